Context: an optimization exercise on an open-source flow, tuned for small area. The choices shown serve that exercise and are no tape-out recipe. Where RTL was checked, it was by simulation tests only, not by an equivalence proof against the original. Order is by start time. A run may have started before the one above it ended, and the first run may already hold edits. The series may have gaps, and a smaller design here may also do less where the tests do not look. For run 2, only the layout was checked, not whether the RTL still works. The flow treats the clock pin as an ideal source, which a real chip does not have. Power and IR drop assume default switching activity.

==> flow/design.v <==
module alu_regs(
    input  wire        clk,
    input  wire [63:0] op1,
    input  wire [63:0] op2,
    input  wire [3:0]  alu_ctrl,
    output reg  [63:0] result,
    output reg         zero
);
    reg  [63:0] op1_q, op2_q;
    reg  [3:0]  alu_ctrl_q;
    wire [63:0] alu_result;
    wire        alu_zero;
    alu alu_inst (
        .op1(op1_q),
        .op2(op2_q),
        .alu_ctrl(alu_ctrl_q),
        .result(alu_result),
        .zero(alu_zero)
    );
    always @(posedge clk) begin
        op1_q      <= op1;
        op2_q      <= op2;
        alu_ctrl_q <= alu_ctrl;
        result     <= alu_result;
        zero       <= alu_zero;
    end
endmodule

module base_alu(
    input  wire [63:0] op1, op2,
    input  wire [3:0]  alu_ctrl,
    output wire [63:0] result
);
    reg [63:0] base_result;
    localparam ALU_ADD  = 4'b0000;
    localparam ALU_SUB  = 4'b0001;
    localparam ALU_AND  = 4'b0010;
    localparam ALU_OR   = 4'b0011;
    localparam ALU_XOR  = 4'b0100;
    localparam ALU_NOT  = 4'b0101;
    localparam ALU_SLT  = 4'b0110;   
    localparam ALU_SLTU = 4'b0111;   
    localparam ALU_SLL  = 4'b1000;   
    localparam ALU_SRL  = 4'b1001;   
    localparam ALU_SRA  = 4'b1010;   
    always @* begin
        case (alu_ctrl)
            ALU_ADD: base_result = op1 + op2;
            ALU_SUB: base_result = op1 - op2;
            ALU_AND: base_result = op1 & op2;
            ALU_OR:  base_result = op1 | op2;
            ALU_XOR: base_result = op1 ^ op2;
            ALU_NOT: base_result = ~op1;
            ALU_SLT: base_result = ($signed(op1) < $signed(op2)) ? 64'd1 : 64'd0;
            ALU_SLTU: base_result = (op1 < op2) ? 64'd1 : 64'd0;
            ALU_SLL: base_result = op1 << op2[5:0]; 
            ALU_SRL: base_result = op1 >> op2[5:0];
            ALU_SRA: base_result = $signed(op1) >>> op2[5:0];
            default: base_result = 64'b0;
        endcase
    end
    assign result = base_result;
endmodule
module alu(
    input  wire [63:0] op1, op2,
    input  wire [3:0]  alu_ctrl,
    output wire [63:0] result,
    output wire        zero                
);
    wire [63:0] base_result;
    base_alu base_alu_inst (
        .op1(op1),
        .op2(op2),
        .alu_ctrl(alu_ctrl),
        .result(base_result)
    );
    assign result = base_result;
    assign zero = (base_result == 64'b0);
endmodule
==> flow/run.sh <==
#!/bin/bash
# synth_recipe.tcl (not shown) runs the flow's synth.tcl, then flattens the netlist and writes it again
# the make line also repeats each setting of config.mk as NAME=value (left out here)
make -C /OpenROAD-flow-scripts/flow DESIGN_CONFIG=/design/flow/config.mk WORK_HOME=/design/flow/orfs CLKGATE_MAP_FILE= SYNTH_SCRIPT=/design/flow/synth_recipe.tcl finish
==> flow/config.mk <==
export PLATFORM = sky130hd
export DESIGN_NAME = alu_regs
export DESIGN_NICKNAME = alu_regs
export VERILOG_FILES = /design/flow/design.v
export SDC_FILE = /design/flow/constraint.sdc
export NUM_CORES = 8
export LEC_CHECK = 0
export CAP_MARGIN = 20
export CORE_MARGIN = 2
export CORE_UTILIZATION = 40
export SETUP_SLACK_MARGIN = 0.15
export SLEW_MARGIN = 20
==> flow/constraint.sdc <==
create_clock -name core_clock -period 6.0 [get_ports {clk}]
set_input_delay 1.2000 -clock core_clock [delete_from_list [all_inputs] [get_ports {clk}]]
set_output_delay 1.2000 -clock core_clock [all_outputs]
set_load 0.01 [all_outputs]
==> impl_metrics.json, run 1 <==
{
  "critPathArrivalTime_ns": 6.18,
  "yosys.area.top_type": "dfxtp_1",
  "dp.cells": 4623,
  "ctsHoldBuffers": 0,
  "fmax_mhz": 174,
  "synth_warnings": 2,
  "grt_remaining_overflow": 0,
  "fp-row-count": 95,
  "tightest_slew_ns": 1.32,
  "required_ns": 6.45,
  "endpoint_kind": "flop",
  "routabilityCongestion": 1.15,
  "path_clk_slew_ns": 0.09,
  "final_hold_viol_count": 0,
  "yosysTopAreaCellShare_pct": 14.6,
  "synth_commonest_cells": "nor2_1, nand2_1, a21oi_1",
  "routed_wirelength_mm": 182,
  "grt_max_degree": 134,
  "cts_buffer_depth": 2,
  "syn-cell-area_um2": 27000,
  "drc": 0,
  "setup_tns_ns": 0,
  "die_area_um2": 69600,
  "ir_worst_vdd_mv": 0.179,
  "synth_flop_cell": "dfxtp_1",
  "synth_area_per_cell_um2": 7.54,
  "finalSetupViolations": 0,
  "critical_path.max_fanout": 78,
  "skew_ns": 0.0220,
  "cts_buffers": 17,
  "synth.area.top_cells": "dfxtp_1, ha_1, mux4_2",
  "vias": 34600,
  "slew_headroom_pct": 11.4,
  "ys_async_sr_fraction_pct": 0,
  "synth_edf_count": 0,
  "critPathKind": "flop to flop",
  "path_depth": 16,
  "antenna_found_initial": 20,
  "dp_hpwl_mm": 145,
  "grt_pass1_vias": 31600,
  "antenna_left": 0,
  "drv_slew": 0,
  "routedWlPerCell_um": 39.0,
  "synth.most_common_cell": "nor2_1",
  "synth-seq-area-share_pct": 14.6,
  "io_pins": 198,
  "cts_sinks": 197,
  "grt_usage_pct": 50.5,
  "power_density_nw_per_um2": 192,
  "fin_crit_ns": 5.74,
  "final_util_pct": 47.4,
  "drive_above_1_share_pct": 14.3,
  "fin_nets": 4105,
  "crit_buf_inv": 3,
  "via_per_inst": 7.42,
  "hp-class": "flop to flop",
  "syn_to_final_growth_pct": 17.5,
  "drt_iter0_drc": 6752,
  "synthCells": 3577,
  "num-fill-cells": 6781,
  "fin_crit_sh_pct": 95.6,
  "start_util_pct": 40.3,
  "cts_tree": "yes",
  "cts-root-buf": "clkbuf_16",
  "status": "finished clean",
  "fin_cells": 4668,
  "die_h_um": 264,
  "io_buffers": 197,
  "cpPeakStageDelay_ns": 1.03,
  "cap_violations": 0,
  "slowest_stage": "o311ai_1",
  "crit_chain": "buf_12 -> inv_1 -> ha_1 -> o21ba_2 -> a2111o_1 -> a21oi_1 -> o311ai_1 -> a31oi_1 -> buf_4 -> a211o_1 -> a311o_1 -> o21ai_0 -> or4bb_1 -> nor4bb_1 -> nand4_1 -> nor2_1",
  "grt_pass1_wl_mm": 249,
  "r2r_cells": 16,
  "drtPass1Iterations": 9,
  "rsz0062_at_grt": "no",
  "holdPathStages": 3,
  "core_area_um2": 66900,
  "ys_types": 100,
  "die_w_um": 264,
  "h-tree-depth": 4,
  "crit_family": "compound AO/OA/AOI/OAI gates",
  "power.leakage_nw": 12.8,
  "cp-start-kind": "flop",
  "insertion_delay_ns": 0.52,
  "synth_fp_nets": 3908,
  "ys_seq_elements": 197
}
-- tightest hold or removal path, cell delays in order, from the launching register on --
cell	delay (ns)
dfxtp_1	0.45
o21ai_0	0.22
nor3_1	0.05
nand3_1	0.11
-- cell type report --
cell class	instances	area [µm²]	area share, %
Antenna cell	8	20.0	0.0631
Clock inverter	15	233	0.734
Inverter	219	822	2.59
Timing Repair Buffer	475	4180	13.2
Sequential cell	197	3970	12.5
Clock buffer	17	425	1.34
Tap cell	873	1090	3.44
Multi-Input combinational cell	2864	21000	66.1
-- sequential cells by signal, indices dropped and copies added (netlist names) --
| signal | count |
|---|---|
| zero | 1 |
| result | 64 |
| alu_ctrl_q | 4 |
| op2_q | 64 |
| op1_q | 64 |
-- what timing repair did --
action	4_1_cts	5_1_grt
resized for setup	0	5
setup buffers	0	3
endpoints found under the setup margin	0	1
-- path summary, 6_finish.rpt --
check / from / to / slack, ns
max: op2_q[1] / zero / 0.26
min: op1_q[9] / result[9] / 0.87
max reg2reg: op2_q[1] / zero / 0.26
min reg2reg: op1_q[9] / result[9] / 0.87
-- logic make-up (layout without fill, tap and decap cells) --
family	count (synthesis)	after routing	synth area share, %
simple gates	1118	1118	19.7
other cells	0	8	0
compound gates	1203	1203	30.5
fa+ha+maj	198	198	9.24
mux	321	321	17.0
buf+inv	516	726	8.11
xor+xnor	24	24	0.779
flops	197	197	14.6
-- cells in the final DEF (no fill, tap or decap), drive strengths merged, types with 62 or more instances in the layout --
cell type	instances
nand3	71
clkdlybuf4s50	197
mux2	64
mux2i	159
mux4	98
o22ai	87
o211ai	62
buf	278
ha	196
inv	223
nor2	328
dfxtp	197
a21oi	278
a211oi	78
nor3	96
nand2	321
o21ai	204
-- power breakdown --
group	internal (mW)	switching [mW]
Sequential	1.43	0.136
Clock	0.685	0.695
Combinational	1.09	2.04
-- metal layers --
layer  up-vias  wire length, µm  global-route usage (%)
met3       842            29300                    22.7
li1      14000                -                       -
met2      3308            69400                    68.1
met5         -              293                    1.59
met4        22            14900                    32.0
met1     16500            68200                    64.5
-- stage by stage --
stage                     total power, mW  cell area [µm²]  hold WS (ns)  setup slack (ns)
after floorplan                      3.13            27000         0.668             0.656
after global placement               4.52            31000         0.813             0.423
after detailed placement             4.50            31000         0.831             0.511
after CTS                            5.88            31600         0.852             0.437
after global routing                 6.17            31700         0.958             0.150
final                                6.08            31700         0.868             0.264
==> inputs of run 2 (changes only) <==
==> flow/design.v (replaced) <==
module alu_regs(
    input  wire        clk,
    input  wire [63:0] op1,
    input  wire [63:0] op2,
    input  wire [3:0]  alu_ctrl,
    output reg  [63:0] result,
    output reg         zero
);
    reg  [63:0] op1_q, op2_q;
    reg  [3:0]  alu_ctrl_q;
    wire [63:0] alu_result;
    wire        alu_zero;
    alu alu_inst (
        .op1(op1_q),
        .op2(op2_q),
        .alu_ctrl(alu_ctrl_q),
        .result(alu_result),
        .zero(alu_zero)
    );
    always @(posedge clk) begin
        op1_q      <= op1;
        op2_q      <= op2;
        alu_ctrl_q <= alu_ctrl;
        result     <= alu_result;
        zero       <= alu_zero;
    end
endmodule

module base_alu(
    input  wire [63:0] op1, op2,
    input  wire [3:0]  alu_ctrl,
    output wire [63:0] result
);
    wire c0 = alu_ctrl == 4'd0;    
    wire c1 = alu_ctrl == 4'd1;    
    wire c2 = alu_ctrl == 4'd2;    
    wire c3 = alu_ctrl == 4'd3;    
    wire c4 = alu_ctrl == 4'd4;    
    wire c5 = alu_ctrl == 4'd5;    
    wire c6 = alu_ctrl == 4'd6;    
    wire c7 = alu_ctrl == 4'd7;    
    wire c8 = alu_ctrl == 4'd8;    
    wire c9 = alu_ctrl == 4'd9;    
    wire c10 = alu_ctrl == 4'd10;  
    wire sub = c1 | c6 | c7;
    wire [63:0] bx = op2 ^ {64{sub}};
    wire [63:0] p = op1 ^ bx;
    wire [63:0] g = op1 & bx;
    localparam K = 8;
    wire [64:0] c;
    wire [63:0] gl, pl;
    wire [64/K:0] cb;
    assign cb[0] = sub;
    genvar i;
    generate
        for (i = 0; i < 64; i = i + 1) begin : g_carry
            if (i % K == 0) begin : g_first
                assign gl[i] = g[i];
                assign pl[i] = p[i];
            end else begin : g_next
                assign gl[i] = g[i] | (p[i] & gl[i-1]);
                assign pl[i] = p[i] & pl[i-1];
            end
            assign c[i+1] = gl[i] | (pl[i] & cb[i/K]);
            if (i % K == K - 1) begin : g_blk
                assign cb[i/K+1] = c[i+1];
            end
        end
    endgenerate
    assign c[0] = sub;
    wire [63:0] sum = p ^ c[63:0];
    wire ltu = ~c[64];
    wire lts = (op1[63] ^ op2[63]) ? op1[63] : ltu;
    wire [63:0] rin;
    generate
        for (i = 0; i < 64; i = i + 1) begin : g_rev
            assign rin[i] = c8 ? op1[63-i] : op1[i];
        end
    endgenerate
    wire fill = c10 & op1[63];
    wire [63:0] sr = $signed({fill, rin}) >>> op2[5:0];
    wire [63:0] sl;
    generate
        for (i = 0; i < 64; i = i + 1) begin : g_rev2
            assign sl[i] = sr[63-i];
        end
    endgenerate
    assign result = ({64{c0 | c1}} & sum)
                  | ({64{c2 | c3}} & (op1 & op2))
                  | ({64{c3 | c4}} & (op1 ^ op2))
                  | ({64{c5}} & ~op1)
                  | {63'd0, (c6 & lts) | (c7 & ltu)}
                  | ({64{c8}} & sl)
                  | ({64{c9 | c10}} & sr);
endmodule
module alu(
    input  wire [63:0] op1, op2,
    input  wire [3:0]  alu_ctrl,
    output wire [63:0] result,
    output wire        zero
);
    wire [63:0] base_result;
    base_alu base_alu_inst (
        .op1(op1),
        .op2(op2),
        .alu_ctrl(alu_ctrl),
        .result(base_result)
    );
    assign result = base_result;
    assign zero = ~|base_result;
endmodule
--- a/flow/config.mk
+++ b/flow/config.mk
@@ -7,2 +7,3 @@
 export LEC_CHECK = 0
+export ABC_AREA = 1
 export CAP_MARGIN = 20
@@ -10,3 +11,3 @@
 export CORE_UTILIZATION = 40
-export SETUP_SLACK_MARGIN = 0.15
+export SETUP_SLACK_MARGIN = 0.05
 export SLEW_MARGIN = 20
==> run 2 against run 1 <==
- setup slack gained 0.015 ns
- total power decreased by 24%
- sequential power hardly changed
- critical path depth rose by 26
- maximum frequency is 0.27% higher
- critical endpoint unchanged
- highest routed layer is now met4
==> impl_metrics.json, run 2 <==
{
  "multi_input_area_um2": 11400,
  "path_common_cell": "nand2_4",
  "final_cell_mix": "nand2_1, nand3_1, clkdlybuf4s50_1",
  "path_clk_slew_ns": 0.09,
  "ys_types": 44,
  "power_mw": 4.59,
  "drive_above_1_share_pct": 7.98,
  "start_util_pct": 40.3,
  "slew_headroom_pct": 25.2,
  "cts-root-buf": "clkbuf_16",
  "synthCells": 2611,
  "die_area_um2": 42600,
  "routabilityCongestion": 1.04,
  "die_h_um": 206,
  "dp_hpwl_mm": 64.5,
  "layout_commonest_cell": "nand2_1",
  "vias": 19700,
  "setup_tns_ns": 0,
  "drt_iter0_drc": 2431,
  "hp-class": "flop to flop",
  "required_ns": 6.45,
  "routed_wirelength_mm": 83.8,
  "synth.most_common_cell": "nand2_1",
  "synth_warnings": 1,
  "drc": 0,
  "endpoint_kind": "flop",
  "dp_slack_ns": -0.0900,
  "cap_violations": 0,
  "yosys.area.top_type": "dfxtp_1",
  "skew_ns": 0.0187,
  "ys_async_sr_fraction_pct": 0,
  "cts_buffers": 17,
  "synth_edf_count": 0,
  "finalSetupViolations": 0,
  "antenna_found_initial": 0,
  "critPathKind": "flop to flop",
  "ys_seq_elements": 197,
  "rsz0062_at_grt": "yes",
  "cts_buffer_depth": 2,
  "r2r-start": "alu_ctrl_q[2]",
  "status": "finished clean",
  "grt_remaining_overflow": 0,
  "fin_ws_ns": 0.280,
  "synth_fp_nets": 2879,
  "antenna_left": 0,
  "fin_crit_ns": 5.72,
  "crit_family": "simple AND/OR/NAND/NOR gates",
  "grt_usage_pct": 39.2,
  "synth-seq-area-share_pct": 24.1,
  "slowest_stage": "fa_1",
  "critPathArrivalTime_ns": 6.17,
  "dp.cells": 3241,
  "tightest_slew_ns": 1.12,
  "die_w_um": 206,
  "drv_slew": 0,
  "routedWlPerCell_um": 25.2,
  "via_per_inst": 5.91,
  "cts_tree": "yes",
  "regArea_um2": 3960,
  "drtPass1Iterations": 6,
  "synth_commonest_cells": "nand2_1, nand3_1, dfxtp_1",
  "syn_to_final_growth_pct": 22.8,
  "fin_nets": 3048,
  "grt_max_degree": 75,
  "hp-start": "op2_q[25]",
  "fmax_mhz": 175,
  "synth.area.top_cells": "dfxtp_1, nand3_1, nand2_1",
  "crit_buf_inv": 4,
  "critical_path.max_fanout": 11,
  "power_density_nw_per_um2": 228,
  "cp-start-kind": "flop",
  "grt_pass1_vias": 18400,
  "synth_area_per_cell_um2": 6.27,
  "cpPeakStageDelay_ns": 0.41,
  "fin_crit_sh_pct": 95.3,
  "io_pins": 198,
  "cts_sinks": 197,
  "core_area_um2": 40600,
  "power.leakage_nw": 9.93,
  "final_hold_viol_count": 0,
  "syn-cell-area_um2": 16400,
  "num-fill-cells": 4133,
  "io_buffers": 197,
  "reg.largest.list": "op1_q (64), op2_q (64), result (64)",
  "synth_flop_cell": "dfxtp_1",
  "yosysTopAreaCellShare_pct": 24.1,
  "cp-startpoint": "alu_ctrl_q[2]",
  "fp-row-count": 74,
  "ctsHoldBuffers": 0,
  "h-tree-depth": 4,
  "fin_cells": 3327,
  "ir_worst_vdd_mv": 0.220,
  "insertion_delay_ns": 0.51,
  "grt_pass1_wl_mm": 120
}
[run 2: cell types whose count changed after synthesis, sizes merged, moves of 77 or more]
| cell | before | now |
|---|---|---|
| a21oi | 278 | 63 |
| clkbuf | 186 | 54 |
| mux2i | 159 | 0 |
| mux4 | 98 | 0 |
| nand2 | 321 | 848 |
| nand3 | 71 | 641 |
| nor2 | 328 | 137 |
| nor3 | 96 | 8 |
| o21ai | 204 | 51 |
| o22ai | 87 | 10 |
[run 2: final timing paths]
| kind | endpoint | depth (start not counted) | slack, ns |
|---|---|---|---|
| worst max register to register | zero | 42 | 0.28 |
| worst min-delay path | result[25] | 3 | 0.72 |
| worst min register to register | result[25] | 3 | 0.72 |
| worst max-delay path | zero | 42 | 0.28 |
[run 2: stage by stage]
step,hold slack [ns],util [%],cell area (µm²)
after floorplan,0.542,-,16400
after global placement,0.679,46.4,18800
after detailed placement,0.697,46.4,18800
after CTS,0.718,48.0,19500
after global routing,0.747,49.4,20100
final,0.724,49.5,20100
[run 2: report_power, final]
part,internal [mW],switching [mW]
sequential,1.42,0.113
clock,0.636,0.624
combinational,0.674,1.13
[run 2: logic make-up (layout without fill, tap and decap cells)]
group / count (synthesis) / after routing / share of synthesized area, %
buffers and inverters: 314 / 496 / 7.71
and+or+nand+nor: 1654 / 1654 / 44.2
DFF: 197 / 197 / 24.1
AOI/OAI and AO/OA: 239 / 239 / 9.48
adders and majority gates: 135 / 135 / 10.6
xor gates and xnor gates: 72 / 72 / 3.85
other: 0 / 2 / 0
[run 2: area by class of cell]
class,instances,share of cell area (%)
antenna,2,0.0249
clock buffer,19,2.15
clock inverter,13,0.896
sequential,197,19.7
timing repair buffer,298,14.0
multi-input combinational,2100,56.8
inverter,166,3.13
tap,532,3.31
[run 2: layer usage]
| layer | vias to the layer above | GRT usage (%) | part of all wire, % |
|---|---|---|---|
| li1 | 9113 | - | - |
| met1 | 9213 | 51.6 | 42 |
| met2 | 1136 | 58.1 | 42 |
| met3 | 217 | 7.76 | 9.1 |
| met4 | 0 | 25.3 | 7.1 |
| met5 | - | 0 | 0 |
[run 2: repair_timing]
action                                  4_1_cts  5_1_grt
setup buffers                                 2       49
pin swaps                                     2       40
gates resized for setup                       4       50
gates cloned                                  1        0
endpoints found under the setup margin        1        1
hold endpoints to repair                      0        0
[run 2: tightest hold or removal path: stages, from the launching register on]
cell and delay [ns]:
dfxtp_1 0.37, ha_1 0.14, a221oi_1 0.08, nand3_1 0.11
==> inputs of run 3 (changes only) <==
--- a/flow/design.v
+++ b/flow/design.v
@@ -45,5 +45,6 @@
     wire sub = c1 | c6 | c7;
-    wire [63:0] bx = op2 ^ {64{sub}};
+    wire arith = c0 | c1 | c6 | c7;
+    wire [63:0] bx = (op2 ^ {64{sub}}) | {64{c5}};
     wire [63:0] p = op1 ^ bx;
-    wire [63:0] g = op1 & bx;
+    wire [63:0] g = op1 & bx & {64{arith}};
     localparam K = 8;
@@ -76,3 +77,3 @@
         for (i = 0; i < 64; i = i + 1) begin : g_rev
-            assign rin[i] = c8 ? op1[63-i] : op1[i];
+            assign rin[i] = (c8 & op1[63-i]) | ((c9 | c10) & op1[i]);
         end
@@ -87,6 +88,6 @@
     endgenerate
-    assign result = ({64{c0 | c1}} & sum)
-                  | ({64{c2 | c3}} & (op1 & op2))
-                  | ({64{c3 | c4}} & (op1 ^ op2))
-                  | ({64{c5}} & ~op1)
+    wire [63:0] ab = op1 & op2;
+    assign result = ({64{c0 | c1 | c4 | c5}} & sum)
+                  | ({64{c2 | c3}} & ab)
+                  | ({64{c3}} & p)
                   | {63'd0, (c6 & lts) | (c7 & ltu)}
==> run 3 against run 2 <==
- critical endpoint unchanged
- worst hold slack worse by 0.14 ns
- highest routed layer unchanged
- register-to-register slack better by 0.34 ns
- clock skew down 0.0048 ns
- critical path depth up 4
- still clean on timing, DRC and antenna
==> impl_metrics.json, run 3 <==
{
  "io_pins": 198,
  "cts-root-buf": "clkbuf_16",
  "finalSetupViolations": 0,
  "routabilityCongestion": 0.991,
  "antenna_left": 0,
  "die_area_um2": 39000,
  "endpoint": "zero",
  "grt_pass1_wl_mm": 98.6,
  "syn_to_final_growth_pct": 19.7,
  "cts_buffer_depth": 2,
  "synth_edf_count": 0,
  "yosys.area.top_type": "dfxtp_1",
  "critPathKind": "flop to flop",
  "die_h_um": 197,
  "ctsHoldBuffers": 0,
  "routed_wirelength_mm": 66.7,
  "diodes": 0,
  "r2r-start": "alu_ctrl_q[0]",
  "fp-row-count": 70,
  "path_common_cell": "nand2_4",
  "drc": 0,
  "insertion_delay_ns": 0.47,
  "grt_pass1_vias": 16300,
  "cts_tree": "yes",
  "core_area_um2": 36700,
  "yosysTopAreaCellShare_pct": 26.3,
  "highest_layer": "met4",
  "final_cell_mix": "nand2_1, inv_1, o21ai_0",
  "grt_usage_pct": 33.9,
  "die_w_um": 197,
  "r2r_cells": 46,
  "synth_area_per_cell_um2": 6.42,
  "dp_hpwl_mm": 51.9,
  "r2r_end": "zero",
  "start_util_pct": 40.8,
  "vias": 17000,
  "path_clk_slew_ns": 0.08,
  "status": "finished clean",
  "cp-startpoint": "alu_ctrl_q[0]",
  "power.leakage_nw": 8.42,
  "skew_ns": 0.0140,
  "ir_worst_vdd_mv": 0.197,
  "required_ns": 6.41,
  "power_density_nw_per_um2": 224,
  "wl_met2_mm": 30.6,
  "r2r_slack_ns": 0.62,
  "grt_max_degree": 71,
  "post_cts_buffers": 0,
  "cp-start-kind": "flop",
  "drt_iter0_drc": 1651,
  "syn-cell-area_um2": 15000,
  "fin_crit_ns": 5.38,
  "synth-seq-area-share_pct": 26.3,
  "ys_types": 61,
  "wirelength_met1_mm": 27.0,
  "final_util_pct": 48.9,
  "whs_ns": 0.588,
  "via_per_inst": 5.78,
  "io_buffers": 197,
  "dp_slack_ns": 0.458,
  "fin_ws_ns": 0.621,
  "endpoint_kind": "flop",
  "synth_warnings": 1,
  "holdPathStages": 2,
  "rsz0062_at_grt": "no",
  "synth_fp_nets": 2538,
  "h-tree-depth": 4,
  "drv_slew": 0,
  "tightest_slew_ns": 1.13,
  "synth.area.top_cells": "dfxtp_1, nand2_1, o21ai_0",
  "synthCells": 2332,
  "slowest_stage": "dfxtp_1",
  "synth_flop_cell": "dfxtp_1",
  "setup_tns_ns": 0,
  "fin_nets": 2659,
  "final_hold_viol_count": 0,
  "ys_seq_elements": 197,
  "fin_crit_sh_pct": 89.6,
  "reg.largest.list": "op1_q (64), op2_q (64), result (64)",
  "critPathArrivalTime_ns": 5.79,
  "dr_wl_met3_mm": 4.91,
  "routedWlPerCell_um": 22.7,
  "slew_headroom_pct": 23.6,
  "synth.most_common_cell": "nand2_1",
  "grt_remaining_overflow": 0,
  "drtPass1Iterations": 6,
  "cpPeakStageDelay_ns": 0.40,
  "fmax_mhz": 186,
  "fin_cells": 2934,
  "layout_commonest_cell": "nand2_1",
  "cap_violations": 0,
  "hp-class": "flop to flop",
  "drive_above_1_share_pct": 7.75,
  "cts_buffers": 17,
  "critical_path.max_fanout": 28,
  "antenna_found_initial": 0,
  "cts_sinks": 197,
  "dp.cells": 2902,
  "ys_async_sr_fraction_pct": 0,
  "synth_commonest_cells": "nand2_1, inv_1, o21ai_0"
}
[run 3: cell types whose count changed after synthesis, moves of 69 or more]
cell and change:
or2_2 +69, nand3_1 -428, mux2i_1 +74, o21ai_0 +177
nand2_1 -227
[run 3: through the flow]
step / power (mW) / instance area (µm²)
after floorplan: 2.27 / 15000
after global placement: 2.82 / 17300
after detailed placement: 2.82 / 17300
after CTS: 4.02 / 17900
after global routing: 4.21 / 17900
final: 4.02 / 17900
[run 3: cell families after synthesis]
kind of cell / Yosys count / share of synthesized area, %
AO/OA/AOI/OAI: 506 / 19.8
flip-flops: 197 / 26.3
multiplexers: 74 / 4.95
AND/OR/NAND/NOR: 1115 / 33.0
buffers and inverters: 366 / 9.80
XOR/XNOR: 1 / 0.0585
adder cells (fa/ha/maj): 73 / 6.10
[run 3: how the worst min path moves through the flow]
stage	from	end	slack (ns)
finish	op2_q[41]	result[41]	0.59
global route	op2_q[49]	result[49]	0.62
CTS	op2_q[41]	result[41]	0.59
global placement	op2_q[41]	result[41]	0.55
floorplan	op2_q[17]	result[17]	0.49
detailed placement	op2_q[41]	result[41]	0.57
[run 3: timing repair]
item	4_1_cts	5_1_grt
hold endpoints to repair	0	0
resized for setup	0	8
endpoints found under the setup margin	0	1
[run 3: routing by layer]
layer | up-vias | track usage (%)
li1 | 8090 | -
met1 | 7778 | 41.0
met2 | 897 | 56.9
met3 | 200 | 5.24
met4 | 0 | 20.5
met5 | - | 0
[run 3: cell type report]
class / count / area [µm²]
Multi-Input combinational cell: 1769 / 9580
Sequential cell: 197 / 3950
Timing Repair Buffer: 244 / 2370
Clock inverter: 14 / 163
Clock buffer: 18 / 439
Fill cell: 3805 / 18800
Inverter: 224 / 846
Tap cell: 468 / 586
[run 3: worst max-delay path, delay by kind of cell, from the launching register on]
| family | cells | cell delay, ns |
|---|---|---|
| simple gates | 38 | 3.59 |
| fa+ha+maj | 2 | 0.51 |
| buf+inv | 3 | 0.41 |
| flops | 1 | 0.40 |
| compound gates | 3 | 0.40 |
[run 3: where the power goes]
group	internal [mW]	total, mW	switching, mW
logic	0.509	1.34	0.829
clock network	0.605	1.19	0.588
registers	1.41	1.49	0.0761
==> inputs of run 4 (changes only) <==
==> flow/flow/run.sh (new file) <==
#!/bin/bash
# Own layout flow.
# 1. the standard synthesis (its netlist gives the register names).
# 2. flow/gen_netlist.py writes the same design as a hand-mapped netlist of
#    sky130 cells (same registers, same instance names and cell type); it
#    simulates the netlist against a model of the ALU first. If it fails, or
#    its registers differ from the standard synthesis's, the standard netlist
#    is kept.
# 3. the standard layout steps, with port buffers of the smallest buffer,
#    no dummy clock-tree loads and power (area) recovery after global routing.
# Each tool's output goes to a log_*.txt file in the work folder.
set -euo pipefail
W=$(pwd)
RES=$W/orfs/results/$FLOW_PLATFORM/alu_regs/base
LIB=$FLOW_HOME/platforms/$FLOW_PLATFORM/lib/sky130_fd_sc_hd__tt_025C_1v80.lib

bash standard.sh synth > $W/log_synth_standard.txt 2>&1
cp $RES/1_2_yosys.v $W/standard_1_2_yosys.v

regs() { grep -oE "sky130_fd_sc_hd__df[a-z0-9_]+ +\\\\[^ ]+" "$1" | sed 's/  */ /' | sort; }
if python3 $W/flow/gen_netlist.py $LIB $W/hand_1_2_yosys.v > $W/log_gen_netlist.txt 2>&1 \
   && diff <(regs $W/standard_1_2_yosys.v) <(regs $W/hand_1_2_yosys.v) > $W/log_regs_diff.txt 2>&1 \
   && [ "$(regs $W/hand_1_2_yosys.v | wc -l)" -gt 0 ]; then
  cp $W/hand_1_2_yosys.v $RES/1_2_yosys.v
  bash standard.sh do-1_synth > $W/log_synth_odb.txt 2>&1
  echo "using the hand-mapped netlist" > $W/log_netlist_choice.txt
else
  echo "using the standard netlist" > $W/log_netlist_choice.txt
fi

export BUFFER_PORTS_ARGS="-buffer_cell sky130_fd_sc_hd__buf_1"
export REMOVE_ABC_BUFFERS=1
export RECOVER_POWER=100
export CTS_ARGS="-sink_clustering_enable -repair_clock_nets -dont_use_dummy_load"
bash standard.sh finish > $W/log_layout.txt 2>&1
==> flow/flow/gen_netlist.py (new file) <==
#!/usr/bin/env python3
"""Write alu_regs as a netlist of sky130_fd_sc_hd cells, mapped by hand.

usage: gen_netlist.py LIBERTY OUT.v

The registers are the standard synthesis's (same instance names and cell);
the logic between them is the ALU of rtl/base_alu.v and rtl/alu.v built from
hand-chosen cells:
  - adder: per-bit propagate/generate, carries rippled inside 8-bit blocks,
    block carries chained with inverting muxes;
  - logic operations from the adder's propagate/generate terms;
  - one right shifter (SLL through bit reversal at its input and output),
    stages alternating a22oi/o22ai so no inverters are needed;
  - result and zero flag.
Before writing, the netlist is simulated with the cells' liberty functions
against a model of the ALU; any mismatch aborts with exit status 1.
"""
import random
import re
import sys

P = "sky130_fd_sc_hd__"


class Netlist:
    def __init__(self):
        self.cells = []  # (type, name, {pin: net})
        self.n = 0

    def net(self, hint="n"):
        self.n += 1
        return f"{hint}_{self.n}"

    def add(self, typ, out_pin, ins, hint="n", out=None):
        o = out or self.net(hint)
        pins = dict(ins)
        pins[out_pin] = o
        self.cells.append((typ, None, pins))
        return o


N = Netlist()


def g(typ, out_pin, hint="n", **ins):
    return N.add(typ, out_pin, ins, hint)


# cell helpers (all drive strength 1; repair sizes them where timing needs)
def inv(a): return g("inv_1", "Y", A=a)
def nand2(a, b): return g("nand2_1", "Y", A=a, B=b)
def nor2(a, b): return g("nor2_1", "Y", A=a, B=b)
def and2(a, b): return g("and2_1", "X", A=a, B=b)
def nand3(a, b, c): return g("nand3_1", "Y", A=a, B=b, C=c)
def nor3(a, b, c): return g("nor3_1", "Y", A=a, B=b, C=c)
def nand4(a, b, c, d): return g("nand4_1", "Y", A=a, B=b, C=c, D=d)
def nor4(a, b, c, d): return g("nor4_1", "Y", A=a, B=b, C=c, D=d)
def xor2(a, b): return g("xor2_1", "X", A=a, B=b)
def xnor2(a, b): return g("xnor2_1", "Y", A=a, B=b)
def a21oi(a1, a2, b1): return g("a21oi_1", "Y", A1=a1, A2=a2, B1=b1)
def o21ai(a1, a2, b1): return g("o21ai_0", "Y", A1=a1, A2=a2, B1=b1)
def a21boi(a1, a2, b1n): return g("a21boi_0", "Y", A1=a1, A2=a2, B1_N=b1n)
def a22oi(a1, a2, b1, b2): return g("a22oi_1", "Y", A1=a1, A2=a2, B1=b1, B2=b2)
def o22ai(a1, a2, b1, b2): return g("o22ai_1", "Y", A1=a1, A2=a2, B1=b1, B2=b2)
def a22o(a1, a2, b1, b2): return g("a22o_1", "X", A1=a1, A2=a2, B1=b1, B2=b2)
def a221oi(a1, a2, b1, b2, c1):
    return g("a221oi_1", "Y", A1=a1, A2=a2, B1=b1, B2=b2, C1=c1)
def o221ai(a1, a2, b1, b2, c1):
    return g("o221ai_1", "Y", A1=a1, A2=a2, B1=b1, B2=b2, C1=c1)
def mux2i(a0, a1, s): return g("mux2i_1", "Y", A0=a0, A1=a1, S=s)


W = 64
K = 8  # adder block size

# register outputs
A = [f"op1_q_{i}" for i in range(W)]
B = [f"op2_q_{i}" for i in range(W)]
C = [f"ctrl_q_{i}" for i in range(4)]

# ---------------------------------------------------------------- decode
Cn = [inv(c) for c in C]
c3n = Cn[3]
# codes (C3 C2 C1 C0)
# sub: 1, 6, 7      notop: 5       arith_n (carries off): 3, 4, 5
# en_s: 0 1 3 4 5   en_ab: 2, 3    c8: 8   cR: 9, 10   c10: 10   c6, c7
t_c2c1 = and2(C[2], C[1])                       # 6, 7 (and 14, 15)
t_001 = nor3(C[2], C[1], Cn[0])                 # x001
sub_pre = nor2(t_c2c1, t_001)                   # !(x11x | x001)
sub = nor2(sub_pre, C[3])                       # 1, 6, 7
notop_n = nand4(c3n, C[2], Cn[1], C[0])         # !5
x21 = xor2(C[2], C[1])
arith_n = and2(x21, g("or2_1", "X", A=C[2], B=C[0]))   # 3, 4, 5 (don't care 2, 8..15)
arith = inv(arith_n)
# en_s: codes 0,1,3,4,5 -> C3=0 and not (2, 6, 7)
#   2 = 0010, 6 = 0110, 7 = 0111 : (C1 & !C0 & !C2) | (C2 & C1)
t_0010 = nor3(C[2], Cn[1], C[0])
en_s_n = g("or3_1", "X", A=C[3], B=t_0010, C=t_c2c1)
en_ab_n = g("or3_1", "X", A=C[3], B=C[2], C=Cn[1])   # !(2, 3)
c8 = nor4(Cn[3], C[2], C[1], C[0])
cR = and2(nor2(Cn[3], C[2]), xor2(C[1], C[0]))      # 9, 10
c10 = nor4(Cn[3], C[2], Cn[1], C[0])
c6 = nor4(C[3], Cn[2], Cn[1], C[0])
c7 = nor4(C[3], Cn[2], Cn[1], Cn[0])

# ---------------------------------------------------------------- adder front
bxt = []   # op2 xor sub, or 1 for NOT
for i in range(W):
    bxn = xnor2(B[i], sub)
    bxt.append(nand2(bxn, notop_n))
gn = [nand2(A[i], bxt[i]) for i in range(W)]
# propagate polarity by position m in block: m = 0 or odd -> p_n, even >= 2 -> p
pp = {}
for i in range(W):
    m = i % K
    if m == 0 or m % 2 == 1:
        pp[i] = ("n", xnor2(A[i], bxt[i]))
    else:
        pp[i] = ("p", xor2(A[i], bxt[i]))

# ---------------------------------------------------------------- carries
# block-local prefix GL, PL: even m inverted, odd m true
GL = {}
PL = {}
for i in range(W):
    m = i % K
    pol, pv = pp[i]
    if m == 0:
        GL[i] = gn[i]          # inverted
        PL[i] = pv             # p_n, inverted
    elif m % 2 == 1:
        # inputs GL[i-1], PL[i-1] inverted; p_n
        GL[i] = o21ai(pv, GL[i - 1], gn[i])         # true
        PL[i] = nor2(pv, PL[i - 1])                 # true
    else:
        # inputs true; p true
        GL[i] = a21boi(pv, GL[i - 1], gn[i])        # inverted
        PL[i] = nand2(pv, PL[i - 1])                # inverted

nblk = W // K
cb = [None] * (nblk + 1)      # block carry in, (true, inverted)
cb_t = sub
cb[0] = (cb_t, inv(cb_t))
for j in range(nblk):
    last = j * K + K - 1      # odd m: GL, PL true
    t, n = cb[j]
    if j % 2 == 0:
        # mux2i with true data -> inverted carry
        gla = and2(GL[last], arith)
        out_n = mux2i(gla, t, PL[last])
        cb[j + 1] = (inv(out_n), out_n)
    else:
        gla_n = nand2(GL[last], arith)
        out = mux2i(gla_n, n, PL[last])
        cb[j + 1] = (out, inv(out))

# carry into each bit, with polarity
carry = {}
for i in range(W):
    m = i % K
    j = i // K
    if m == 0:
        carry[i] = ("t", cb[j][0])
    else:
        k = i - 1
        km = k % K
        if km % 2 == 1:   # GL, PL true
            carry[i] = ("n", a22oi(GL[k], arith, PL[k], cb[j][0]))
        else:             # GL, PL inverted
            carry[i] = ("t", o22ai(GL[k], arith_n, PL[k], cb[j][1]))

sum_n = []
for i in range(W):
    ppol, pv = pp[i]
    cpol, cv = carry[i]
    # sum = p ^ c; sum_n = !(p ^ c)
    if (ppol == "p") == (cpol == "t"):
        sum_n.append(xnor2(pv, cv))
    else:
        sum_n.append(xor2(pv, cv))

# ---------------------------------------------------------------- shifter
fill = and2(c10, A[W - 1])
x = [a22o(c8, A[W - 1 - i], cR, A[i]) for i in range(W)]   # true
xpol = "t"
for k in range(6):
    d = 1 << k
    s = B[k]
    sn = inv(s)
    if xpol == "t":
        F = and2(s, fill)
        y = []
        for i in range(W):
            if i + d < W:
                y.append(a22oi(x[i + d], s, x[i], sn))
            else:
                y.append(a21oi(sn, x[i], F))
        xpol = "n"
    else:
        Fn = nand2(s, fill)
        y = []
        for i in range(W):
            if i + d < W:
                y.append(o22ai(x[i + d], sn, x[i], s))
            else:
                y.append(o21ai(s, x[i], Fn))
        xpol = "t"
    x = y
assert xpol == "t"
sr = x

# ---------------------------------------------------------------- SLT / SLTU
ltu = cb[nblk][1]                       # no carry out of op1 - op2
p63n = pp[W - 1][1]
assert pp[W - 1][0] == "n"
p63 = inv(p63n)
lts = a22o(p63, ltu, p63n, A[W - 1])    # equal signs: ltu, else op1's sign
lt = a22o(c6, lts, c7, ltu)

# ---------------------------------------------------------------- result
res = []
for i in range(W):
    if i == 0:
        t2n = a221oi(sr[i], cR, sr[W - 1 - i], c8, lt)
    else:
        t2n = a22oi(sr[i], cR, sr[W - 1 - i], c8)
    res.append(o221ai(sum_n[i], en_s_n, gn[i], en_ab_n, t2n))

z1 = [nor4(*res[4 * q:4 * q + 4]) for q in range(16)]
z2 = [nand4(*z1[4 * q:4 * q + 4]) for q in range(4)]
zero = nor4(*z2)


# ---------------------------------------------------------------- check
def parse_lib(path):
    txt = open(path).read()
    funcs = {}
    for cm in re.finditer(r'\bcell\s*\(\s*"?(\w+)"?\s*\)\s*\{', txt):
        name = cm.group(1)
        if not name.startswith(P):
            continue
        end = group_end(txt, cm.end())
        body = txt[cm.end():end]
        for pm in re.finditer(r'\bpin\s*\(\s*"?(\w+)"?\s*\)\s*\{', body):
            pend = group_end(body, pm.end())
            pb = body[pm.end():pend]
            top = re.sub(r"\{[^{}]*\}", "", pb)
            while "{" in top:
                top = re.sub(r"\{[^{}]*\}", "", top)
            if re.search(r'direction\s*:\s*"?output"?', top):
                fm = re.search(r'\bfunction\s*:\s*"([^"]+)"', top)
                if fm:
                    funcs[(name[len(P):], pm.group(1))] = fm.group(1)
    return funcs


def group_end(txt, start):
    depth = 1
    i = start
    while depth:
        j = txt.index("{", i) if "{" in txt[i:i + 1] else None
        m = re.compile(r"[{}]").search(txt, i)
        depth += 1 if m.group() == "{" else -1
        i = m.end()
    return i - 1


def pyexpr(f):
    f = f.replace("!", "~").replace("+", "|").replace("*", "&")
    f = re.sub(r"\)\s+\(", ")&(", f)
    return f


def simulate(funcs, a, b, c, nvec):
    mask = (1 << nvec) - 1
    val = {}
    for i in range(W):
        val[A[i]] = a[i]
        val[B[i]] = b[i]
    for i in range(4):
        val[C[i]] = c[i]
    for typ, _, pins in N.cells:
        outs = [p for p in pins if (typ, p) in funcs]
        assert len(outs) == 1, (typ, pins)
        op = outs[0]
        env = {p: val[n] for p, n in pins.items() if p != op}
        val[pins[op]] = eval(pyexpr(funcs[(typ, op)]), {}, env) & mask
    return val


def model(a, b, c):
    m = (1 << 64) - 1
    sa = a - (1 << 64) if a >> 63 else a
    sb = b - (1 << 64) if b >> 63 else b
    sh = b & 63
    r = {0: (a + b) & m, 1: (a - b) & m, 2: a & b, 3: a | b, 4: a ^ b,
         5: ~a & m, 6: int(sa < sb), 7: int(a < b), 8: (a << sh) & m,
         9: a >> sh, 10: (sa >> sh) & m}.get(c, 0)
    return r


def check(lib):
    funcs = parse_lib(lib)
    rnd = random.Random(12345)
    specials = [0, 1, (1 << 64) - 1, 1 << 63, (1 << 63) - 1, (1 << 63) + 1,
                (1 << 32) - 1, 1 << 32, 2, 0x5555555555555555, 0xAAAAAAAAAAAAAAAA]
    vecs = []
    for c in range(16):
        for sa in specials:
            for sb in specials:
                vecs.append((sa, sb, c))
    for _ in range(20000):
        c = rnd.randrange(16)
        kind = rnd.randrange(6)
        a = rnd.getrandbits(64)
        b = rnd.getrandbits(64)
        if kind == 1:
            b = a
        elif kind == 2:
            b = (a + rnd.randrange(-8, 9)) % (1 << 64)
        elif kind == 3:
            b = (~a + rnd.randrange(2)) % (1 << 64)
        elif kind == 4:
            a = rnd.choice(specials)
            b = rnd.getrandbits(6) | (rnd.getrandbits(58) << 6)
        vecs.append((a, b, c))
    nvec = len(vecs)
    a = [sum(((v[0] >> i) & 1) << k for k, v in enumerate(vecs)) for i in range(W)]
    b = [sum(((v[1] >> i) & 1) << k for k, v in enumerate(vecs)) for i in range(W)]
    c = [sum(((v[2] >> i) & 1) << k for k, v in enumerate(vecs)) for i in range(4)]
    val = simulate(funcs, a, b, c, nvec)
    bad = 0
    for k, (va, vb, vc) in enumerate(vecs):
        exp = model(va, vb, vc)
        got = sum(((val[res[i]] >> k) & 1) << i for i in range(W))
        z = (val[zero] >> k) & 1
        if got != exp or z != int(exp == 0):
            bad += 1
            if bad < 5:
                print(f"mismatch a={va:x} b={vb:x} c={vc} got={got:x} exp={exp:x} z={z}")
    print(f"checked {nvec} vectors, {bad} mismatches, {len(N.cells)} cells")
    return bad == 0


def area(lib):
    txt = open(lib).read()
    ar = {}
    for m in re.finditer(r'cell\s*\(\s*"?(\w+)"?\s*\)\s*\{.*?\barea\s*:\s*([\d.]+)', txt, re.S):
        ar[m.group(1)[len(P):]] = float(m.group(2))
    tot = sum(ar[t] for t, _, _ in N.cells)
    return tot + W * 3 * 20.0192 + 4 * 20.0192 + 20.0192


# ---------------------------------------------------------------- write
def esc(n):
    return "\\" + n + " " if re.search(r"[^A-Za-z0-9_]", n) else n


def write(path):
    nets = set()
    for _, _, pins in N.cells:
        nets.update(pins.values())
    nets.update(A + B + C)
    nets.add(zero)
    nets.update(res)
    lines = ["module alu_regs(clk, op1, op2, alu_ctrl, result, zero);",
             "  input clk;", "  input [63:0] op1;", "  input [63:0] op2;",
             "  input [3:0] alu_ctrl;", "  output [63:0] result;", "  output zero;"]
    for n in sorted(nets):
        lines.append(f"  wire {esc(n)};")
    def ff(name, d, q):
        lines.append(f"  {P}dfxtp_1 {esc(name)} (.CLK(clk), .D({d}), .Q({q}));")
    for i in range(4):
        ff(f"alu_ctrl_q[{i}]$_DFF_P_", f"alu_ctrl[{i}]", C[i])
    for i in range(W):
        ff(f"op1_q[{i}]$_DFF_P_", f"op1[{i}]", A[i])
    for i in range(W):
        ff(f"op2_q[{i}]$_DFF_P_", f"op2[{i}]", B[i])
    for i in range(W):
        ff(f"result[{i}]$_DFF_P_", res[i], f"result[{i}]")
    ff("zero$_DFF_P_", zero, "zero")
    for k, (typ, _, pins) in enumerate(N.cells):
        conn = ", ".join(f".{p}({esc(n)})" for p, n in pins.items())
        lines.append(f"  {P}{typ} g_{k} ({conn});")
    lines.append("endmodule")
    open(path, "w").write("\n".join(lines) + "\n")


def write_comb(path):
    """The logic alone, as module alu, for an equivalence check against rtl/."""
    nets = set()
    for _, _, pins in N.cells:
        nets.update(pins.values())
    lines = ["module alu(op1, op2, alu_ctrl, result, zero);",
             "  input [63:0] op1;", "  input [63:0] op2;",
             "  input [3:0] alu_ctrl;", "  output [63:0] result;", "  output zero;"]
    for n in sorted(nets - set(A + B + C)):
        lines.append(f"  wire {esc(n)};")
    for i in range(W):
        lines.append(f"  wire {A[i]} = op1[{i}];")
        lines.append(f"  wire {B[i]} = op2[{i}];")
        lines.append(f"  assign result[{i}] = {res[i]};")
    for i in range(4):
        lines.append(f"  wire {C[i]} = alu_ctrl[{i}];")
    lines.append(f"  assign zero = {zero};")
    for k, (typ, _, pins) in enumerate(N.cells):
        conn = ", ".join(f".{p}({esc(n)})" for p, n in pins.items())
        lines.append(f"  {P}{typ} g_{k} ({conn});")
    lines.append("endmodule")
    open(path, "w").write("\n".join(lines) + "\n")


if __name__ == "__main__":
    lib, out = sys.argv[1], sys.argv[2]
    ok = check(lib)
    print(f"area estimate (cells + flops, before layout): {area(lib):.1f}")
    if not ok:
        sys.exit(1)
    write(out)
    if len(sys.argv) > 3:
        write_comb(sys.argv[3])
==> flow/standard.sh (new file) <==
#!/bin/bash
# synth_recipe.tcl (not shown) runs the flow's synth.tcl, then flattens the netlist and writes it again
# the make line also repeats each setting of config.mk as NAME=value (left out here)
make -C /OpenROAD-flow-scripts/flow DESIGN_CONFIG=/design/flow/config.mk WORK_HOME=/design/flow/orfs CLKGATE_MAP_FILE= SYNTH_SCRIPT=/design/flow/synth_recipe.tcl "${@:-finish}"
--- a/flow/config.mk
+++ b/flow/config.mk
@@ -7,3 +7,2 @@
 export LEC_CHECK = 0
-export ABC_AREA = 1
 export CAP_MARGIN = 20
removed: flow/run.sh
==> run 4 against run 3 <==
- still clean on timing, DRC and antenna
- non-clock buffer count rose by 68
- register-to-register slack got worse by 0.22 ns
- first-iteration DRC count fell by 9.5%
- cell count fell by 30%
- total power fell by 7.8%
- critical path depth fell by 15
- flip-flop and latch count did not move
- die area fell by 22%
- synthesized area fell by 22%
- clock skew rose by 0.0066 ns
- global-route usage fell by 3.8 points
- critical path type unchanged
- highest routed layer is now met5
==> impl_metrics.json, run 4 <==
{
  "status": "finished clean",
  "die_h_um": 175,
  "routed_wirelength_mm": 47.2,
  "endpoint_kind": "flop",
  "path_clk_slew_ns": 0.07,
  "dp_hpwl_mm": 35.7,
  "syn_to_final_growth_pct": 22.7,
  "dpl_cell_area_um2": 13800,
  "critPathArrivalTime_ns": 5.96,
  "required_ns": 6.36,
  "power_mw": 3.71,
  "clock_power_share_pct": 24.8,
  "io_buffers": 197,
  "final_area_um2": 14300,
  "routabilityCongestion": 0.987,
  "r2r_slack_ns": 0.40,
  "ir_worst_vdd_mv": 0.217,
  "routedWlPerCell_um": 22.9,
  "reg.largest.list": "op1_q (64), op2_q (64), result (64)",
  "insertion_delay_ns": 0.45,
  "final_hold_viol_count": 0,
  "p_comb_share_pct": 34.8,
  "final_cell_mix": "a22oi_1, buf_1, dfxtp_1",
  "drive_above_1_share_pct": 9.07,
  "ctsHoldBuffers": 0,
  "critPathKind": "flop to flop",
  "multi_input_area_um2": 7740,
  "r2r-start": "alu_ctrl_q[2]",
  "power.leakage_nw": 5.01,
  "layout_commonest_cell": "a22oi_1",
  "path_common_cell": "o21ai_1",
  "drv_slew": 0,
  "fmax_mhz": 178,
  "synthCells": 1346,
  "tightest_slew_ns": 0.856,
  "core_area_um2": 28700,
  "die_area_um2": 30600,
  "finalSetupViolations": 0,
  "antenna_left": 0,
  "start_util_pct": 40.7,
  "antenna_found_initial": 2,
  "regArea_um2": 3950,
  "grt_pass1_wl_mm": 70.9,
  "hp-class": "flop to flop",
  "cts_buffer_depth": 2,
  "drc": 0,
  "fp-row-count": 62,
  "seqPwrFrac_pct": 40.5,
  "syn-cell-area_um2": 11700,
  "cts_buffers": 17,
  "p_int_mw": 2.44,
  "switching_share_pct": 34.2,
  "skew_ns": 0.0206,
  "drt_iter0_drc": 1494,
  "grt_pass1_vias": 12200,
  "io_pins": 198,
  "die_w_um": 175,
  "cap_violations": 0,
  "cts-root-buf": "clkbuf_16",
  "fin_crit_sh_pct": 93.4,
  "power_density_nw_per_um2": 259,
  "fin_crit_ns": 5.60,
  "cp-startpoint": "alu_ctrl_q[2]",
  "cpPeakStageDelay_ns": 0.36,
  "vias": 13100,
  "r2r_end": "zero",
  "synth_area_per_cell_um2": 8.67,
  "slowest_stage": "clkbuf_1",
  "via_per_inst": 6.35,
  "cts_tree": "yes",
  "p_sw_mw": 1.27,
  "h-tree-depth": 4,
  "fin_nets": 1810,
  "final_util_pct": 49.9,
  "grt_remaining_overflow": 0,
  "holdPathStages": 2,
  "r2r_cells": 31,
  "cp-start-kind": "flop",
  "grt_max_degree": 129,
  "rsz0062_at_grt": "no",
  "grt_usage_pct": 30.1,
  "hp-start": "op1_q[22]",
  "cts_sinks": 197,
  "drtPass1Iterations": 8,
  "synth_warnings": 1,
  "slew_headroom_pct": 42.9,
  "min_delay_worst_endpoint": "result[22]",
  "num-fill-cells": 2852,
  "critical_path.max_fanout": 5
}
## run 4: how the worst max path moves through the flow
stage                       to  slack, ns
after floorplan           zero      -6.41
after global placement    zero       0.09
after detailed placement  zero      -0.20
after CTS                 zero       0.05
after global routing      zero       0.03
final                     zero       0.40
## run 4: power groups by stage
stage | Sequential [mW] | Clock, mW | Combinational [mW]
final | 1.50 | 0.919 | 1.29
after global routing | 1.51 | 1.00 | 1.39
after CTS | 1.50 | 0.944 | 1.25
after detailed placement | 1.53 | 0 | 1.23
after global placement | 1.53 | 0 | 1.22
after floorplan | 1.57 | 0 | 0.704
## run 4: per-layer routing
layer / up-vias / routed length [µm] / GRT usage [%]
met3: 80 / 4520 / 7.79
met5: - / 41 / 0
met2: 674 / 20800 / 46.4
met4: 2 / 1310 / 10.3
met1: 6199 / 20500 / 40.8
li1: 6122 / - / -
## run 4: final cells by class
cell class                 instances  area share (%)
antenna                            1          0.0175
multi-input combinational       1128            54.0
sequential                       197            27.6
tap                              384            3.35
timing repair buffer             312            11.5
clock buffer                      17            2.97
inverter                          21           0.550
## run 4: timing repair
action,4_1_cts,5_1_grt
endpoints found under the setup margin,1,5
pin swaps,1,12
resized for setup,6,37
cloned,0,0
buffers inserted,2,3
## run 4: critical path, delay by kind of cell, from the launching register on
family	cells	cell delay (ns)
simple gates	8	1.18
xor+xnor	3	0.47
compound gates	9	1.55
mux	5	0.76
flops	1	0.32
buf+inv	6	1.24
## run 4: through the flow
stage | setup TNS (ns) | hold slack [ns] | std cells | setup WS (ns)
CTS | 0 | 0.629 | 2056 | 0.0519
finish | 0 | 0.636 | 2060 | 0.398
global placement | 0 | 0.632 | 2037 | 0.0917
detailed placement | -0.197 | 0.641 | 2037 | -0.197
global route | 0 | 0.661 | 2059 | 0.0295
floorplan | -400.45 | 0.579 | 1346 | -6.41
==> inputs of run 5 (changes only) <==
--- a/flow/flow/run.sh
+++ b/flow/flow/run.sh
@@ -34,2 +34,2 @@
 export CTS_ARGS="-sink_clustering_enable -repair_clock_nets -dont_use_dummy_load"
-bash standard.sh finish > $W/log_layout.txt 2>&1
+bash standard.sh ${FLOW_TARGET:-finish} > $W/log_layout.txt 2>&1
--- a/flow/flow/gen_netlist.py
+++ b/flow/flow/gen_netlist.py
@@ -9,3 +9,3 @@
   - adder: per-bit propagate/generate, carries rippled inside 8-bit blocks,
-    block carries chained with inverting muxes;
+    block carries from a Kogge-Stone prefix network over the blocks;
   - logic operations from the adder's propagate/generate terms;
@@ -49,3 +49,3 @@
 # cell helpers (all drive strength 1; repair sizes them where timing needs)
-def inv(a): return g("inv_1", "Y", A=a)
+def inv(a): return g("inv_2", "Y", A=a)
 def nand2(a, b): return g("nand2_1", "Y", A=a, B=b)
@@ -60,4 +60,4 @@
 def a21oi(a1, a2, b1): return g("a21oi_1", "Y", A1=a1, A2=a2, B1=b1)
-def o21ai(a1, a2, b1): return g("o21ai_0", "Y", A1=a1, A2=a2, B1=b1)
-def a21boi(a1, a2, b1n): return g("a21boi_0", "Y", A1=a1, A2=a2, B1_N=b1n)
+def o21ai(a1, a2, b1): return g("o21ai_1", "Y", A1=a1, A2=a2, B1=b1)
+def a21boi(a1, a2, b1n): return g("a21boi_1", "Y", A1=a1, A2=a2, B1_N=b1n)
 def a22oi(a1, a2, b1, b2): return g("a22oi_1", "Y", A1=a1, A2=a2, B1=b1, B2=b2)
@@ -70,2 +70,3 @@
 def mux2i(a0, a1, s): return g("mux2i_1", "Y", A0=a0, A1=a1, S=s)
+def drv(a, size): return g(f"inv_{size}", "Y", A=a)
 
@@ -74,2 +75,3 @@
 K = 8  # adder block size
+FANOUT_UPSIZE = 5
 
@@ -81,4 +83,2 @@
 # ---------------------------------------------------------------- decode
-Cn = [inv(c) for c in C]
-c3n = Cn[3]
 # codes (C3 C2 C1 C0)
@@ -86,10 +86,21 @@
 # en_s: 0 1 3 4 5   en_ab: 2, 3    c8: 8   cR: 9, 10   c10: 10   c6, c7
+# The registers drive the two decodes on the adder's critical path (sub,
+# notop) and one inverter each; the rest of the decode uses those copies.
+Cn = [inv(c) for c in C]
+Cp = [inv(c) for c in Cn]
+# Control nets with many loads are driven by strong inverters (drv), which
+# the layout flow keeps (it removes buffers before placement).
+# sub (1, 6, 7; don't care for 8..15, where the sum is not used):
+#   = (C0 | C2) & (C1 == C2)
+sub_n = g("o21ai_2", "Y", A1=C[0], A2=C[2], B1=xnor2(C[1], C[2]))
+sub_lo, sub_hi = drv(sub_n, 8), drv(sub_n, 8)   # bits 0..31, 32..63
+sub = sub_lo
+notop = g("nor2_2", "Y", A=nand2(C[2], C[0]), B=g("or2_1", "X", A=C[3], B=C[1]))  # 5
+notop_n_lo, notop_n_hi = drv(notop, 6), drv(notop, 6)
+C = Cp
 t_c2c1 = and2(C[2], C[1])                       # 6, 7 (and 14, 15)
-t_001 = nor3(C[2], C[1], Cn[0])                 # x001
-sub_pre = nor2(t_c2c1, t_001)                   # !(x11x | x001)
-sub = nor2(sub_pre, C[3])                       # 1, 6, 7
-notop_n = nand4(c3n, C[2], Cn[1], C[0])         # !5
 x21 = xor2(C[2], C[1])
-arith_n = and2(x21, g("or2_1", "X", A=C[2], B=C[0]))   # 3, 4, 5 (don't care 2, 8..15)
-arith = inv(arith_n)
+arith_nw = and2(x21, g("or2_1", "X", A=C[2], B=C[0]))  # 3, 4, 5 (don't care 2, 8..15)
+arith = drv(arith_nw, 4)
+arith_n = drv(arith, 4)
 # en_s: codes 0,1,3,4,5 -> C3=0 and not (2, 6, 7)
@@ -97,6 +108,8 @@
 t_0010 = nor3(C[2], Cn[1], C[0])
-en_s_n = g("or3_1", "X", A=C[3], B=t_0010, C=t_c2c1)
-en_ab_n = g("or3_1", "X", A=C[3], B=C[2], C=Cn[1])   # !(2, 3)
-c8 = nor4(Cn[3], C[2], C[1], C[0])
-cR = and2(nor2(Cn[3], C[2]), xor2(C[1], C[0]))      # 9, 10
+en_s_n = drv(nor3(C[3], t_0010, t_c2c1), 8)
+en_ab_n = drv(nor3(C[3], C[2], Cn[1]), 8)      # !(2, 3)
+c8n = inv(nor4(Cn[3], C[2], C[1], C[0]))
+c8a, c8b = drv(c8n, 8), drv(c8n, 8)             # 8: shifter input, result
+cRn = nand2(nor2(Cn[3], C[2]), xor2(C[1], C[0]))
+cRa, cRb = drv(cRn, 8), drv(cRn, 8)             # 9, 10
 c10 = nor4(Cn[3], C[2], Cn[1], C[0])
@@ -104,2 +117,3 @@
 c7 = nor4(C[3], Cn[2], Cn[1], Cn[0])
+C = [f"ctrl_q_{i}" for i in range(4)]
 
@@ -108,4 +122,4 @@
 for i in range(W):
-    bxn = xnor2(B[i], sub)
-    bxt.append(nand2(bxn, notop_n))
+    bxn = xnor2(B[i], sub_lo if i < 32 else sub_hi)
+    bxt.append(nand2(bxn, notop_n_lo if i < 32 else notop_n_hi))
 gn = [nand2(A[i], bxt[i]) for i in range(W)]
@@ -140,17 +154,66 @@
 nblk = W // K
-cb = [None] * (nblk + 1)      # block carry in, (true, inverted)
-cb_t = sub
-cb[0] = (cb_t, inv(cb_t))
+# Block carries: a Kogge-Stone prefix network over the blocks' (generate,
+# propagate) pairs, with the carry-in folded into block 0. Signals carry a
+# polarity ("t" true, "n" inverted); each node picks the cell that takes its
+# inputs' polarities, inverting an input only where they disagree.
+_inv_cache = {}
+
+
+def flip(s):
+    net, pol = s
+    if net not in _inv_cache:
+        _inv_cache[net] = inv(net)
+    return (_inv_cache[net], "n" if pol == "t" else "t")
+
+
+def gnode(gh, ph, gl):
+    """gh | ph & gl"""
+    if ph[1] != gl[1]:
+        gl = flip(gl)
+    if ph[1] == "t":
+        if gh[1] == "t":
+            return (a21oi(ph[0], gl[0], gh[0]), "n")
+        return (a21boi(ph[0], gl[0], gh[0]), "n")
+    if gh[1] == "n":
+        return (o21ai(ph[0], gl[0], gh[0]), "t")
+    return (g("o21bai_1", "Y", A1=ph[0], A2=gl[0], B1_N=gh[0]), "t")
+
+
+def pnode(ph, pl):
+    """ph & pl"""
+    if ph[1] != pl[1]:
+        pl = flip(pl)
+    if ph[1] == "t":
+        return (nand2(ph[0], pl[0]), "n")
+    return (nor2(ph[0], pl[0]), "t")
+
+
+eG = []
+eP = []
 for j in range(nblk):
     last = j * K + K - 1      # odd m: GL, PL true
-    t, n = cb[j]
-    if j % 2 == 0:
-        # mux2i with true data -> inverted carry
-        gla = and2(GL[last], arith)
-        out_n = mux2i(gla, t, PL[last])
-        cb[j + 1] = (inv(out_n), out_n)
-    else:
-        gla_n = nand2(GL[last], arith)
-        out = mux2i(gla_n, n, PL[last])
-        cb[j + 1] = (out, inv(out))
+    if j == 0:
+        eG.append((a22oi(GL[last], arith, PL[last], sub), "n"))
+        eP.append(None)
+    else:
+        eG.append((nand2(GL[last], arith), "n"))
+        eP.append(flip((PL[last], "t")))
+# Kogge-Stone: every node drives at most two others
+lvl = 0
+while (1 << lvl) < nblk:
+    d = 1 << lvl
+    nG, nP = list(eG), list(eP)
+    for j in range(d, nblk):
+        nG[j] = gnode(eG[j], eP[j], eG[j - d])
+        nP[j] = None if eP[j - d] is None else pnode(eP[j], eP[j - d])
+    eG, eP = nG, nP
+    lvl += 1
+# each block's carry reaches its bits through two inverters, so the prefix
+# network sees one load per block
+cb = [(sub, sub_n)]
+for j in range(nblk):
+    x_, pol = eG[j]
+    y_ = inv(x_)
+    z_ = inv(y_)
+    cb.append((z_, y_) if pol == "t" else (y_, z_))
 
@@ -183,3 +246,3 @@
 fill = and2(c10, A[W - 1])
-x = [a22o(c8, A[W - 1 - i], cR, A[i]) for i in range(W)]   # true
+x = [a22o(c8a, A[W - 1 - i], cRa, A[i]) for i in range(W)]   # true
 xpol = "t"
@@ -187,6 +250,6 @@
     d = 1 << k
-    s = B[k]
-    sn = inv(s)
+    sn = drv(B[k], 8)
+    s = drv(inv(B[k]), 8)
     if xpol == "t":
-        F = and2(s, fill)
+        F = and2(s, fill) if d < 16 else drv(nand2(s, fill), 4)
         y = []
@@ -199,3 +262,3 @@
     else:
-        Fn = nand2(s, fill)
+        Fn = nand2(s, fill) if d < 16 else drv(and2(s, fill), 4)
         y = []
@@ -216,4 +279,6 @@
 p63 = inv(p63n)
-lts = a22o(p63, ltu, p63n, A[W - 1])    # equal signs: ltu, else op1's sign
-lt = a22o(c6, lts, c7, ltu)
+# lt = c7 & ltu | c6 & (equal signs ? ltu : op1's sign) = k1 & ltu | k0,
+# with the late ltu last
+k1 = g("a21o_1", "X", A1=c6, A2=p63, B1=c7)
+k0 = g("and3_1", "X", A=c6, B=p63n, C=A[W - 1])
 
@@ -223,6 +288,8 @@
     if i == 0:
-        t2n = a221oi(sr[i], cR, sr[W - 1 - i], c8, lt)
+        t2n = a221oi(sr[i], cRb, sr[W - 1 - i], c8b, k0)
+        xn = g("o221a_1", "X", A1=sum_n[i], A2=en_s_n, B1=gn[i], B2=en_ab_n, C1=t2n)
+        res.append(nand2(xn, nand2(k1, ltu)))
     else:
-        t2n = a22oi(sr[i], cR, sr[W - 1 - i], c8)
-    res.append(o221ai(sum_n[i], en_s_n, gn[i], en_ab_n, t2n))
+        t2n = a22oi(sr[i], cRb, sr[W - 1 - i], c8b)
+        res.append(o221ai(sum_n[i], en_s_n, gn[i], en_ab_n, t2n))
 
@@ -232,2 +299,20 @@
 
+
+# ---------------------------------------------------------------- sizing
+# Cells (other than the strong inverters) driving many loads get the next
+# drive strength.
+UPSIZE = {"nand2_1": "nand2_2", "nor2_1": "nor2_2", "a21oi_1": "a21oi_2",
+          "o21ai_1": "o21ai_2", "a21boi_1": "a21boi_2", "o21bai_1": "o21bai_2",
+          "a22oi_1": "a22oi_2", "o22ai_1": "o22ai_2", "inv_2": "inv_4",
+          "and2_1": "and2_2", "mux2i_1": "mux2i_2"}
+_fo = {}
+for _t, _, _p in N.cells:
+    for _pin, _n in _p.items():
+        if _pin not in ("X", "Y"):
+            _fo[_n] = _fo.get(_n, 0) + 1
+for _k, (_t, _nm, _p) in enumerate(N.cells):
+    _out = _p.get("Y", _p.get("X"))
+    if _fo.get(_out, 0) >= FANOUT_UPSIZE and _t in UPSIZE:
+        N.cells[_k] = (UPSIZE[_t], _nm, _p)
+
 
==> run 5 against run 4 <==
- clock power rose by 0.7%
- maximum frequency is 1.0% higher
- synthesized area up 3.6%
- non-clock buffer count fell by 107
- cell count shrank 1.7%
- combinational power up 6%
- sequential power about the same
- register-to-register slack better by 0.06 ns
- critical path depth down 6
- critical endpoint unchanged
- largest cell class unchanged
- largest power group unchanged
- highest routed layer is now met4
==> impl_metrics.json, run 5 <==
{
  "setup_tns_ns": 0,
  "routedWlPerCell_um": 23.0,
  "hp-start": "op1_q[38]",
  "fin_cells": 2025,
  "rsz0062_at_grt": "no",
  "final_hold_viol_count": 0,
  "drtPass1Iterations": 7,
  "die_area_um2": 31600,
  "critical_path.max_fanout": 32,
  "reg.largest.list": "op1_q (64), op2_q (64), result (64)",
  "cts-root-buf": "clkbuf_16",
  "cts_resized": 0,
  "via_per_inst": 6.49,
  "cap_violations": 0,
  "fin_crit_sh_pct": 92.4,
  "status": "finished clean",
  "crit_family": "compound AO/OA/AOI/OAI gates",
  "slowest_stage": "nor4_1",
  "regArea_um2": 3940,
  "cts_buffer_depth": 2,
  "cp-startpoint": "alu_ctrl_q[3]",
  "final_cell_mix": "a22oi_1, dfxtp_1, buf_1",
  "tightest_slew_ns": 0.926,
  "die_h_um": 178,
  "power.leakage_nw": 4.70,
  "fp-row-count": 63,
  "dp.cells": 2008,
  "layout_commonest_cell": "a22oi_1",
  "fin_crit_ns": 5.55,
  "io_pins": 198,
  "crit_buf_inv": 6,
  "die_w_um": 178,
  "grt_remaining_overflow": 0,
  "critPathKind": "flop to flop",
  "endpoint_kind": "flop",
  "io_buffers": 197,
  "cts_buffers": 17,
  "diodes": 0,
  "path_clk_slew_ns": 0.08,
  "final_util_pct": 46.4,
  "r2r-start": "alu_ctrl_q[3]",
  "antenna_found_initial": 0,
  "grt_pass1_vias": 11800,
  "critPathArrivalTime_ns": 5.90,
  "ir_worst_vdd_mv": 0.246,
  "drt_iter0_drc": 1306,
  "antenna_left": 0,
  "fmax_mhz": 180,
  "skew_ns": 0.0328,
  "grt_pass1_wl_mm": 69.2,
  "synthCells": 1413,
  "insertion_delay_ns": 0.46,
  "h-tree-depth": 4,
  "routed_wirelength_mm": 46.6,
  "num-fill-cells": 2979,
  "cp-start-kind": "flop",
  "core_area_um2": 29700,
  "finalSetupViolations": 0,
  "synth_warnings": 1,
  "routabilityCongestion": 0.982,
  "slew_headroom_pct": 37.6,
  "fin_nets": 1770,
  "post_cts_buffers": 0,
  "grt_max_degree": 66,
  "drive_above_1_share_pct": 5.50,
  "grt_usage_pct": 29.0,
  "start_util_pct": 40.7,
  "dp_hpwl_mm": 34.1,
  "drv_slew": 0,
  "ctsHoldBuffers": 0,
  "path_common_cell": "o21ai_1",
  "hp-class": "flop to flop",
  "multi_input_area_um2": 7700,
  "syn_to_final_growth_pct": 14.2,
  "required_ns": 6.36,
  "cts_tree": "yes",
  "syn-cell-area_um2": 12100,
  "cpPeakStageDelay_ns": 0.51,
  "power_density_nw_per_um2": 277,
  "drc": 0,
  "vias": 13100,
  "cts_sinks": 197,
  "synth_area_per_cell_um2": 8.56
}
-- run 5: worst register-to-register path: stages (launching register included) --
cell	delay (ns)
dfxtp_1	0.32
or2_0	0.23
nor2_2	0.27
inv_6	0.18
nand2_1	0.17
nand2_1	0.12
o21ai_1	0.19
a21boi_1	0.12
o21ai_0	0.40
a21boi_1	0.17
o21ai_1	0.18
a21boi_0	0.17
o21ai_1	0.16
a22oi_1	0.10
buf_4	0.19
o21ai_1	0.34
inv_2	0.04
o21ai_0	0.29
inv_4	0.10
inv_2	0.12
xor2_1	0.19
o221ai_1	0.25
nor4_1	0.51
buf_4	0.21
nand4_1	0.18
nor4_1	0.24
-- run 5: final timing paths --
kind / cells past startpoint / slack (ns) / end
hold / removal: 2 / 0.63 / result[38]
hold reg to reg: 2 / 0.63 / result[38]
setup reg to reg: 25 / 0.45 / zero
setup / recovery: 25 / 0.45 / zero
-- run 5: power by group --
part           internal, mW  switching, mW  leakage, nW
logic                 0.496          0.873         2.84
registers              1.44         0.0791         1.65
clock network         0.491          0.434        0.209
total                  2.43           1.39         4.70
-- run 5: layout make-up --
cell class	count	share of cell area, %
clock buffers	17	3.08
repair buffers	205	5.79
inverters	66	3.20
well taps	390	3.54
flip-flops and latches	197	28.6
multi-input cells	1150	55.8
-- run 5: per-layer routing --
| metal | share of wire (%) | GRT usage [%] | routed length [µm] |
|---|---|---|---|
| met2 | 44 | 43.8 | 20400 |
| met3 | 8.1 | 4.52 | 3780 |
| met1 | 45 | 40.9 | 20900 |
| met5 | 0 | 0 | 0 |
| met4 | 3.3 | 12.1 | 1560 |
-- run 5: stage by stage --
| step | worst slack [ns] | hold WS [ns] | area (µm²) | power [mW] |
|---|---|---|---|---|
| after global placement | 0.887 | 0.621 | 13400 | 2.88 |
| final | 0.455 | 0.635 | 13800 | 3.82 |
| after floorplan | 1.48 | 0.579 | 12100 | 2.48 |
| after CTS | 0.729 | 0.642 | 13800 | 3.83 |
| after detailed placement | 0.768 | 0.637 | 13400 | 2.89 |
| after global routing | 0.111 | 0.682 | 13800 | 4.03 |
==> inputs of run 6 (changes only) <==
--- a/flow/flow/run.sh
+++ b/flow/flow/run.sh
@@ -33,3 +33,3 @@
 export RECOVER_POWER=100
-export CTS_ARGS="-sink_clustering_enable -repair_clock_nets -dont_use_dummy_load"
+export CTS_ARGS="-sink_clustering_enable -repair_clock_nets -dont_use_dummy_load -buf_list sky130_fd_sc_hd__clkbuf_8"
 bash standard.sh ${FLOW_TARGET:-finish} > $W/log_layout.txt 2>&1
--- a/flow/flow/gen_netlist.py
+++ b/flow/flow/gen_netlist.py
@@ -108,8 +108,8 @@
 t_0010 = nor3(C[2], Cn[1], C[0])
-en_s_n = drv(nor3(C[3], t_0010, t_c2c1), 8)
-en_ab_n = drv(nor3(C[3], C[2], Cn[1]), 8)      # !(2, 3)
+en_s_n = drv(nor3(C[3], t_0010, t_c2c1), 4)
+en_ab_n = drv(nor3(C[3], C[2], Cn[1]), 4)      # !(2, 3)
 c8n = inv(nor4(Cn[3], C[2], C[1], C[0]))
-c8a, c8b = drv(c8n, 8), drv(c8n, 8)             # 8: shifter input, result
+c8a, c8b = drv(c8n, 4), drv(c8n, 4)             # 8: shifter input, result
 cRn = nand2(nor2(Cn[3], C[2]), xor2(C[1], C[0]))
-cRa, cRb = drv(cRn, 8), drv(cRn, 8)             # 9, 10
+cRa, cRb = drv(cRn, 4), drv(cRn, 4)             # 9, 10
 c10 = nor4(Cn[3], C[2], Cn[1], C[0])
@@ -250,4 +250,4 @@
     d = 1 << k
-    sn = drv(B[k], 8)
-    s = drv(inv(B[k]), 8)
+    sn = drv(B[k], 4)
+    s = drv(inv(B[k]), 4)
     if xpol == "t":
--- a/flow/config.mk
+++ b/flow/config.mk
@@ -9,3 +9,4 @@
 export CORE_MARGIN = 2
-export CORE_UTILIZATION = 40
+export CORE_UTILIZATION = 60
+export PLACE_DENSITY = 0.7
 export SETUP_SLACK_MARGIN = 0.05
==> run 6 against run 5 <==
- first-iteration DRC count rose by 77%
- die area down 33%
- combinational power is essentially flat
- still clean
- total power shrank 6.4%
- worst hold slack improved by 0.018 ns
- setup slack worse by 0.20 ns
- sequential power is essentially flat
- critical path depth fell by 1
- flip-flop and latch count did not move
- maximum frequency shrank 3.4%
- non-clock buffer count shrank 1
==> impl_metrics.json, run 6 <==
{
  "power_mw": 3.57,
  "routed_wirelength_mm": 45.5,
  "synthCells": 1413,
  "power_density_nw_per_um2": 267,
  "tightest_slew_ns": 1.05,
  "rsz0062_at_grt": "no",
  "drtPass1Iterations": 8,
  "critPathKind": "flop to flop",
  "ctsHoldBuffers": 0,
  "routabilityCongestion": 1.02,
  "skew_ns": 0.0470,
  "diodes": 0,
  "core_area_um2": 19500,
  "antenna_found_initial": 0,
  "final_area_um2": 13400,
  "grt_usage_pct": 41.3,
  "die_h_um": 145,
  "synth_warnings": 1,
  "via_per_inst": 7.19,
  "cpPeakStageDelay_ns": 0.70,
  "grt_pass1_wl_mm": 69.5,
  "reg.largest.list": "op1_q (64), op2_q (64), result (64)",
  "drt_iter0_drc": 2314,
  "setup_tns_ns": 0,
  "hp-class": "flop to flop",
  "cts_sinks": 197,
  "layout_commonest_cell": "a22oi_1",
  "drive_above_1_share_pct": 5.63,
  "crit_chain": "xnor2_1 -> o21ai_2 -> inv_8 -> buf_4 -> xnor2_1 -> nand2_1 -> xnor2_1 -> o21ai_0 -> a21boi_1 -> o21ai_1 -> a21boi_1 -> o21ai_1 -> a21boi_1 -> o21ai_1 -> nand2_1 -> o21ai_1 -> a21oi_1 -> inv_4 -> a22oi_1 -> xor2_1 -> o221ai_1 -> nor4_1 -> nand4_1 -> nor4_1",
  "cts-root-buf": "clkbuf_8",
  "die_area_um2": 21100,
  "synth_area_per_cell_um2": 8.49,
  "cap_violations": 0,
  "start_util_pct": 61.5,
  "grt_remaining_overflow": 0,
  "path_clk_slew_ns": 0.09,
  "cp-start-kind": "flop",
  "fin_crit_ns": 5.74,
  "multi_input_area_um2": 7710,
  "vias": 13700,
  "whs_ns": 0.652,
  "path_common_cell": "o21ai_1",
  "ir_worst_vdd_mv": 0.253,
  "die_w_um": 145,
  "critical_path.max_fanout": 20,
  "routedWlPerCell_um": 23.9,
  "final_hold_viol_count": 0,
  "dpl_cell_area_um2": 13100,
  "syn_to_final_growth_pct": 11.4,
  "status": "finished clean",
  "fin_crit_sh_pct": 95.7,
  "grt_pass1_vias": 12800,
  "power.leakage_nw": 4.58,
  "syn-cell-area_um2": 12000,
  "drc": 0,
  "h-tree-depth": 4,
  "num-fill-cells": 1651,
  "cts_buffers": 17,
  "fin_nets": 1769,
  "slew_headroom_pct": 29.2,
  "cts_tree": "yes",
  "io_buffers": 197,
  "post_cts_buffers": 0,
  "final_cell_mix": "a22oi_1, dfxtp_1, buf_1",
  "finalSetupViolations": 0,
  "insertion_delay_ns": 0.49,
  "required_ns": 6.38,
  "endpoint_kind": "flop",
  "cts_resized": 0,
  "io_pins": 198,
  "final_util_pct": 68.5,
  "slowest_stage": "nor4_1",
  "fp-row-count": 51,
  "critPathArrivalTime_ns": 6.12,
  "antenna_left": 0,
  "drv_slew": 0,
  "cts_buffer_depth": 2,
  "regArea_um2": 3940,
  "dp_hpwl_mm": 32.7,
  "grt_max_degree": 66,
  "fmax_mhz": 174
}
[run 6: critical path: cells and delay by family (launching register included)]
kind / cells / cell delay, ns
buf+inv: 3 / 0.68
flops: 1 / 0.42
xor+xnor: 4 / 0.82
simple gates: 5 / 1.60
compound gates: 12 / 2.09
[run 6: layout make-up]
cell class / count / area share (%)
sequential: 197 / 29.5
clock buffer: 17 / 1.75
multi-input combinational: 1150 / 57.7
inverter: 66 / 2.62
tap: 265 / 2.48
timing repair buffer: 204 / 5.93
[run 6: path summary, 6_finish.rpt]
path / startpoint / to / slack, ns / depth (start not counted)
setup / recovery: alu_ctrl_q[1] / zero / 0.26 / 24
hold / removal: op1_q[53] / result[53] / 0.65 / 2
setup reg to reg: alu_ctrl_q[1] / zero / 0.26 / 24
hold reg to reg: op1_q[53] / result[53] / 0.65 / 2
[run 6: per-layer routing]
| metal | vias up | global-route usage, % | wire length, µm |
|---|---|---|---|
| met5 | - | 0 | 0 |
| met4 | 0 | 22.3 | 2540 |
| met3 | 173 | 9.40 | 5570 |
| met2 | 1056 | 64.1 | 19900 |
| met1 | 6356 | 53.7 | 17500 |
| li1 | 6075 | - | - |
[run 6: power by group]
part           internal (mW)  leakage, nW  total (mW)  switching [mW]
registers               1.44         1.65        1.52          0.0754
clock network          0.251        0.122       0.664           0.412
logic                  0.492         2.80        1.39           0.901
total                   2.19         4.58        3.57            1.39
[run 6: metrics by stage]
step,setup slack [ns],std cells
after CTS,0.390,1899
final,0.258,1899
after detailed placement,0.443,1882
after global routing,0.0374,1899
after floorplan,1.47,1413
after global placement,0.630,1882
==> inputs of run 7 (changes only) <==
--- a/flow/flow/gen_netlist.py
+++ b/flow/flow/gen_netlist.py
@@ -92,3 +92,3 @@
 # the layout flow keeps (it removes buffers before placement).
-# sub (1, 6, 7; don't care for 8..15, where the sum is not used):
+# sub (1, 6, 7; 0 for 5; don't care for 8..15, where the sum is not used):
 #   = (C0 | C2) & (C1 == C2)
@@ -97,4 +97,8 @@
 sub = sub_lo
-notop = g("nor2_2", "Y", A=nand2(C[2], C[0]), B=g("or2_1", "X", A=C[3], B=C[1]))  # 5
-notop_n_lo, notop_n_hi = drv(notop, 6), drv(notop, 6)
+notop_nw = g("or2_1", "X", A=nand2(C[2], C[0]), B=g("or2_1", "X", A=C[3], B=C[1]))  # !5
+# The adder's second operand, per bit: op2 (ADD), ~op2 (SUB), 1 (NOT), as
+# op2 ? t1 : t0 with t1 = !sub, t0 = sub | notop (sub is 0 for NOT); the
+# inverting mux takes their complements: t1_n = sub, t0_n = !(sub | notop).
+t0 = nand2(sub_n, notop_nw)
+t0_n_lo, t0_n_hi = drv(t0, 8), drv(t0, 8)
 C = Cp
@@ -122,4 +126,4 @@
 for i in range(W):
-    bxn = xnor2(B[i], sub_lo if i < 32 else sub_hi)
-    bxt.append(nand2(bxn, notop_n_lo if i < 32 else notop_n_hi))
+    lo = i < 32
+    bxt.append(mux2i(t0_n_lo if lo else t0_n_hi, sub_lo if lo else sub_hi, B[i]))
 gn = [nand2(A[i], bxt[i]) for i in range(W)]
==> run 7 against run 6 <==
- critical path depth unchanged
- clock skew down 0.012 ns
- critical path type unchanged
- flip-flop and latch count unchanged
- still clean
- clock power down 1%
- total power down 3.6%
- utilization down 0.20 points
- via count down 1.6%
- sequential share of layout area up 0.28 points
- maximum frequency down 0.88%
- combinational power down 8%
- clock-buffer cell count unchanged
- setup slack worse by 0.051 ns
==> impl_metrics.json, run 7 <==
{
  "synth_warnings": 1,
  "antenna_left": 0,
  "finalSetupViolations": 0,
  "slew_headroom_pct": 44.5,
  "path_clk_slew_ns": 0.08,
  "required_ns": 6.37,
  "ir_worst_vdd_mv": 0.222,
  "hp-class": "flop to flop",
  "drt_iter0_drc": 2115,
  "die_area_um2": 20900,
  "fp-row-count": 51,
  "rsz0062_at_grt": "no",
  "drc": 0,
  "critPathArrivalTime_ns": 6.16,
  "grt_max_degree": 66,
  "cts_sinks": 197,
  "power_mw": 3.45,
  "antenna_found_initial": 1,
  "cts_buffer_depth": 2,
  "h-tree-depth": 4,
  "reg.largest.list": "op1_q (64), op2_q (64), result (64)",
  "routabilityCongestion": 1.09,
  "drtPass1Iterations": 7,
  "io_pins": 198,
  "skew_ns": 0.0354,
  "grt_pass1_wl_mm": 67.8,
  "num-fill-cells": 1638,
  "cp-start-kind": "flop",
  "syn-cell-area_um2": 11800,
  "fin_cells": 1839,
  "cts-root-buf": "clkbuf_8",
  "routedWlPerCell_um": 24.4,
  "grt_remaining_overflow": 0,
  "die_h_um": 145,
  "endpoint_kind": "flop",
  "io_buffers": 197,
  "power_density_nw_per_um2": 260,
  "status": "finished clean",
  "cts_buffers": 17,
  "synth_area_per_cell_um2": 8.78,
  "diodes": 0,
  "ctsHoldBuffers": 0,
  "final_cell_mix": "a22oi_1, dfxtp_1, buf_1",
  "fin_crit_sh_pct": 96.5,
  "insertion_delay_ns": 0.48,
  "fmax_mhz": 173,
  "final_hold_viol_count": 0,
  "core_area_um2": 19400,
  "drive_above_1_share_pct": 5.84,
  "power.leakage_nw": 4.61,
  "dp_hpwl_mm": 32.2,
  "tightest_slew_ns": 0.823,
  "grt_usage_pct": 42.0,
  "routed_wirelength_mm": 44.9,
  "critPathKind": "flop to flop",
  "layout_commonest_cell": "a22oi_1",
  "cts_tree": "yes",
  "setup_tns_ns": 0,
  "start_util_pct": 61.1,
  "drv_slew": 0,
  "vias": 13400,
  "critical_path.max_fanout": 17,
  "syn_to_final_growth_pct": 11.8,
  "fin_nets": 1709,
  "die_w_um": 145,
  "cap_violations": 0,
  "dp.cells": 1822,
  "via_per_inst": 7.31,
  "dpl_cell_area_um2": 13000,
  "final_area_um2": 13200,
  "synthCells": 1350,
  "grt_pass1_vias": 12300,
  "fin_crit_ns": 5.79
}
run 7: changes by cell type in the layout (fill, tap and decap cells not counted), sizes merged:
cell / before / now
or2: 2 / 3
nor2: 40 / 39
nand2: 170 / 107
buf: 204 / 206
clkbuf: 17 / 18
xnor2: 105 / 41
mux2i: 0 / 64
run 7: cell type report:
| class | instances | area, µm² | area share, % |
|---|---|---|---|
| multi-input cells | 1087 | 7560 | 57.1 |
| inverters | 66 | 355 | 2.68 |
| well taps | 265 | 332 | 2.50 |
| clock buffers | 17 | 234 | 1.77 |
| flip-flops and latches | 197 | 3940 | 29.8 |
| repair buffers | 207 | 811 | 6.12 |
run 7: path summary, 6_finish.rpt:
kind / startpoint / end / slack [ns] / cells after the start
worst min register to register: op1_q[13] / result[13] / 0.63 / 2
worst min-delay path: op1_q[13] / result[13] / 0.63 / 2
worst max register to register: alu_ctrl_q[1] / zero / 0.21 / 24
worst max-delay path: alu_ctrl_q[1] / zero / 0.21 / 24
run 7: through the flow:
step	worst slack, ns	hold slack, ns	util, %
2_1_floorplan	1.21	0.579	-
4_1_cts	0.386	0.625	68.2
6_report	0.207	0.633	68.3
3_3_place_gp	0.581	0.623	67.0
5_1_grt	0.0484	0.654	68.3
3_5_place_dp	0.403	0.637	67.0
run 7: worst max-delay path, cell delays in order (launching register included):
cell and delay (ns):
dfxtp_1 0.35, or2_1 0.21, or2_1 0.21, nand2_1 0.28
inv_8 0.12, mux2i_1 0.23, xnor2_1 0.21, o21ai_1 0.15
a21boi_1 0.21, o21ai_1 0.11, a21boi_1 0.20, o21ai_0 0.13
a21boi_1 0.21, o21ai_1 0.08, a22oi_1 0.43, o21ai_0 0.28
a21oi_1 0.41, inv_4 0.09, inv_1 0.16, o22ai_1 0.12
xor2_1 0.16, o221ai_1 0.19, nor4_1 0.54, nand4_1 0.32
nor4_1 0.28
run 7: what timing repair did:
item	in CTS	in global routing
setup buffers	0	0
resized for setup	0	3
setup endpoints to repair	0	1
run 7: per-layer routing:
metal / vias up / global-route usage (%) / part of all wire (%)
li1: 5949 / - / -
met1: 6210 / 53.7 / 38
met2: 1043 / 66.5 / 44
met3: 232 / 8.54 / 12
met4: 2 / 23.3 / 6.6
met5: - / 0 / 0.029
run 7: where the power goes:
group | switching (mW) | total (mW) | internal [mW]
Clock | 0.406 | 0.657 | 0.251
Sequential | 0.0739 | 1.51 | 1.44
Combinational | 0.833 | 1.28 | 0.447
==> inputs of run 8 (changes only) <==
--- a/flow/flow/gen_netlist.py
+++ b/flow/flow/gen_netlist.py
@@ -133,6 +133,7 @@
     m = i % K
+    # p = (op1 | b) & !(op1 & b), sharing the generate term gn
     if m == 0 or m % 2 == 1:
-        pp[i] = ("n", xnor2(A[i], bxt[i]))
+        pp[i] = ("n", o21ai(A[i], bxt[i], gn[i]))
     else:
-        pp[i] = ("p", xor2(A[i], bxt[i]))
+        pp[i] = ("p", g("o21a_1", "X", A1=A[i], A2=bxt[i], B1=gn[i]))
 
==> run 8 against run 7 <==
- register-to-register slack better by 0.13 ns
- sequential share of layout area up 0.37 points
- design area down 1.2%
- sequential power about the same
==> impl_metrics.json, run 8 <==
{
  "status": "finished clean",
  "crit_buf_inv": 6,
  "path_common_cell": "o21ai_1",
  "grt_pass1_wl_mm": 69.9,
  "antenna_left": 0,
  "synth_warnings": 1,
  "routabilityCongestion": 1.02,
  "fp-row-count": 51,
  "routed_wirelength_mm": 46.9,
  "num-fill-cells": 1643,
  "dp.cells": 1819,
  "io_buffers": 197,
  "hp-class": "flop to flop",
  "fmax_mhz": 177,
  "grt_remaining_overflow": 0,
  "synth_area_per_cell_um2": 8.65,
  "whs_ns": 0.649,
  "slowest_stage": "nor4_1",
  "grt_max_degree": 66,
  "tightest_slew_ns": 0.877,
  "grt_usage_pct": 44.2,
  "clock_power_share_pct": 19.8,
  "drt_iter0_drc": 2679,
  "ctsHoldBuffers": 0,
  "antenna_found_initial": 0,
  "cap_violations": 0,
  "final_cell_mix": "a22oi_1, dfxtp_1, buf_1",
  "final_area_um2": 13100,
  "multi_input_area_um2": 7400,
  "h-tree-depth": 4,
  "skew_ns": 0.0429,
  "critPathKind": "flop to flop",
  "syn_to_final_growth_pct": 12.1,
  "diodes": 0,
  "cts_tree": "yes",
  "p_sw_mw": 1.31,
  "fin_crit_ns": 5.67,
  "dpl_cell_area_um2": 12800,
  "p_comb_share_pct": 36.2,
  "ir_worst_vdd_mv": 0.238,
  "fin_ws_ns": 0.335,
  "vias": 13800,
  "via_per_inst": 7.48,
  "cts_sinks": 197,
  "core_area_um2": 19300,
  "grt_pass1_vias": 12400,
  "synthCells": 1350,
  "fin_nets": 1709,
  "final_hold_viol_count": 0,
  "required_ns": 6.39,
  "die_h_um": 143,
  "dp_slack_ns": 0.156,
  "routedWlPerCell_um": 25.5,
  "cp-start-kind": "flop",
  "power_mw": 3.40,
  "cpPeakStageDelay_ns": 0.63,
  "grt_util_met2_pct": 68.1,
  "critPathArrivalTime_ns": 6.05,
  "power_density_nw_per_um2": 260,
  "grt-busiest-layer": "met2",
  "cts_buffers": 17,
  "cts_buffer_depth": 2,
  "p_int_mw": 2.09,
  "start_util_pct": 60.6,
  "die_w_um": 143,
  "fin_crit_sh_pct": 94.4,
  "syn-cell-area_um2": 11700,
  "critical_path.max_fanout": 20,
  "met1_usage_pct": 57.6,
  "insertion_delay_ns": 0.49,
  "drc": 0,
  "dp_hpwl_mm": 33.3,
  "drtPass1Iterations": 10,
  "switching_share_pct": 38.6,
  "drive_above_1_share_pct": 6.29,
  "cts-root-buf": "clkbuf_8",
  "finalSetupViolations": 0,
  "layout_commonest_cell": "a22oi_1",
  "endpoint_kind": "flop",
  "use_met3_pct": 13.0,
  "io_pins": 198,
  "reg.largest.list": "op1_q (64), op2_q (64), result (64)",
  "rsz0062_at_grt": "no",
  "seqPwrFrac_pct": 44.0,
  "regArea_um2": 3940,
  "crit_family": "compound AO/OA/AOI/OAI gates",
  "fin_cells": 1839,
  "path_clk_slew_ns": 0.11,
  "slew_headroom_pct": 41.0,
  "power.leakage_nw": 4.55,
  "final_util_pct": 67.9,
  "die_area_um2": 20600,
  "setup_tns_ns": 0,
  "drv_slew": 0
}
==> run 8: final timing paths <==
path	cells after the start	slack, ns	from	endpoint
min	2	0.65	op1_q[54]	result[54]
max	27	0.33	alu_ctrl_q[2]	zero
min reg2reg	2	0.65	op1_q[54]	result[54]
max reg2reg	27	0.33	alu_ctrl_q[2]	zero
==> run 8: tightest hold or removal path: stages (launching register included) <==
cell and delay [ns]:
dfxtp_1 0.35, nand2_1 0.10, o221ai_1 0.14
==> run 8: metal layers <==
layer / wire [µm] / vias up
met5: 0 / -
met4: 2520 / 0
met3: 6540 / 239
met2: 20400 / 1231
met1: 17400 / 6258
li1: - / 6032
==> run 8: final cells by class <==
class | count | area share [%]
clock buffers | 17 | 1.79
inverters | 66 | 2.73
multi-input cells | 1087 | 56.6
flip-flops and latches | 197 | 30.2
well taps | 265 | 2.54
repair buffers | 207 | 6.20
==> run 8: timing repair <==
item | 4_1_cts | 5_1_grt
setup endpoints to repair | 0 | 1
gates resized for setup | 0 | 6
buffers inserted | 0 | 3
==> run 8: power groups by stage <==
| stage | Sequential [mW] | Clock, mW | Combinational [mW] |
|---|---|---|---|
| global placement | 1.52 | 0 | 1.13 |
| detailed placement | 1.52 | 0 | 1.16 |
| floorplan | 1.55 | 0 | 0.757 |
| global route | 1.51 | 0.724 | 1.31 |
| finish | 1.50 | 0.673 | 1.23 |
| CTS | 1.49 | 0.673 | 1.17 |
==> inputs of run 9 (changes only) <==
--- a/flow/flow/run.sh
+++ b/flow/flow/run.sh
@@ -9,3 +9,3 @@
 # 3. the standard layout steps, with port buffers of the smallest buffer,
-#    no dummy clock-tree loads and power (area) recovery after global routing.
+#    a clock tree of clkbuf_8 without dummy loads.
 # Each tool's output goes to a log_*.txt file in the work folder.
@@ -32,3 +32,2 @@
 export REMOVE_ABC_BUFFERS=1
-export RECOVER_POWER=100
 export CTS_ARGS="-sink_clustering_enable -repair_clock_nets -dont_use_dummy_load -buf_list sky130_fd_sc_hd__clkbuf_8"
--- a/flow/flow/gen_netlist.py
+++ b/flow/flow/gen_netlist.py
@@ -97,3 +97,2 @@
 sub = sub_lo
-notop_nw = g("or2_1", "X", A=nand2(C[2], C[0]), B=g("or2_1", "X", A=C[3], B=C[1]))  # !5
 # The adder's second operand, per bit: op2 (ADD), ~op2 (SUB), 1 (NOT), as
@@ -101,3 +100,4 @@
 # inverting mux takes their complements: t1_n = sub, t0_n = !(sub | notop).
-t0 = nand2(sub_n, notop_nw)
+# t0 (1, 5, 6, 7; don't care for 8..15) = C1 ? C2 : C0
+t0 = g("mux2_1", "X", A0=C[0], A1=C[2], S=C[1])
 t0_n_lo, t0_n_hi = drv(t0, 8), drv(t0, 8)
==> run 9 against run 8 <==
- flip-flop and latch count stayed put
- combinational power is 8% lower
- global-route usage is 2.8 points lower
- utilization is 0.99 points higher
- critical path depth is 5 lower
- clock skew is 0.0074 ns lower
- synthesized cell count is 0.22% lower
- clock power is 4.0% lower
- critical endpoint unchanged
- largest power group unchanged
- highest routed layer unchanged
==> impl_metrics.json, run 9 <==
{
  "status": "finished clean",
  "required_ns": 6.36,
  "cts-root-buf": "clkbuf_8",
  "finalSetupViolations": 0,
  "grt_remaining_overflow": 0,
  "drtPass1Iterations": 9,
  "reg.largest.list": "op1_q (64), op2_q (64), result (64)",
  "dp_slack_ns": 0.408,
  "rsz0062_at_grt": "no",
  "drive_above_1_share_pct": 5.95,
  "dp_hpwl_mm": 31.3,
  "cp-startpoint": "alu_ctrl_q[1]",
  "h-tree-depth": 4,
  "die_h_um": 143,
  "fin_crit_ns": 5.71,
  "start_util_pct": 61.7,
  "synthCells": 1347,
  "final_util_pct": 68.9,
  "fin_cells": 1824,
  "cts_tree": "yes",
  "power_density_nw_per_um2": 251,
  "r2r-start": "alu_ctrl_q[1]",
  "routabilityCongestion": 1.05,
  "insertion_delay_ns": 0.48,
  "r2r_slack_ns": 0.29,
  "fin_crit_sh_pct": 95.2,
  "grt_pass1_wl_mm": 66.7,
  "p_int_mw": 2.05,
  "num-fill-cells": 1598,
  "final_hold_viol_count": 0,
  "grt_pass1_vias": 12000,
  "routedWlPerCell_um": 24.4,
  "clock_power_share_pct": 19.8,
  "fin_ws_ns": 0.286,
  "vias": 13500,
  "grt_usage_pct": 41.4,
  "critPathKind": "flop to flop",
  "die_w_um": 143,
  "via_per_inst": 7.39,
  "r2r_end": "zero",
  "drc": 0,
  "io_buffers": 197,
  "setup_tns_ns": 0,
  "seqPwrFrac_pct": 45.6,
  "fmax_mhz": 175,
  "grt_max_degree": 66,
  "antenna_found_initial": 0,
  "die_area_um2": 20600,
  "final_cell_mix": "a22oi_1, dfxtp_1, buf_1",
  "switching_share_pct": 37.1,
  "cts_sinks": 197,
  "slew_headroom_pct": 30.6,
  "layout_commonest_cell": "a22oi_1",
  "io_pins": 198,
  "core_area_um2": 18900,
  "ctsHoldBuffers": 0,
  "synth_warnings": 1,
  "synth_area_per_cell_um2": 8.66,
  "ir_worst_vdd_mv": 0.195,
  "hp-class": "flop to flop",
  "cts_resized": 0,
  "critPathArrivalTime_ns": 6.07,
  "fp-row-count": 50,
  "fin_nets": 1699,
  "endpoint_kind": "flop",
  "path_clk_slew_ns": 0.09,
  "dp.cells": 1807,
  "routed_wirelength_mm": 44.6,
  "tightest_slew_ns": 1.03,
  "p_comb_share_pct": 34.6,
  "cap_violations": 0,
  "critical_path.max_fanout": 32,
  "endpoint": "zero",
  "antenna_left": 0,
  "skew_ns": 0.0355,
  "drt_iter0_drc": 2292,
  "r2r_cells": 22,
  "cp-start-kind": "flop",
  "p_sw_mw": 1.21,
  "cts_buffer_depth": 2,
  "syn_to_final_growth_pct": 11.6,
  "diodes": 0,
  "power.leakage_nw": 4.53,
  "post_cts_buffers": 0,
  "drv_slew": 0,
  "cts_buffers": 17,
  "syn-cell-area_um2": 11700
}
==> run 9: changes by cell type in the layout (fill, tap and decap cells not counted), moves of 2 or more <==
cell and delta:
o21ai_0 -4, or2_1 -2, o21ai_1 +4, inv_2 +2, buf_4 -6
==> run 9: metal layers <==
| layer | share of wire, % | wire, µm | track usage [%] |
|---|---|---|---|
| met4 | 4.8 | 2140 | 17.9 |
| met1 | 38 | 17000 | 55.3 |
| met3 | 13 | 5930 | 8.83 |
| met5 | 0 | 0 | 0 |
| met2 | 44 | 19500 | 64.8 |
==> run 9: how the worst min path moves through the flow <==
stage,to,slack (ns),startpoint,depth (start not counted)
after floorplan,result[11],0.59,op1_q[11],2
after global placement,result[46],0.62,op1_q[46],2
after detailed placement,result[1],0.64,op1_q[1],2
after CTS,result[53],0.64,op1_q[53],2
after global routing,result[53],0.67,op1_q[53],2
final,result[22],0.66,op1_q[22],2
==> run 9: power by group through the flow <==
stage / Sequential, mW / Combinational (mW) / Clock (mW)
CTS: 1.49 / 1.07 / 0.652
finish: 1.49 / 1.13 / 0.646
floorplan: 1.54 / 0.713 / 0
detailed placement: 1.52 / 1.07 / 0
global placement: 1.52 / 1.05 / 0
global route: 1.50 / 1.20 / 0.702
==> run 9: stage by stage <==
stage	area [µm²]	hold WS, ns	power, mW
final	13000	0.661	3.27
after global routing	13000	0.675	3.40
after CTS	13000	0.639	3.21
after detailed placement	12700	0.643	2.58
after global placement	12700	0.623	2.56
after floorplan	11700	0.588	2.25
==> run 9: area by class of cell <==
type	count	area, µm²	share of cell area, %
clock buffer	17	234	1.80
inverter	66	358	2.75
multi-input combinational	1084	7390	56.8
sequential	197	3940	30.3
tap	260	325	2.50
timing repair buffer	200	762	5.86
==> run 9: worst max-delay path: stages (launching register included) <==
cell      delay, ns
dfxtp_1        0.45
mux2_1         0.50
inv_8          0.26
mux2i_1        0.15
o21ai_1        0.26
o21ai_1        0.16
a21boi_1       0.28
o21ai_1        0.16
a21boi_1       0.24
o21ai_1        0.11
a21boi_1       0.21
o21ai_1        0.08
a22oi_1        0.18
buf_4          0.19
inv_2          0.03
a21oi_1        0.30
inv_4          0.11
a22oi_1        0.20
xor2_1         0.16
o221ai_1       0.18
nor4_1         0.75
nand4_1        0.31
nor4_1         0.32
==> inputs of run 10 (changes only) <==
--- a/flow/flow/gen_netlist.py
+++ b/flow/flow/gen_netlist.py
@@ -256,3 +256,3 @@
     sn = drv(B[k], 4)
-    s = drv(inv(B[k]), 4)
+    s = drv(sn, 4)
     if xpol == "t":
@@ -304,2 +304,17 @@
 
+
+# ---------------------------------------------------------------- cleanup
+# drop cells whose outputs drive nothing (e.g. an unused carry polarity)
+_keep = set(res) | {zero}
+while True:
+    _used = set(_keep)
+    for _t, _, _p in N.cells:
+        for _pin, _n in _p.items():
+            if _pin not in ("X", "Y"):
+                _used.add(_n)
+    _before = len(N.cells)
+    N.cells = [c for c in N.cells if c[2].get("Y", c[2].get("X")) in _used]
+    if len(N.cells) == _before:
+        break
+
 
==> run 10 against run 9 <==
- still clean on timing, DRC and antenna
- clock skew about the same
- synthesized area down 0.19%
- flip-flop and latch count unchanged
- critical path type unchanged
- critical endpoint unchanged
==> impl_metrics.json, run 10 <==
{
  "drc": 0,
  "syn_to_final_growth_pct": 11.8,
  "hp-class": "flop to flop",
  "skew_ns": 0.0352,
  "fin_crit_ns": 5.72,
  "fin_crit_sh_pct": 95.4,
  "cts_sinks": 197,
  "grt_max_degree": 66,
  "path_clk_slew_ns": 0.10,
  "r2r_cells": 26,
  "cts-root-buf": "clkbuf_8",
  "dp.cells": 1804,
  "io_buffers": 197,
  "rsz0062_at_grt": "no",
  "min_delay_worst_endpoint": "result[25]",
  "cts_resized": 0,
  "layout_commonest_cell": "a22oi_1",
  "final_cell_mix": "a22oi_1, dfxtp_1, buf_1",
  "drtPass1Iterations": 9,
  "syn-cell-area_um2": 11600,
  "h-tree-depth": 4,
  "antenna_found_initial": 0,
  "cp-start-kind": "flop",
  "cts_buffers": 17,
  "ir_worst_vdd_mv": 0.199,
  "synth_warnings": 1,
  "power.leakage_nw": 4.52,
  "holdPathStages": 2,
  "num-fill-cells": 1636,
  "cts_tree": "yes",
  "dp_hpwl_mm": 30.8,
  "fmax_mhz": 175,
  "cap_violations": 0,
  "routedWlPerCell_um": 23.7,
  "r2r_end": "zero",
  "tightest_slew_ns": 0.743,
  "r2r_slack_ns": 0.28,
  "drt_iter0_drc": 2309,
  "critical_path.max_fanout": 32,
  "fp-row-count": 50,
  "final_area_um2": 13000,
  "diodes": 0,
  "io_pins": 198,
  "grt_usage_pct": 40.4,
  "fin_cells": 1821,
  "setup_tns_ns": 0,
  "cts_buffer_depth": 2,
  "post_cts_buffers": 0,
  "grt_pass1_vias": 11800,
  "synth_area_per_cell_um2": 8.68,
  "grt_remaining_overflow": 0,
  "critPathKind": "flop to flop",
  "finalSetupViolations": 0,
  "core_area_um2": 18900,
  "die_w_um": 143,
  "cpPeakStageDelay_ns": 0.50,
  "synthCells": 1341,
  "r2r-start": "alu_ctrl_q[1]",
  "crit_buf_inv": 6,
  "start_util_pct": 61.6,
  "dpl_cell_area_um2": 12700,
  "hp-start": "op1_q[25]",
  "path_common_cell": "o21ai_1",
  "reg.largest.list": "op1_q (64), op2_q (64), result (64)",
  "routabilityCongestion": 1.06,
  "endpoint_kind": "flop",
  "slowest_stage": "mux2_1",
  "whs_ns": 0.654,
  "routed_wirelength_mm": 43.1,
  "ctsHoldBuffers": 0,
  "insertion_delay_ns": 0.48,
  "die_h_um": 143,
  "antenna_left": 0,
  "grt_pass1_wl_mm": 64.4,
  "drv_slew": 0,
  "slew_headroom_pct": 50.4,
  "drive_above_1_share_pct": 5.83,
  "fin_nets": 1696,
  "crit_family": "compound AO/OA/AOI/OAI gates",
  "power_density_nw_per_um2": 252,
  "via_per_inst": 7.38,
  "required_ns": 6.36,
  "status": "finished clean",
  "vias": 13400,
  "critPathArrivalTime_ns": 6.08,
  "die_area_um2": 20500,
  "final_hold_viol_count": 0
}
run 10: per-stage QoR:
step / total power [mW] / util, % / setup WS [ns]
finish: 3.28 / 68.9 / 0.278
detailed placement: 2.59 / 67.5 / 0.292
global route: 3.42 / 68.9 / 0.0487
CTS: 3.23 / 68.7 / 0.214
floorplan: 2.25 / - / 1.60
global placement: 2.56 / 67.5 / 0.459
run 10: layer usage:
layer / up-vias / routed length (µm) / track usage [%]
met2: 1084 / 18700 / 62.7
met3: 173 / 5540 / 9.76
met4: 0 / 2240 / 17.9
met5: - / 0 / 0
met1: 6188 / 16600 / 53.3
li1: 6001 / - / -
run 10: cell type report:
type                    instances  area (µm²)  share of cell area (%)
flip-flops and latches        197        3940                    30.3
repair buffers                203         785                    6.03
inverters                      60         335                    2.58
well taps                     260         325                    2.50
multi-input cells            1084        7390                    56.8
clock buffers                  17         234                    1.80
run 10: power by group:
group | switching [mW] | internal (mW)
clock | 0.401 | 0.251
combinational | 0.747 | 0.386
sequential | 0.0666 | 1.43
total | 1.21 | 2.06
run 10: how the worst max path moves through the flow:
| stage | endpoint | cells after the start | start | slack (ns) |
|---|---|---|---|---|
| after floorplan | zero | 21 | alu_ctrl_q[1] | 1.60 |
| after global placement | zero | 25 | alu_ctrl_q[2] | 0.46 |
| after detailed placement | zero | 25 | alu_ctrl_q[2] | 0.29 |
| after CTS | zero | 25 | alu_ctrl_q[2] | 0.21 |
| after global routing | zero | 24 | alu_ctrl_q[1] | 0.05 |
| final | zero | 26 | alu_ctrl_q[1] | 0.28 |
run 10: worst reg2reg max path, stage by stage (launching register included):
cell	delay (ns)
dfxtp_1	0.43
mux2_1	0.50
inv_8	0.26
mux2i_1	0.15
nand2_1	0.12
o21ai_1	0.12
o21ai_1	0.22
a21boi_1	0.11
o21ai_1	0.17
a21boi_1	0.12
o21ai_1	0.18
a21boi_1	0.12
o21ai_1	0.14
a22oi_1	0.11
buf_4	0.20
o21ai_1	0.50
inv_2	0.04
o21ai_1	0.33
inv_4	0.14
inv_2	0.16
a22oi_1	0.10
xor2_1	0.16
o221ai_1	0.22
nor4_1	0.34
buf_4	0.17
nand4_1	0.21
nor4_1	0.28
==> inputs of run 11 (changes only) <==
--- a/flow/flow/run.sh
+++ b/flow/flow/run.sh
@@ -9,3 +9,4 @@
 # 3. the standard layout steps, with port buffers of the smallest buffer,
-#    a clock tree of clkbuf_8 without dummy loads.
+#    a clock tree of clkbuf_8 without dummy loads, whose lightly loaded
+#    leaf buffers flow/leaf_resize.tcl then makes clkbuf_4.
 # Each tool's output goes to a log_*.txt file in the work folder.
@@ -33,2 +34,3 @@
 export CTS_ARGS="-sink_clustering_enable -repair_clock_nets -dont_use_dummy_load -buf_list sky130_fd_sc_hd__clkbuf_8"
+export POST_CTS_TCL=$W/flow/leaf_resize.tcl
 bash standard.sh ${FLOW_TARGET:-finish} > $W/log_layout.txt 2>&1
==> flow/flow/leaf_resize.tcl (new file) <==
set leaf_limit 0.105
proc leaf_max_slew {inst} {
  set mx 0
  set net [get_nets -of_objects [get_pins -of_objects $inst -filter "direction==output"]]
  foreach p [get_pins -of_objects $net -filter "direction==input"] {
    foreach e {rise fall} {
      set s [get_property $p slew_max_$e]
      if {$s > $mx} { set mx $s }
    }
  }
  return $mx
}
if {[catch {
  set_propagated_clock [all_clocks]
  estimate_parasitics -placement
  foreach inst [get_cells clkbuf_*] {
    if {[get_property $inst ref_name] ne "sky130_fd_sc_hd__clkbuf_8"} { continue }
    set net [get_nets -of_objects [get_pins -of_objects $inst -filter "direction==output"]]
    set leaf 1
    foreach p [get_pins -of_objects $net -filter "direction==input"] {
      if {![string match "*/CLK" [get_full_name $p]]} { set leaf 0 }
    }
    if {!$leaf} { continue }
    replace_cell $inst sky130_fd_sc_hd__clkbuf_4
    estimate_parasitics -placement
    set s4 [leaf_max_slew $inst]
    if {$s4 > $leaf_limit} {
      replace_cell $inst sky130_fd_sc_hd__clkbuf_8
      estimate_parasitics -placement
      puts "leaf_resize: [get_full_name $inst] kept clkbuf_8 (clkbuf_4 slew $s4)"
    } else {
      puts "leaf_resize: [get_full_name $inst] -> clkbuf_4 (slew $s4)"
    }
  }
  unset_propagated_clock [all_clocks]
} err]} {
  puts "leaf_resize: skipped ($err)"
}
==> run 11 against run 10 <==
- synthesized cell count unchanged
- clock skew decreased by 0.0017 ns
- wire length decreased by 0.28%
- highest routed layer unchanged
- combinational power about the same
- still clean
- critical path depth decreased by 2
- global-route usage about the same
- critical endpoint unchanged
- setup slack improved by 0.019 ns
==> impl_metrics.json, run 11 <==
{
  "die_w_um": 143,
  "endpoint_kind": "flop",
  "num-fill-cells": 1640,
  "via_per_inst": 7.34,
  "reg.largest.list": "op1_q (64), op2_q (64), result (64)",
  "fmax_mhz": 175,
  "grt_remaining_overflow": 0,
  "synth_warnings": 1,
  "critPathKind": "flop to flop",
  "grt_max_degree": 66,
  "final_area_um2": 13000,
  "core_area_um2": 18900,
  "power.leakage_nw": 4.51,
  "power_density_nw_per_um2": 250,
  "routabilityCongestion": 1.06,
  "critical_path.max_fanout": 32,
  "dp_slack_ns": 0.292,
  "cap_violations": 0,
  "final_util_pct": 68.8,
  "routedWlPerCell_um": 23.6,
  "path_common_cell": "o21ai_1",
  "routed_wirelength_mm": 43.0,
  "grt_pass1_vias": 11800,
  "fin_nets": 1696,
  "cpPeakStageDelay_ns": 0.51,
  "cp-start-kind": "flop",
  "tightest_slew_ns": 0.741,
  "diodes": 0,
  "final_hold_viol_count": 0,
  "die_area_um2": 20500,
  "slowest_stage": "nor4_2",
  "io_buffers": 197,
  "skew_ns": 0.0334,
  "hp-class": "flop to flop",
  "syn-cell-area_um2": 11600,
  "antenna_left": 0,
  "layout_commonest_cell": "a22oi_1",
  "synth_area_per_cell_um2": 8.68,
  "crit_family": "compound AO/OA/AOI/OAI gates",
  "cts_sinks": 197,
  "rsz0062_at_grt": "no",
  "grt_usage_pct": 40.4,
  "finalSetupViolations": 0,
  "critPathArrivalTime_ns": 6.05,
  "drt_iter0_drc": 2383,
  "fin_crit_sh_pct": 95.0,
  "cts_tree": "yes",
  "drtPass1Iterations": 9,
  "syn_to_final_growth_pct": 11.6,
  "vias": 13400,
  "antenna_found_initial": 0,
  "grt_pass1_wl_mm": 64.4,
  "ir_worst_vdd_mv": 0.196,
  "required_ns": 6.35,
  "drv_slew": 0,
  "final_cell_mix": "a22oi_1, dfxtp_1, buf_1",
  "slew_headroom_pct": 50.6,
  "fin_ws_ns": 0.298,
  "io_pins": 198,
  "drive_above_1_share_pct": 5.83,
  "dpl_cell_area_um2": 12700,
  "insertion_delay_ns": 0.47,
  "start_util_pct": 61.6,
  "dp.cells": 1804,
  "r2r_slack_ns": 0.30,
  "fp-row-count": 50,
  "status": "finished clean",
  "fin_cells": 1821,
  "path_clk_slew_ns": 0.10,
  "crit_buf_inv": 5,
  "die_h_um": 143,
  "fin_crit_ns": 5.70,
  "synthCells": 1341,
  "crit_chain": "mux2_1 -> inv_8 -> mux2i_1 -> o21ai_1 -> o21ai_1 -> a21boi_1 -> o21ai_1 -> a21boi_1 -> o21ai_1 -> a21boi_1 -> o21ai_1 -> a22oi_1 -> buf_4 -> inv_2 -> a21oi_1 -> o21ai_1 -> inv_4 -> inv_2 -> a22oi_1 -> xor2_1 -> o221ai_1 -> nor4_2 -> nand4_1 -> nor4_1",
  "setup_tns_ns": 0,
  "dp_hpwl_mm": 30.8,
  "drc": 0
}
run 11: stage by stage:
stage | power, mW | hold WS [ns]
2_1_floorplan | 2.25 | 0.588
3_3_place_gp | 2.56 | 0.625
3_5_place_dp | 2.59 | 0.641
5_1_grt | 3.38 | 0.704
6_report | 3.24 | 0.654
run 11: final cells by class:
class	count	area, µm²	area share (%)
Multi-Input combinational cell	1084	7390	56.9
Sequential cell	197	3940	30.4
Timing Repair Buffer	203	785	6.04
Inverter	60	335	2.58
Tap cell	260	325	2.50
Clock buffer	17	209	1.61
run 11: routing by layer:
layer | vias to the layer above | GRT usage [%] | routed length [µm]
met3 | 172 | 9.76 | 5370
li1 | 5992 | - | -
met4 | 0 | 17.9 | 2240
met2 | 1058 | 62.7 | 18800
met5 | - | 0 | 0
met1 | 6141 | 53.3 | 16600
run 11: worst min-delay path, stage by stage, from the launching register on:
cell and delay (ns):
dfxtp_1 0.35, nand2_1 0.11, o221ai_1 0.15
run 11: final timing paths:
kind                 startpoint    endpoint  cells after the start
setup / recovery  alu_ctrl_q[1]        zero                     24
hold / removal        op1_q[18]  result[18]                      2
setup reg to reg  alu_ctrl_q[1]        zero                     24
hold reg to reg       op1_q[18]  result[18]                      2
run 11: power breakdown:
| part | switching, mW | leakage (nW) | internal (mW) |
|---|---|---|---|
| Combinational | 0.745 | 2.74 | 0.386 |
| Clock | 0.395 | 0.112 | 0.224 |
| Sequential | 0.0666 | 1.65 | 1.43 |
| Total | 1.21 | 4.51 | 2.04 |

-- afterwards: timing with drivers on the ports --
In the flow no input, the clock included, has a driving cell. The finished layouts below were timed again as built, in two steps. Step 1, drivers: a clkbuf_16 drives clk and a buf_2 each remaining input, both assumed. Step 2 times the ports against the registers' clock, not the clock port: input delays grow and output delays shrink by t, the midpoint of the rising clock arrivals with the driver on. a / b / c = no drivers / after step 1 / after step 2; a / b = the first two.
run | t, ns | setup slack, ns | worst setup path after step 2 | latest minus earliest clock arrival (ns) | pins driven straight from the clock port
run 1 | 0.587 | 0.264 / 0.264 / 0.264 | register to register | 0.022 / 0.021 | 1
run 2 | 0.556 | 0.280 / 0.280 / 0.280 | register to register | 0.019 / 0.019 | 1
run 3 | 0.520 | 0.621 / 0.621 / 0.621 | register to register | 0.014 / 0.013 | 1
run 4 | 0.494 | 0.398 / 0.398 / 0.398 | register to register | 0.021 / 0.021 | 1
run 5 | 0.499 | 0.455 / 0.455 / 0.455 | register to register | 0.033 / 0.033 | 1
run 6 | 0.510 | 0.258 / 0.258 / 0.258 | register to register | 0.047 / 0.047 | 1
run 7 | 0.506 | 0.207 / 0.207 / 0.207 | register to register | 0.036 / 0.035 | 1
run 8 | 0.520 | 0.335 / 0.335 / 0.335 | register to register | 0.043 / 0.043 | 1
run 9 | 0.502 | 0.286 / 0.286 / 0.286 | register to register | 0.036 / 0.036 | 1
run 10 | 0.506 | 0.278 / 0.278 / 0.278 | register to register | 0.035 / 0.035 | 1
run 11 | 0.497 | 0.298 / 0.298 / 0.298 | register to register | 0.034 / 0.033 | 1
After both steps setup and hold are still met in every run listed.
